Source: an optimization exercise on an open RTL-to-GDS flow (aim: small area). Production flows keep margins and buffers that such runs may drop. Where RTL was checked, it was by simulation tests only, not by an equivalence proof against the original. Runs are listed by start time; runs that overlapped did not see each other's results, and the first one shown may already differ from the original design. The series may have gaps, and a smaller design here may also do less where the tests do not look. Function not checked in runs 2 and 4: the RTL went through the layout flow alone. The flow treats the clock pin as an ideal source, which a real chip does not have. Power and IR drop assume default switching activity.

[design/flow/design.v]
`timescale 1ns / 1ps
module uart_stopwatch(
    input clk, rst_n,
    input rx,
    output [7:0] seg_out,
    output [7:0] sel_out,
    output tx
);
    reg rd_uart;
    wire rx_empty;
    wire [7:0] rd_data;
    reg clr; 
    reg up_reg, up_nxt; 
    reg go_reg, go_nxt; 
    reg wr_uart;
    reg [7:0] displaytime[9:0]; 
    reg [7:0] wr_data, wr_data_nxt;
    wire [4:0] in0, in1, in2, in3, in4, in5, in6, in7; 
    reg [3:0] index, index_nxt; 
    reg lock, lock_nxt;
    enhanced_stopwatch m0(
        .clk(clk),
        .rst_n(rst_n),
        .up(up_reg),
        .go(go_reg),
        .clr(clr),
        .in0(in0), 
        .in1(in1), 
        .in2(in2), 
        .in3(in3),
        .in4(in4), 
        .in5(in5),  
        .in6(in6), 
        .in7(in7) 
    );
    LED_mux m1(
        .clk(clk),
        .rst(rst_n),
        .in0(in0),
        .in1(in1),
        .in2(in2),
        .in3(in3),
        .in4(in4),
        .in5(in5),
        .in6(in6),
        .in7(in7),
        .seg_out(seg_out),
        .sel_out(sel_out)
    );
    uart #(.DBIT(8), .SB_TICK(16), .DVSR(27), .DVSR_WIDTH(9), .FIFO_W(4)) m2(
        .clk(clk),
        .rst_n(rst_n),
        .rd_uart(rd_uart),
        .wr_uart(wr_uart),
        .wr_data(wr_data),
        .rx(rx),
        .tx(tx),
        .rd_data(rd_data),
        .rx_empty(rx_empty),
        .tx_full()
    );
    always @(posedge clk, negedge rst_n) 
        begin
            if (!rst_n) 
                begin
                    index <= 0;
                    up_reg <= 1;
                    go_reg <= 0;
                    lock <= 0;
                end
            else 
                begin
                    index <= index_nxt;
                    up_reg <= up_nxt;
                    go_reg <= go_nxt;
                    lock <= lock_nxt;
                end
        end
    always @* 
        begin
            up_nxt = up_reg;
            go_nxt = go_reg;
            lock_nxt = lock;
            index_nxt = index;
            wr_uart = 0;
            wr_data = 8'h00;
            rd_uart = 0;
            clr = 0;
            if (!rx_empty) 
                begin
                    if (rd_data == 8'h43 || rd_data == 8'h63) 
                        begin  
                            clr = 1;
                            up_nxt = 1;
                        end
                    else if (rd_data == 8'h47 || rd_data == 8'h67) 
                        begin  
                            go_nxt = 1;
                        end
                    else if (rd_data == 8'h50 || rd_data == 8'h70) 
                        begin  
                            go_nxt = 0;
                        end
                    else if (rd_data == 8'h55 || rd_data == 8'h75) 
                        begin  
                            up_nxt = !up_reg;
                        end
                    else if (rd_data == 8'h52 || rd_data == 8'h72) 
                        begin  
                            lock_nxt = 1;
                            index_nxt = 0;
                        end
                    rd_uart = 1;
                end
            if (lock) 
                begin
                    wr_data = displaytime[index];
                    wr_uart = 1;
                    if (index == 9) 
                        lock_nxt = 0;  
                    else 
                        index_nxt = index + 1;
                end    
        end
    always @* 
        begin
            displaytime[0] = {4'h3, in6[3:0]};  
            displaytime[1] = {4'h3, in5[3:0]};  
            displaytime[2] = 8'h3a;             
            displaytime[3] = {4'h3, in4[3:0]};  
            displaytime[4] = {4'h3, in3[3:0]};  
            displaytime[5] = 8'h3a;             
            displaytime[6] = {4'h3, in2[3:0]};  
            displaytime[7] = {4'h3, in1[3:0]};  
            displaytime[8] = 8'h2e;             
            displaytime[9] = {4'h3, in0[3:0]};  
        end
endmodule
`timescale 1ns / 1ps
module enhanced_stopwatch(   
    input clk, rst_n,
    input up, go, clr, 
    output [4:0] in0, in1, in2, in3, in4, in5, in6, in7
);
    reg [23:0] mod_10M;  
    reg [3:0] D0, S0, S1, M0, M1, H0, H1;
    reg [23:0] mod_10M_nxt;
    reg [3:0] D0_nxt, S0_nxt, S1_nxt, M0_nxt, M1_nxt, H0_nxt, H1_nxt;
    reg mod_10M_max, D0_max, S0_max, S1_max, M0_max, M1_max, H0_max, H1_max;
    always @(posedge clk, negedge rst_n) 
        begin
            if (!rst_n) 
                begin
                    mod_10M <= 0;
                    D0 <= 0;
                    S0 <= 0;
                    S1 <= 0;
                    M0 <= 0;
                    M1 <= 0;
                    H0 <= 0;
                    H1 <= 0;
                end
            else 
                begin
                    if (clr) 
                        begin
                            mod_10M <= 0;
                            D0 <= 0;
                            S0 <= 0;
                            S1 <= 0;
                            M0 <= 0;
                            M1 <= 0;
                            H0 <= 0;
                            H1 <= 0;    
                        end
                    else if (go) 
                        begin 
                            mod_10M <= mod_10M_nxt;
                            D0 <= D0_nxt;
                            S0 <= S0_nxt;
                            S1 <= S1_nxt;
                            M0 <= M0_nxt;
                            M1 <= M1_nxt;
                            H0 <= H0_nxt;
                            H1 <= H1_nxt;
                        end
                end
        end
    always @* 
        begin
            mod_10M_nxt = mod_10M;
            D0_nxt = D0;
            S0_nxt = S0;
            S1_nxt = S1;
            M0_nxt = M0;
            M1_nxt = M1;
            H0_nxt = H0;
            H1_nxt = H1;
            mod_10M_max = 0;
            D0_max = 0;
            S0_max = 0;
            S1_max = 0;
            M0_max = 0;
            M1_max = 0;
            H0_max = 0;
            H1_max = 0;
            mod_10M_nxt = up ? mod_10M + 1 : mod_10M - 1;  
            mod_10M_max = (mod_10M_nxt == 5 || mod_10M_nxt == {24{1'b1}}) ? 1 : 0; 
            mod_10M_nxt = (mod_10M_nxt == 5) ? 0 : mod_10M_nxt; 
            mod_10M_nxt = (mod_10M_nxt == {24{1'b1}}) ? 4 : mod_10M_nxt; 
            if (mod_10M_max) 
                begin  
                    D0_nxt = up ? D0 + 1 : D0 - 1;
                    D0_max = (D0_nxt == 10 || D0_nxt == 4'b1111) ? 1 : 0;
                    D0_nxt = (D0_nxt == 10) ? 0 : D0_nxt;
                    D0_nxt = (D0_nxt == 4'b1111) ? 9 : D0_nxt;
                end
            if (D0_max && mod_10M_max) 
                begin  
                    S0_nxt = up ? S0 + 1 : S0 - 1;
                    S0_max = (S0_nxt == 10 || S0_nxt == 4'b1111) ? 1 : 0;
                    S0_nxt = (S0_nxt == 10) ? 0 : S0_nxt;
                    S0_nxt = (S0_nxt == 4'b1111) ? 9 : S0_nxt;
                end
            if (S0_max && D0_max && mod_10M_max) 
                begin  
                    S1_nxt = up ? S1 + 1 : S1 - 1;
                    S1_max = (S1_nxt == 6 || S1_nxt == 4'b1111) ? 1 : 0;
                    S1_nxt = (S1_nxt == 6) ? 0 : S1_nxt;
                    S1_nxt = (S1_nxt == 4'b1111) ? 5 : S1_nxt;
                end
            if (S1_max && S0_max && D0_max && mod_10M_max) 
                begin  
                    M0_nxt = up ? M0 + 1 : M0 - 1;
                    M0_max = (M0_nxt == 10 || M0_nxt == 4'b1111) ? 1 : 0;
                    M0_nxt = (M0_nxt == 10) ? 0 : M0_nxt;
                    M0_nxt = (M0_nxt == 4'b1111) ? 9 : M0_nxt;
                end
            if (M0_max && S1_max && S0_max && D0_max && mod_10M_max) 
                begin  
                    M1_nxt = up ? M1 + 1 : M1 - 1;
                    M1_max = (M1_nxt == 6 || M1_nxt == 4'b1111) ? 1 : 0;
                    M1_nxt = (M1_nxt == 6) ? 0 : M1_nxt;
                    M1_nxt = (M1_nxt == 4'b1111) ? 5 : M1_nxt;
                end
            if (M1_max && M0_max && S1_max && S0_max && D0_max && mod_10M_max) 
                begin  
                    H0_nxt = up ? H0 + 1 : H0 - 1;
                    H0_max = (H0_nxt == 10 || H0_nxt == 4'b1111) ? 1 : 0;
                    H0_nxt = (H0_nxt == 10) ? 0 : H0_nxt;
                    H0_nxt = (H0_nxt == 4'b1111) ? 9 : H0_nxt;
                end
            if (H0_max && M1_max && M0_max && S1_max && S0_max && D0_max && mod_10M_max) 
                begin  
                    H1_nxt = up ? H1 + 1 : H1 - 1;
                    H1_max = (H1_nxt == 3 || H1_nxt == 4'b1111) ? 1 : 0;
                    H1_nxt = (H1_nxt == 3) ? 0 : H1_nxt;
                end        
            if (H1_max == 1) 
                begin 
                    mod_10M_nxt = mod_10M;
                    D0_nxt = D0;
                    S0_nxt = S0;
                    S1_nxt = S1;
                    M0_nxt = M0;
                    M1_nxt = M1;
                    H0_nxt = H0;
                    H1_nxt = H1;
                end
        end
    assign in0 = {1'b0, D0},
           in1 = {1'b1, S0},
           in2 = {2'b0, S1},
           in3 = {1'b1, M0},
           in4 = {2'b0, M1},
           in5 = {1'b1, H0},
           in6 = {1'b0, H1},
           in7 = 0;  
endmodule
`timescale 1ns / 1ps
module LED_mux #(parameter N=20)( 
    input clk, rst,
    input [4:0] in0, in1, in2, in3, in4, in5, in6, in7, 
    output reg [7:0] seg_out,
    output reg [7:0] sel_out
);
	reg [N-1:0] r_reg;
	reg [4:0] hex_out;
	wire [N-1:0] r_nxt;
	wire [2:0] out_counter;  
	always @(posedge clk or negedge rst)
	if (!rst) 
		r_reg <= 0;
	else 
		r_reg <= r_nxt;
	assign r_nxt = (r_reg == {3'd7, {(N-3){1'b1}}}) ? {N{1'b0}} : r_reg + 1'b1; 
	assign out_counter = r_reg[N-1:N-3];
	always @(out_counter) 
	   begin
	       sel_out = 8'b1111_1111; 
	       sel_out[out_counter] = 1'b0;
	   end
	always @* 
	   begin
	       hex_out = 0;
	       case(out_counter)
	           3'b000: hex_out = in0;
	           3'b001: hex_out = in1;
	           3'b010: hex_out = in2;
	           3'b011: hex_out = in3;
	           3'b100: hex_out = in4;
	           3'b101: hex_out = in5;
	           3'b110: hex_out = in6;
	           3'b111: hex_out = in7;
	       endcase
       end
	always @* 
	   begin
	       seg_out = 0;
	       case(hex_out[3:0])
	           4'h0: seg_out[6:0] = 7'b1000_000;
	           4'h1: seg_out[6:0] = 7'b1111_001;
	           4'h2: seg_out[6:0] = 7'b0100_100;
	           4'h3: seg_out[6:0] = 7'b0110_000;
	           4'h4: seg_out[6:0] = 7'b0011_001;
	           4'h5: seg_out[6:0] = 7'b0010_010;
	           4'h6: seg_out[6:0] = 7'b0000_010;
	           4'h7: seg_out[6:0] = 7'b1111_000;
	           4'h8: seg_out[6:0] = 7'b0000_000;
	           4'h9: seg_out[6:0] = 7'b0011_000;
	       endcase
	       seg_out[7] = !hex_out[4];
	   end
endmodule
`timescale 1ns / 1ps
module uart #(parameter DBIT = 8, SB_TICK = 16, DVSR = 326, DVSR_WIDTH = 9, FIFO_W = 2)(
    input clk, rst_n,
    input rd_uart, wr_uart,
    input[7:0] wr_data,
    input rx,
    output tx,
    output[7:0] rd_data,
    output rx_empty, tx_full
);
    wire s_tick, rx_done_tick, empty;
    wire[7:0] dout, rd_data_tx;
    baud_generator #(.N(DVSR), .N_width(DVSR_WIDTH)) m0(
        .clk(clk),
        .rst_n(rst_n),
        .s_tick(s_tick)
    );
    uart_rx #(.DBIT(DBIT), .SB_TICK(SB_TICK)) m1(
        .clk(clk),
        .rst_n(rst_n),
        .rx(rx),
        .s_tick(s_tick),
        .rx_done_tick(rx_done_tick),
        .dout(dout)
    );
    fifo #(.W(FIFO_W), .B(DBIT)) m2(
        .clk(clk),
        .rst_n(rst_n),
        .wr(rx_done_tick),
        .rd(rd_uart),
        .wr_data(dout),
        .rd_data(rd_data),
        .full(),
        .empty(rx_empty)
    );
    uart_tx #(.DBIT(DBIT), .SB_TICK(SB_TICK)) m3(
        .clk(clk),
        .rst_n(rst_n),
        .s_tick(s_tick),
        .tx_start(empty),
        .din(rd_data_tx),
        .tx_done_tick(tx_done_tick),
        .tx(tx)
    );
    fifo #(.W(FIFO_W), .B(DBIT)) m4(
        .clk(clk),
        .rst_n(rst_n),
        .wr(wr_uart),
        .rd(tx_done_tick),
        .wr_data(wr_data),
        .rd_data(rd_data_tx),
        .full(tx_full),
        .empty(empty)
    );
endmodule
`timescale 1ns / 1ps
module uart_rx #(parameter DBIT=8,SB_TICK=16)(  
    input clk, rst_n,
    input rx,
    input s_tick,
    output reg rx_done_tick,
    output[7:0] dout
);
    localparam[1:0] idle = 2'b00,
					start = 2'b01,
					data = 2'b10,
					stop = 2'b11;
	reg[1:0] state_reg, state_nxt;
	reg[3:0] s_reg, s_nxt; 
	reg[2:0] n_reg, n_nxt; 
	reg[7:0] b_reg, b_nxt; 
    always @(posedge clk, negedge rst_n) 
        begin
            if(!rst_n) 
                begin
                    state_reg <= idle;
                    s_reg <= 0;
                    n_reg <= 0;
                    b_reg <= 0;
                end
            else 
                begin
                    state_reg<=state_nxt;
                    s_reg<=s_nxt;
                    n_reg<=n_nxt;
                    b_reg<=b_nxt;		
	           	end
	    end
    always @* 
        begin
            state_nxt = state_reg;
            s_nxt = s_reg;
            n_nxt = n_reg;
            b_nxt = b_reg;
            rx_done_tick = 0;
            case(state_reg)
                idle: if(rx == 0) 
                    begin 
                        s_nxt = 0;
                        state_nxt = start;
                    end						
                start: if(s_tick == 1) 
                    begin 
                        if(s_reg == 7) 
                            begin
                                s_nxt = 0;
                                n_nxt = 0;
                                state_nxt = data;
                            end
                        else 
                            s_nxt = s_reg + 1;
                    end
                data: if(s_tick == 1) 
                    begin 
                        if(s_reg == 15) 
                            begin
                                b_nxt = {rx, b_reg[7:1]};
                                s_nxt = 0;
                                if(n_reg == DBIT-1) 
                                    state_nxt = stop;
                                else n_nxt = n_reg + 1;
                            end
                        else 
                            s_nxt = s_reg + 1;
                    end
                stop: if(s_tick == 1) 
                    begin  
                        if(s_reg == SB_TICK - 1) 
                            begin
                                rx_done_tick = 1;
                                state_nxt = idle;
                            end
                        else 
                            s_nxt = s_reg + 1;
                    end	
                default: state_nxt = idle;
            endcase
        end
    assign dout = b_reg;
endmodule
`timescale 1ns / 1ps
module uart_tx #(parameter DBIT=8, SB_TICK=16)(
    input clk, rst_n,
    input s_tick, tx_start,
    input[7:0] din,
    output reg tx_done_tick,
    output tx
);
    localparam[1:0] idle = 2'd0,
                    start = 2'd1,
                    data = 2'd2,
                    stop = 2'd3;
    reg[1:0] state_reg, state_nxt;
    reg[3:0] s_reg, s_nxt; 
    reg[2:0] n_reg, n_nxt; 
    reg[7:0] din_reg, din_nxt;
    reg tx_reg, tx_nxt;
    always @(posedge clk, negedge rst_n) 
        begin
            if(!rst_n) 
                begin
                    state_reg <= idle;
                    s_reg <= 0;
                    n_reg <= 0;
                    din_reg <= 0;
                    tx_reg <= 0;
                end
            else 
                begin
                    state_reg <= state_nxt;
                    s_reg <= s_nxt;
                    n_reg <= n_nxt;
                    din_reg <= din_nxt;
                    tx_reg <= tx_nxt;
                end
        end
    always @* 
        begin
            state_nxt = state_reg;
            s_nxt = s_reg;
            n_nxt = n_reg;
            din_nxt = din_reg;
            tx_nxt = tx_reg;
            tx_done_tick = 0;
            case(state_reg)
                idle: 
                    begin 
                        tx_nxt = 1;
                        if(tx_start == 0) 
                            begin 
                                din_nxt = din;
                                s_nxt = 0;
                                state_nxt = start;
                            end
                    end
                start: 
                    begin  
                        tx_nxt = 0;
                        if(s_tick == 1) 
                            begin
                                if(s_reg == 15) 
                                    begin
                                        s_nxt = 0;
                                        n_nxt = 0;
                                        state_nxt = data;
                                    end
                                else 
                                    s_nxt = s_reg + 1;
                            end
                    end
                data: 
                    begin 
                        tx_nxt = din_reg[0];
                        if(s_tick == 1) 
                            begin
                                if(s_reg == 15) 
                                    begin
                                        din_nxt = din_reg >> 1;
                                        s_nxt = 0;
                                        if(n_reg == DBIT - 1) 
                                            state_nxt = stop;
                                        else 
                                            n_nxt = n_reg + 1;
                                    end
                                else 
                                    s_nxt = s_reg + 1;
                            end
                    end
                stop: 
                    begin 
                        tx_nxt = 1;
                        if(s_tick == 1) 
                            begin
                                if(s_reg == SB_TICK - 1) 
                                    begin
                                        tx_done_tick = 1;
                                        state_nxt = idle;
                                    end
                                else 
                                    s_nxt = s_reg + 1;
                            end
                    end
                default: 
                    state_nxt = idle;
            endcase
        end
    assign tx = tx_reg;
endmodule
`timescale 1ns / 1ps
module baud_generator #(parameter N=163, N_width=8)(
    input clk, rst_n,
    output reg s_tick
);
    reg[N_width-1:0] counter;
    always @(posedge clk, negedge rst_n) 
        begin
            if(!rst_n) 
                begin
                    counter <= 0;
                    s_tick <= 0;
                end
            else 
                begin
                    s_tick <= (counter == N - 1);
                    if(counter == N - 1) 
                        counter <= 0;
                    else 
                        counter <= counter + 1;
                end
        end
endmodule
`timescale 1ns / 1ps
module fifo #(parameter W=4, B=8)(
    input clk, rst_n,
    input wr, rd,
    input[B-1:0] wr_data,
    output[B-1:0] rd_data,
    output reg full, empty
);
    reg[W-1:0] rd_ptr, wr_ptr;
    reg[B-1:0] array_reg[2**W-1:0];
    always @(posedge clk) 
        begin
            if(wr && !full && !(wr && rd && empty)) 
                array_reg[wr_ptr] <= wr_data;
        end
    assign rd_data = array_reg[rd_ptr];
    always @(posedge clk, negedge rst_n) 
        begin
            if(!rst_n) 
                begin
                    rd_ptr <= 0;
                    wr_ptr <= 0;
                    full <= 0;
                    empty <= 1;
                end
            else 
                begin
                    case({rd, wr})
                        2'b01: 
                            if(!full) 
                                begin
                                    wr_ptr <= wr_ptr + 1;
                                    empty <= 0;
                                    full <= ((wr_ptr + 1'b1) == rd_ptr);
                                end
                        2'b10: 
                            if(!empty) 
                                begin
                                    rd_ptr <= rd_ptr + 1;
                                    full <= 0;
                                    empty <= ((rd_ptr + 1'b1) == wr_ptr);
                                end
                        2'b11: 
                            if(!empty && !full) 
                                begin
                                    rd_ptr <= rd_ptr + 1;
                                    wr_ptr <= wr_ptr + 1;
                                end
                    endcase
                end
        end
endmodule
[design/flow/run.sh]
#!/bin/bash
# synth_recipe.tcl (not shown) runs the flow's synth.tcl, then flattens the netlist and writes it again
# the make line also repeats each setting of config.mk as NAME=value (left out here)
make -C /OpenROAD-flow-scripts/flow DESIGN_CONFIG=/design/flow/config.mk WORK_HOME=/design/flow/orfs CLKGATE_MAP_FILE= SYNTH_SCRIPT=/design/flow/synth_recipe.tcl finish
[design/flow/config.mk]
export PLATFORM = sky130hd
export DESIGN_NAME = uart_stopwatch
export DESIGN_NICKNAME = uart_stopwatch
export VERILOG_FILES = /design/flow/design.v
export SDC_FILE = /design/flow/constraint.sdc
export NUM_CORES = 4
export LEC_CHECK = 0
export CAP_MARGIN = 20
export CORE_MARGIN = 2
export CORE_UTILIZATION = 40
export PLACE_DENSITY = 0.6
export SLEW_MARGIN = 20
[design/flow/constraint.sdc]
create_clock -name core_clock -period 10.0 [get_ports {clk}]
set_input_delay 2.0000 -clock core_clock [delete_from_list [all_inputs] [get_ports {clk}]]
set_output_delay 2.0000 -clock core_clock [all_outputs]
set_load 0.01 [all_outputs]
==> flow_summary.ini, run 1 <==
[clock_network]
clk_pin_slew_worst_paths_ns = 0.06
cts_resized = 0
cts_sinks = 350
clock_latency_ns = 0.53
cts-buffers-inserted = 39
root_buffer = clkbuf_16
htreeDepth = 2
postCtsHoldBufs = 0
cts_tree = yes
clk_path_buf_depth = 3
post_cts_buffers = 0

[final_layout]
stdcell_area_mm2 = 0.0208
drive_gt1_frac = 0.100
fin_nets = 1696
area_delta_synth_final_pct = 11.3
n_fill_cell = 4161
largest_reg_flops = 112
antenna_cells = 0

[place]
dpl-instance-area_mm2 = 0.0195
port_buffers = 19
hpwlAfterDp_um = 29000
gp_congestion = 0.922

[timing]
final.period_utilization = 0.548
fin_skew_ns = 0.0195
timing.final.crit_period_ns = 5.48
drv_slew = 0
rsz0062_at_grt = no
clock.fmax_mhz = 182
slew_headroom = 0.291
whs_ns = 0.470
finalHoldViolations = 0
setup_viol = 0
fin_tns_setup_ns = 0
worstMarginPinSlew_ns = 1.05

[synthesis]
yosysMostFrequentCell = edfxtp_1
ys_warn_count = 9
synth_nets = 1690
synth_top_area_frac = 0.334
yosys.area.top_type = edfxtp_1
synth_edf_count = 208
netlist_instances = 1582
synth-seq-cells = 350
yosysUniqueCellTypes = 87
synth_common_cells = edfxtp_1 (208), dfrtp_1 (139), nand2_1 (123), nor2_1 (119), ha_1 (97)
synth_seq_area_share = 0.524
syn_area_mm2 = 0.0187
avgSynthCellArea_um2 = 11.8
synth_ff_type = edfxtp_1
synth-async-reset-ratio = 0.406
synth_area_leaders = edfxtp_1 (33%), dfrtp_1 (19%), ha_1 (6.5%)

[floorplanning]
die_y_um = 220
coreArea_mm2 = 0.0464
die_w_um = 220
die_area_mm2 = 0.0485
initial_core_util = 0.404
rows = 79
ios = 20

[detailed_routing]
wirelength_um = 41400
drtIter0Drc = 909
via_per_inst = 5.61
drcViolationCount = 0
vias = 12500
first_pass_iters = 5
ant_nets = 0
wl_per_cell_um = 18.6

[critical_path]
crit_type = flip-flop to primary output
cp_cell_sequence = inv_1 -> ha_1 -> nor2_1 -> a21oi_1 -> a21oi_1 -> o22ai_1 -> inv_1 -> ha_1 -> nor2_1 -> a211oi_1 -> a21oi_1 -> clkdlybuf4s50_1
cp-start-kind = flip-flop
cp_max_fo = 13
cp_slowest_cell = clkdlybuf4s50_1
worstReg2RegStart = up_reg$_DFFE_PN1P_
required_ns = 8.00
crit_top_cell = a21oi_1
critical_path.max_stage_delay_ns = 0.56
cp.arrival_ns = 3.48
endpoint_kind = primary output
rrSetupSlack_ns = 4.75
critical_path.startpoint = m1.r_reg[18]$_DFF_PN0_

[grt]
grtUsageTotal = 0.174
grtUsageMet3 = 0.0236
grt_overflow = 0
grt_pass1_wl_um = 67200
grt_use_met2 = 0.284
busiest_layer = met2
antenna_found_initial = 0
grt_max_degree = 74
gr-usage-met1 = 0.246
first_global_vias = 12300

[job]
maxCapViolCount = 0

[outcome]
status = timing/DRC/antenna clean

[worst_hold_path]
hold_class = flip-flop to flip-flop
hold_path_startpoint = m1.r_reg[16]$_DFF_PN0_
kinds of logic after synthesis:
family	Yosys count	share of synthesized area
mux	89	0.0826
compound gates	327	0.118
buf+inv	138	0.0299
fa+ha+maj	105	0.0734
simple gates	478	0.127
xor+xnor	95	0.0456
flops	350	0.524
stage by stage:
| stage | setup slack [ns] | instances | util |
|---|---|---|---|
| after detailed placement | 4.85 | 2154 | 0.420 |
| after floorplan | 4.99 | 1582 | - |
| after global placement | 4.89 | 2154 | 0.420 |
| final | 4.52 | 2225 | 0.449 |
| after CTS | 4.53 | 2225 | 0.449 |
| after global routing | 4.26 | 2225 | 0.449 |
area by class of cell:
class	instances	area, um2	share of cell area
repair buffers	34	304	0.0146
clock buffers	50	1070	0.0513
well taps	607	759	0.0365
flip-flops and latches	350	9800	0.471
multi-input cells	1094	8380	0.402
inverters	69	259	0.0124
clock inverters	21	259	0.0124
worst max-delay path: cells and delay by family (launching register included):
family / cells / cell delay [ns]
AND/OR/NAND/NOR: 2 / 0.25
buffers and inverters: 3 / 0.83
adder cells (fa/ha/maj): 2 / 0.66
AO/OA/AOI/OAI: 5 / 0.75
flip-flops: 1 / 0.46
path summary, 6_finish.rpt:
path,to,depth (start not counted)
worst max-delay path,seg_out[4],12
worst min-delay path,m1.r_reg[16]$_DFF_PN0_,1
worst max register to register,m0.H1[0]$_DFFE_PN0P_,14
worst min register to register,m1.r_reg[16]$_DFF_PN0_,1
max in group asynchronous,m0.H1[1]$_DFFE_PN0P_,2
min in group asynchronous,m2.m3.tx_reg$_DFF_PN0_,1
per-layer routing:
metal	vias to the layer above	routed length, um	part of all wire
li1	5941	-	-
met1	6234	19300	0.47
met2	242	19800	0.48
met3	65	1530	0.037
met4	0	741	0.018
met5	-	0	0
layout by cell type (no fill, tap or decap), types with 37 or more instances in the layout:
cell / instances
xor2_1: 37
a21oi_1: 89
o21ai_0: 64
dfrtp_1: 139
nand3_1: 66
ha_1: 97
inv_1: 69
edfxtp_1: 208
mux4_2: 51
xnor2_1: 56
nor2_1: 118
clkbuf_16: 41
nand2_1: 123
Power of run 1 is not shown: the default activity estimate is doubtful for this run.
==> inputs of run 2 (changes only) <==
==> design/flow/design.v (replaced) <==
`timescale 1ns / 1ps
module uart_stopwatch(
    input clk, rst_n,
    input rx,
    output [7:0] seg_out,
    output [7:0] sel_out,
    output tx
);
    reg [4:0] bcnt;
    wire s_tick = bcnt[4] & bcnt[3] & bcnt[1] & bcnt[0];    
    always @(posedge clk, negedge rst_n)
        if (!rst_n)
            bcnt <= 5'd0;
        else
            bcnt <= s_tick ? 5'd1 : bcnt + 5'd1;
    reg [7:0] rc;
    reg [2:0] rb;      
    reg       rok;     
    wire r_idle  = ~rc[7] & ~rc[6] & rc[4];
    wire r_data  = rc[7];
    wire r_sample = r_data & s_tick & (rc[3:0] == 4'hf);
    wire fire = r_idle & rok;    
    always @(posedge clk, negedge rst_n)
        if (!rst_n)
            rc <= 8'b0001_0000;
        else if (r_idle) begin
            if (!rx)
                rc <= 8'b0111_1000;
        end else if (s_tick)
            rc <= rc + 8'd1;
    always @(posedge clk)
        if (r_sample && !rc[6] && !(rc[5] & rc[4]))
            rb <= {rx, rb[2:1]};
    always @(posedge clk, negedge rst_n)
        if (!rst_n)
            rok <= 1'b0;
        else if (r_idle)
            rok <= 1'b0;
        else if (r_sample)
            case (rc[6:4])
                3'd0: rok <= 1'b1;
                3'd3: rok <= rok & ~rx;
                3'd4: rok <= rok & (rx ^ (rb[0] & rb[1]));
                3'd6: rok <= rok & rx;
                3'd7: rok <= rok & ~rx;
                default: ;
            endcase
    wire cmd_c = fire & ( rb[0] &  rb[1] & ~rb[2]);
    wire cmd_g = fire & ( rb[0] &  rb[1] &  rb[2]);
    wire cmd_p = fire & (~rb[0] & ~rb[1] & ~rb[2]);
    wire cmd_u = fire & ( rb[0] & ~rb[1] &  rb[2]);
    wire cmd_r = fire & (~rb[0] &  rb[1] & ~rb[2]);
    reg up, go;
    reg [3:0] idx;                           
    wire lock = ~(idx[3] & idx[1]);
    always @(posedge clk, negedge rst_n)
        if (!rst_n) begin
            up <= 1'b1;
            go <= 1'b0;
            idx <= 4'd10;
        end else begin
            if (cmd_c) up <= 1'b1;
            else if (cmd_u) up <= ~up;
            if (cmd_g) go <= 1'b1;
            else if (cmd_p) go <= 1'b0;
            if (cmd_r) idx <= 4'd0;
            else if (lock) idx <= idx + 4'd1;
        end
    reg [2:0] pm;
    reg [3:0] d0, s0, m0, h0;
    reg [2:0] s1, m1;
    reg [1:0] h1;
    wire t_pm = up ? (pm == 3'd4) : (pm == 3'd0);
    wire t_d0 = up ? (d0 == 4'd9) : (d0 == 4'd0);
    wire t_s0 = up ? (s0 == 4'd9) : (s0 == 4'd0);
    wire t_s1 = up ? (s1 == 3'd5) : (s1 == 3'd0);
    wire t_m0 = up ? (m0 == 4'd9) : (m0 == 4'd0);
    wire t_m1 = up ? (m1 == 3'd5) : (m1 == 3'd0);
    wire t_h0 = up ? (h0 == 4'd9) : (h0 == 4'd0);
    wire t_h1 = up ? (h1 == 2'd2) : (h1 == 2'd0);
    wire c1 = t_pm;
    wire c2 = c1 & t_d0;
    wire c3 = c2 & t_s0;
    wire c4 = c3 & t_s1;
    wire c5 = c4 & t_m0;
    wire c6 = c5 & t_m1;
    wire c7 = c6 & t_h0;
    wire adv = go & ~(c7 & t_h1);
    always @(posedge clk, negedge rst_n)
        if (!rst_n) begin
            pm <= 0; d0 <= 0; s0 <= 0; s1 <= 0; m0 <= 0; m1 <= 0; h0 <= 0; h1 <= 0;
        end else if (cmd_c) begin
            pm <= 0; d0 <= 0; s0 <= 0; s1 <= 0; m0 <= 0; m1 <= 0; h0 <= 0; h1 <= 0;
        end else if (adv) begin
            pm <= t_pm ? (up ? 3'd0 : 3'd4) : (up ? pm + 3'd1 : pm - 3'd1);
            if (c1) d0 <= t_d0 ? (up ? 4'd0 : 4'd9) : (up ? d0 + 4'd1 : d0 - 4'd1);
            if (c2) s0 <= t_s0 ? (up ? 4'd0 : 4'd9) : (up ? s0 + 4'd1 : s0 - 4'd1);
            if (c3) s1 <= t_s1 ? (up ? 3'd0 : 3'd5) : (up ? s1 + 3'd1 : s1 - 3'd1);
            if (c4) m0 <= t_m0 ? (up ? 4'd0 : 4'd9) : (up ? m0 + 4'd1 : m0 - 4'd1);
            if (c5) m1 <= t_m1 ? (up ? 3'd0 : 3'd5) : (up ? m1 + 3'd1 : m1 - 3'd1);
            if (c6) h0 <= t_h0 ? (up ? 4'd0 : 4'd9) : (up ? h0 + 4'd1 : h0 - 4'd1);
            if (c7) h1 <= up ? h1 + 2'd1 : h1 - 2'd1;
        end
    reg [3:0] code;
    always @*
        case (idx)
            4'd0: code = {2'b00, h1};
            4'd1: code = h0;
            4'd3: code = {1'b0, m1};
            4'd4: code = m0;
            4'd6: code = {1'b0, s1};
            4'd7: code = s0;
            4'd8: code = 4'he;
            4'd9: code = d0;
            default: code = 4'ha;
        endcase
    reg [3:0] q [0:15];    
    reg [4:0] qp;          
    wire q_empty = qp[4];
    wire q_full  = ~qp[4] & (qp[3:0] == 4'hf);
    wire tx_done;
    wire do_wr = lock & ~q_full & ~(tx_done & q_empty);
    wire do_rd = tx_done & ~q_empty & ~(lock & q_full);
    wire [3:0] head = q[qp[3:0]];
    integer i;
    always @(posedge clk)
        if (do_wr) begin
            q[0] <= code;
            for (i = 1; i < 16; i = i + 1)
                q[i] <= q[i-1];
        end
    always @(posedge clk, negedge rst_n)
        if (!rst_n)
            qp <= 5'h1f;
        else if (do_wr & ~do_rd)
            qp <= qp + 5'd1;
        else if (do_rd & ~do_wr)
            qp <= qp - 5'd1;
    reg [7:0] tc;
    reg tx_reg;
    wire t_idle = ~tc[7] & ~tc[6] & tc[4];
    wire t_start = ~tc[7] & tc[6];
    wire t_stop = ~tc[7] & ~tc[4];
    assign tx_done = t_stop & s_tick & (tc[3:0] == 4'hf);
    always @(posedge clk, negedge rst_n)
        if (!rst_n)
            tc <= 8'b0001_0000;
        else if (t_idle) begin
            if (!q_empty)
                tc <= 8'b0111_0000;
        end else if (s_tick)
            tc <= tc + 8'd1;
    reg tbit;
    always @*
        case (tc[6:4])
            3'd4: tbit = ~(head[3] & head[2]);
            3'd5: tbit = 1'b1;
            3'd6, 3'd7: tbit = 1'b0;
            default: tbit = head[tc[5:4]];
        endcase
    always @(posedge clk, negedge rst_n)
        if (!rst_n)
            tx_reg <= 1'b0;
        else
            tx_reg <= tc[7] ? tbit : ~t_start;
    assign tx = tx_reg;
    reg [19:0] dcnt;
    always @(posedge clk, negedge rst_n)
        if (!rst_n)
            dcnt <= 20'd0;
        else
            dcnt <= dcnt + 20'd1;
    wire [2:0] pos = dcnt[19:17];
    assign sel_out = ~(8'b1 << pos);
    reg [3:0] hx;
    always @*
        case (pos)
            3'd0: hx = d0;
            3'd1: hx = s0;
            3'd2: hx = {1'b0, s1};
            3'd3: hx = m0;
            3'd4: hx = {1'b0, m1};
            3'd5: hx = h0;
            3'd6: hx = {2'b00, h1};
            default: hx = 4'd0;
        endcase
    wire A = hx[3], B = hx[2], C = hx[1], D = hx[0];
    wire sa = A | C | (B & D) | (~B & ~D);
    wire sb = ~B | (~C & ~D) | (C & D);
    wire sc = B | ~C | D;
    wire sd = (~B & ~D) | (~B & C) | (C & ~D) | (B & ~C & D);
    wire se = (~B & ~D) | (C & ~D);
    wire sf = A | (~C & ~D) | (B & ~C) | (B & ~D);
    wire sg = A | (~B & C) | (B & ~C) | (C & ~D);
    assign seg_out[6:0] = ~{sg, sf, se, sd, sc, sb, sa};
    assign seg_out[7] = ~(pos[0] & ~(pos[1] & pos[2]));
endmodule
==> run 2 against run 1 <==
Die area is 56% lower. Synthesized cell count fell by 51%. Still clean. Largest cell class unchanged. Via count fell by 52%.
==> flow_summary.ini, run 2 <==
[synthesis]
synth_ff_type = dfrtp_1
synth-async-reset-ratio = 0.547
syn_area_mm2 = 0.00805
synth_top_area_frac = 0.250
yosysMostFrequentCell = dfrtp_1
synth_area_leaders = edfxtp_1 (25%), dfrtp_1 (22%), xnor2_1 (3.6%)
avgSynthCellArea_um2 = 10.4
synth_edf_count = 67
netlist_instances = 771
synth_seq_area_share = 0.503
synth_nets = 802
synth_common_cells = dfrtp_1 (71), edfxtp_1 (67), nor2_1 (67), nand2_1 (55), o21ai_0 (41)
yosys.area.top_type = edfxtp_1
ys_warn_count = 2
synth-seq-cells = 148
yosysUniqueCellTypes = 73

[timing]
worstMarginPinSlew_ns = 0.862
timing.final.crit_period_ns = 5.10
final.period_utilization = 0.510
slew_headroom = 0.425
finalHoldViolations = 0
clock.fmax_mhz = 196
fin_tns_setup_ns = 0
fin_skew_ns = 0.00604
setup_viol = 0
rsz0062_at_grt = no
drv_slew = 0

[critical_path]
crit_buf_inv = 1
required_ns = 8.00
cp_max_fo = 18
cp-start-kind = flip-flop
cp_cell_sequence = mux4_2 -> mux2i_1 -> xor2_1 -> o21ai_0 -> clkdlybuf4s50_1
path_delay_family = multiplexers
cp.arrival_ns = 3.10
crit_type = flip-flop to primary output
endpoint_kind = primary output
critical_path.max_stage_delay_ns = 0.69
cp_slowest_cell = dfrtp_1

[final_layout]
final_cell_mix = dfrtp_1 (71), nor2_1 (67), edfxtp_1 (67), nand2_1 (55), o21ai_0 (41)
area_delta_synth_final_pct = 12.0
mostFrequentLayoutCell = dfrtp_1
largest_reg_flops = 64
drive_gt1_frac = 0.0902
fin_nets = 805
antenna_cells = 0

[grt]
antenna_found_initial = 0
grtUsageTotal = 0.174
grt_pass1_wl_um = 30400
grt_overflow = 0
first_global_vias = 6028
grt_max_degree = 82

[outcome]
status = timing/DRC/antenna clean

[clock_network]
htreeDepth = 4
cts_tree = yes
clock_latency_ns = 0.42
cts_resized = 0
cts_sinks = 148
root_buffer = clkbuf_16
clk_pin_slew_worst_paths_ns = 0.06
cts-buffers-inserted = 17
clk_path_buf_depth = 2
postCtsHoldBufs = 0
post_cts_buffers = 0

[floorplanning]
rows = 51
die_area_mm2 = 0.0213
initial_core_util = 0.411
die_y_um = 146
ios = 20
die_w_um = 146
coreArea_mm2 = 0.0196

[worst_hold_path]
hold_class = flip-flop to flip-flop

[detailed_routing]
drtIter0Drc = 429
via_per_inst = 5.67
wl_per_cell_um = 16.9
wirelength_um = 17800
drcViolationCount = 0
first_pass_iters = 5
ant_nets = 0
vias = 5962

[place]
hpwlAfterDp_um = 12000
gp_congestion = 0.839
port_buffers = 19

[job]
maxCapViolCount = 0
## run 2: final timing paths
check / start / to / slack, ns / cells after the start
hold / removal: q[4][0]$_DFFE_PP_ / q[5][0]$_DFFE_PP_ / 0.44 / 0
setup reg to reg: qp[3]$_DFFE_PN1P_ / qp[4]$_DFFE_PN1P_ / 6.38 / 12
setup / recovery: dcnt[17]$_DFF_PN0_ / seg_out[3] / 4.90 / 5
max in group asynchronous: rst_n / rc[0]$_DFFE_PN0P_ / 7.83 / 1
min in group asynchronous: rst_n / h0[0]$_DFFE_PN0P_ / 1.61 / 1
hold reg to reg: q[4][0]$_DFFE_PP_ / q[5][0]$_DFFE_PP_ / 0.44 / 0
## run 2: per-layer routing
layer | wire [um] | GRT usage | vias up
met2 | 8540 | 0.282 | 141
met3 | 790 | 0.0348 | 35
met5 | 0 | 0 | -
li1 | - | - | 2833
met1 | 8050 | 0.231 | 2953
met4 | 432 | 0.0691 | 0
## run 2: layout make-up
cell class,count,area [um2]
Tap cell,265,332
Fill cell,1846,10600
Inverter,28,105
Sequential cell,148,4050
Clock inverter,12,131
Multi-Input combinational cell,558,3760
Timing Repair Buffer,21,206
Clock buffer,20,437
## run 2: logic make-up (layout without fill, tap and decap cells)
group,Yosys count,count (layout),synth area share
AND/OR/NAND/NOR,279,279,0.177
buffers and inverters,65,81,0.0326
XOR/XNOR,53,53,0.0576
flip-flops,148,148,0.503
AO/OA/AOI/OAI,172,172,0.144
multiplexers,26,26,0.0350
adder cells (fa/ha/maj),28,28,0.0510
## run 2: metrics by stage
step | utilization | hold slack (ns) | cell area [um2] | setup slack, ns | instances
after floorplan | - | 0.417 | 8050 | 2.04 | 771
after global placement | 0.431 | 0.425 | 8450 | 5.46 | 1020
after detailed placement | 0.431 | 0.429 | 8450 | 5.35 | 1020
after CTS | 0.460 | 0.443 | 9020 | 4.87 | 1052
after global routing | 0.460 | 0.458 | 9020 | 4.63 | 1052
final | 0.460 | 0.445 | 9020 | 4.90 | 1052
Power of run 2 is not shown: the default activity estimate is doubtful for this run.
==> inputs of run 3 (changes only) <==
--- a/design/flow/design.v
+++ b/design/flow/design.v
@@ -8,4 +8,26 @@
 );
+    wire s_tick, fire, lock, q_empty, q_full, tx_done;
+    wire [2:0] rb;
+    wire [3:0] code, head;
+    wire [3:0] d0, s0, m0, h0;
+    wire [2:0] s1, m1;
+    wire [1:0] h1;
+    wire cmd_c;
+    wire up, go;
+    sw_baud u_baud(.clk(clk), .rst_n(rst_n), .s_tick(s_tick));
+    sw_rx u_rx(.clk(clk), .rst_n(rst_n), .rx(rx), .s_tick(s_tick), .fire(fire), .rb(rb));
+    sw_ctrl u_ctrl(.clk(clk), .rst_n(rst_n), .fire(fire), .rb(rb), .cmd_c(cmd_c), .up(up), .go(go),
+                   .lock(lock), .d0(d0), .s0(s0), .s1(s1), .m0(m0), .m1(m1), .h0(h0), .h1(h1), .code(code));
+    sw_time u_time(.clk(clk), .rst_n(rst_n), .clr(cmd_c), .up(up), .go(go),
+                   .d0(d0), .s0(s0), .s1(s1), .m0(m0), .m1(m1), .h0(h0), .h1(h1));
+    sw_txq u_txq(.clk(clk), .rst_n(rst_n), .wr(lock), .code(code), .rd(tx_done),
+                 .head(head), .empty(q_empty), .full(q_full));
+    sw_tx u_tx(.clk(clk), .rst_n(rst_n), .s_tick(s_tick), .head(head), .empty(q_empty),
+               .tx_done(tx_done), .tx(tx));
+    sw_led u_led(.clk(clk), .rst_n(rst_n), .d0(d0), .s0(s0), .s1(s1), .m0(m0), .m1(m1), .h0(h0), .h1(h1),
+                 .seg_out(seg_out), .sel_out(sel_out));
+endmodule
+module sw_baud(input clk, rst_n, output s_tick);
     reg [4:0] bcnt;
-    wire s_tick = bcnt[4] & bcnt[3] & bcnt[1] & bcnt[0];    
+    assign s_tick = bcnt[4] & bcnt[3] & bcnt[1] & bcnt[0];    
     always @(posedge clk, negedge rst_n)
@@ -15,9 +37,9 @@
             bcnt <= s_tick ? 5'd1 : bcnt + 5'd1;
+endmodule
+module sw_rx(input clk, rst_n, rx, s_tick, output fire, output reg [2:0] rb);
     reg [7:0] rc;
-    reg [2:0] rb;      
     reg       rok;     
     wire r_idle  = ~rc[7] & ~rc[6] & rc[4];
-    wire r_data  = rc[7];
-    wire r_sample = r_data & s_tick & (rc[3:0] == 4'hf);
-    wire fire = r_idle & rok;    
+    wire r_sample = rc[7] & s_tick & (rc[3:0] == 4'hf);
+    assign fire = r_idle & rok;    
     always @(posedge clk, negedge rst_n)
@@ -47,3 +69,8 @@
             endcase
-    wire cmd_c = fire & ( rb[0] &  rb[1] & ~rb[2]);
+endmodule
+module sw_ctrl(input clk, rst_n, fire, input [2:0] rb,
+               output cmd_c, output reg up, go, output lock,
+               input [3:0] d0, s0, m0, h0, input [2:0] s1, m1, input [1:0] h1,
+               output reg [3:0] code);
+    assign cmd_c = fire & ( rb[0] &  rb[1] & ~rb[2]);
     wire cmd_g = fire & ( rb[0] &  rb[1] &  rb[2]);
@@ -52,5 +79,4 @@
     wire cmd_r = fire & (~rb[0] &  rb[1] & ~rb[2]);
-    reg up, go;
     reg [3:0] idx;                           
-    wire lock = ~(idx[3] & idx[1]);
+    assign lock = ~(idx[3] & idx[1]);
     always @(posedge clk, negedge rst_n)
@@ -68,6 +94,18 @@
         end
+    always @*
+        case (idx)
+            4'd0: code = {2'b00, h1};
+            4'd1: code = h0;
+            4'd3: code = {1'b0, m1};
+            4'd4: code = m0;
+            4'd6: code = {1'b0, s1};
+            4'd7: code = s0;
+            4'd8: code = 4'he;
+            4'd9: code = d0;
+            default: code = 4'ha;
+        endcase
+endmodule
+module sw_time(input clk, rst_n, clr, up, go,
+               output reg [3:0] d0, s0, m0, h0, output reg [2:0] s1, m1, output reg [1:0] h1);
     reg [2:0] pm;
-    reg [3:0] d0, s0, m0, h0;
-    reg [2:0] s1, m1;
-    reg [1:0] h1;
     wire t_pm = up ? (pm == 3'd4) : (pm == 3'd0);
@@ -91,3 +129,3 @@
             pm <= 0; d0 <= 0; s0 <= 0; s1 <= 0; m0 <= 0; m1 <= 0; h0 <= 0; h1 <= 0;
-        end else if (cmd_c) begin
+        end else if (clr) begin
             pm <= 0; d0 <= 0; s0 <= 0; s1 <= 0; m0 <= 0; m1 <= 0; h0 <= 0; h1 <= 0;
@@ -103,23 +141,11 @@
         end
-    reg [3:0] code;
-    always @*
-        case (idx)
-            4'd0: code = {2'b00, h1};
-            4'd1: code = h0;
-            4'd3: code = {1'b0, m1};
-            4'd4: code = m0;
-            4'd6: code = {1'b0, s1};
-            4'd7: code = s0;
-            4'd8: code = 4'he;
-            4'd9: code = d0;
-            default: code = 4'ha;
-        endcase
-    reg [3:0] q [0:15];    
+endmodule
+module sw_txq(input clk, rst_n, wr, rd, input [3:0] code,
+              output [3:0] head, output empty, full);
+    reg [3:0] q [0:15];
     reg [4:0] qp;          
-    wire q_empty = qp[4];
-    wire q_full  = ~qp[4] & (qp[3:0] == 4'hf);
-    wire tx_done;
-    wire do_wr = lock & ~q_full & ~(tx_done & q_empty);
-    wire do_rd = tx_done & ~q_empty & ~(lock & q_full);
-    wire [3:0] head = q[qp[3:0]];
+    assign empty = qp[4];
+    assign full  = ~qp[4] & (qp[3:0] == 4'hf);
+    wire do_wr = wr & ~full;
+    assign head = q[qp[3:0]];
     integer i;
@@ -134,8 +160,9 @@
             qp <= 5'h1f;
-        else if (do_wr & ~do_rd)
+        else if (do_wr)
             qp <= qp + 5'd1;
-        else if (do_rd & ~do_wr)
+        else if (rd)
             qp <= qp - 5'd1;
+endmodule
+module sw_tx(input clk, rst_n, s_tick, empty, input [3:0] head, output tx_done, output reg tx);
     reg [7:0] tc;
-    reg tx_reg;
     wire t_idle = ~tc[7] & ~tc[6] & tc[4];
@@ -148,3 +175,3 @@
         else if (t_idle) begin
-            if (!q_empty)
+            if (!empty)
                 tc <= 8'b0111_0000;
@@ -162,6 +189,8 @@
         if (!rst_n)
-            tx_reg <= 1'b0;
+            tx <= 1'b0;
         else
-            tx_reg <= tc[7] ? tbit : ~t_start;
-    assign tx = tx_reg;
+            tx <= tc[7] ? tbit : ~t_start;
+endmodule
+module sw_led(input clk, rst_n, input [3:0] d0, s0, m0, h0, input [2:0] s1, m1, input [1:0] h1,
+              output [7:0] seg_out, sel_out);
     reg [19:0] dcnt;
==> run 3 against run 2 <==
Non-clock buffer count stayed put. Fmax shrank 2.5%. Clock skew barely moved. Global-route usage decreased by 0.82 points. Core utilization decreased by 0.24 points. Sequential share of layout area up 0.38 points. Area after synthesis shrank 0.73%. Critical path type unchanged. Critical endpoint unchanged. Highest routed layer unchanged.
==> flow_summary.ini, run 3 <==
[outcome]
status = timing/DRC/antenna clean

[clock_network]
postCtsHoldBufs = 0
clock_latency_ns = 0.42
htreeDepth = 4
cts-buffers-inserted = 17
clk_path_buf_depth = 2
cts_tree = yes
post_cts_buffers = 0
root_buffer = clkbuf_16
cts_sinks = 148
cts_resized = 0
clk_pin_slew_worst_paths_ns = 0.06

[final_layout]
drive_gt1_frac = 0.0915
mostFrequentLayoutCell = dfrtp_1
multiInputGateArea_mm2 = 0.00367
n_fill_cell = 1807
fin_nets = 782
final_core_util = 0.458
largest_reg_flops = 64
antenna_cells = 0
final_cell_mix = dfrtp_1 (71), edfxtp_1 (67), nand2_1 (57), nor2_1 (52), nand3_1 (45)
regArea_mm2 = 0.00405
area_delta_synth_final_pct = 11.9

[worst_hold_path]
hold_class = flip-flop to flip-flop
hold_path_startpoint = u_txq.q[2][3]$_DFFE_PP_
hold_end = u_txq.q[3][3]$_DFFE_PP_
hold_depth = 0

[place]
hpwlAfterDp_um = 11200
gp_congestion = 0.838
port_buffers = 19

[grt]
grtUsageTotal = 0.166
grt_pass1_wl_um = 28700
antenna_found_initial = 0
first_global_vias = 5736
grt_max_degree = 82
grt_overflow = 0

[timing]
worstMarginPinSlew_ns = 0.993
rsz0062_at_grt = no
timing.final.crit_period_ns = 5.23
drv_slew = 0
clock.fmax_mhz = 191
finalHoldViolations = 0
slew_headroom = 0.338
setup_viol = 0
fin_tns_setup_ns = 0
final.period_utilization = 0.523
fin_skew_ns = 0.00613

[synthesis]
yosysUniqueCellTypes = 74
syn_area_mm2 = 0.00800
synth_common_cells = dfrtp_1 (71), edfxtp_1 (67), nand2_1 (57), nor2_1 (52), nand3_1 (45)
netlist_instances = 753
yosys.area.top_type = edfxtp_1
avgSynthCellArea_um2 = 10.6
synth_area_leaders = edfxtp_1 (25%), dfrtp_1 (22%), xnor2_1 (4.3%)
synth_edf_count = 67
synth_top_area_frac = 0.252
ys_warn_count = 8
synth_seq_area_share = 0.507
synth_nets = 783
synth_ff_type = dfrtp_1
synth-seq-cells = 148
yosysMostFrequentCell = dfrtp_1
synth-async-reset-ratio = 0.547

[floorplanning]
die_w_um = 145
die_area_mm2 = 0.0211
die_y_um = 145
rows = 51
coreArea_mm2 = 0.0195
ios = 20
initial_core_util = 0.409

[critical_path]
critical_path.startpoint = u_led.dcnt[17]$_DFF_PN0_
cp-start-kind = flip-flop
cp.arrival_ns = 3.23
required_ns = 8.00
crit_type = flip-flop to primary output
r2r-end = u_time.h1[1]$_DFFE_PN0P_
endpoint_kind = primary output
critical_path.max_stage_delay_ns = 0.74
r2r_cells = 6
cp_slowest_cell = dfrtp_1
rrSetupSlack_ns = 6.60
cp_cell_sequence = mux4_2 -> a21oi_1 -> xnor2_1 -> o21ai_0 -> clkdlybuf4s50_1
cp_max_fo = 19
worstReg2RegStart = u_ctrl.up$_DFFE_PN1P_

[detailed_routing]
via_per_inst = 5.56
wl_per_cell_um = 16.4
ant_nets = 0
drcViolationCount = 0
first_pass_iters = 5
drtIter0Drc = 352
wirelength_um = 16900
vias = 5731

[job]
maxCapViolCount = 0
run 3: cell types whose count changed in the layout (fill, tap and decap cells not counted), sizes merged, moves of 6 or more:
cell / before / now
nor3: 21 / 9
a31oi: 18 / 7
nor2: 67 / 52
xnor2: 33 / 39
a21oi: 31 / 42
nand3: 40 / 46
nand2b: 8 / 14
run 3: worst max-delay path by stage:
| stage | endpoint | cells past startpoint |
|---|---|---|
| final | seg_out[3] | 5 |
| after global routing | seg_out[6] | 7 |
| after CTS | seg_out[3] | 5 |
| after detailed placement | seg_out[3] | 5 |
| after global placement | seg_out[3] | 5 |
| after floorplan | seg_out[3] | 5 |
run 3: layer usage:
layer	track usage	routed length (um)	vias up
met1	0.213	7610	2882
met5	0	0	-
met4	0.0627	229	0
met2	0.280	8550	82
met3	0.0323	540	19
li1	-	-	2748
run 3: final cells by class:
class                      count  area share
clock buffer                  17      0.0476
clock inverter                15      0.0173
tap                          265      0.0371
timing repair buffer          21      0.0231
inverter                      28      0.0118
sequential                   148       0.453
multi-input combinational    536       0.410
run 3: cells by family after synthesis:
logic type | share of synthesized area
buffers and inverters | 0.0344
adder cells (fa/ha/maj) | 0.0498
flip-flops | 0.507
multiplexers | 0.0413
AO/OA/AOI/OAI | 0.139
AND/OR/NAND/NOR | 0.167
XOR/XNOR | 0.0624
run 3: critical path, delay by kind of cell (launching register included):
kind                   cells  cell delay, ns
AO/OA/AOI/OAI              2            0.72
XOR/XNOR                   1            0.16
multiplexers               1            0.60
flip-flops                 1            0.74
buffers and inverters      1            0.59
run 3: through the flow:
step | instance area [um2] | setup slack [ns] | hold WS (ns) | std cells
2_1_floorplan | 8000 | 6.01 | 0.417 | 753
3_3_place_gp | 8360 | 5.41 | 0.425 | 998
3_5_place_dp | 8360 | 5.30 | 0.424 | 998
4_1_cts | 8940 | 4.82 | 0.439 | 1030
5_1_grt | 8940 | 4.65 | 0.453 | 1030
6_report | 8940 | 4.77 | 0.444 | 1030
Power of run 3 is not shown: the default activity estimate is doubtful for this run.
==> inputs of run 4 (changes only) <==
--- a/design/flow/design.v
+++ b/design/flow/design.v
@@ -110,10 +110,27 @@
     reg [2:0] pm;
-    wire t_pm = up ? (pm == 3'd4) : (pm == 3'd0);
-    wire t_d0 = up ? (d0 == 4'd9) : (d0 == 4'd0);
-    wire t_s0 = up ? (s0 == 4'd9) : (s0 == 4'd0);
-    wire t_s1 = up ? (s1 == 3'd5) : (s1 == 3'd0);
-    wire t_m0 = up ? (m0 == 4'd9) : (m0 == 4'd0);
-    wire t_m1 = up ? (m1 == 3'd5) : (m1 == 3'd0);
-    wire t_h0 = up ? (h0 == 4'd9) : (h0 == 4'd0);
-    wire t_h1 = up ? (h1 == 2'd2) : (h1 == 2'd0);
+    wire [2:0] tg_pm = up ? {pm[2] | (pm[1] & pm[0]), pm[0], ~pm[2]}
+                          : {~pm[1] & ~pm[0], ~pm[0] & (pm[1] | pm[2]), pm[2] | pm[1] | pm[0]};
+    wire t_pm = up ? pm[2] : ~(pm[2] | pm[1] | pm[0]);
+    function [3:0] tg10(input u, input [3:0] b);
+        tg10 = u ? {(b[2] & b[1] & b[0]) | (b[3] & b[0]), b[1] & b[0], b[0] & ~b[3], 1'b1}
+                 : {(b[3] & ~b[0]) | ~(b[3] | b[2] | b[1] | b[0]), ~b[1] & ~b[0] & (b[2] | b[3]),
+                    ~b[0] & (b[1] | b[2] | b[3]), 1'b1};
+    endfunction
+    function tm10(input u, input [3:0] b);
+        tm10 = u ? (b[3] & b[0]) : ~(b[3] | b[2] | b[1] | b[0]);
+    endfunction
+    function [2:0] tg6(input u, input [2:0] b);
+        tg6 = u ? {b[0] & (b[1] | b[2]), b[0] & ~b[2], 1'b1}
+                : {~b[1] & ~b[0], ~b[0] & (b[1] | b[2]), 1'b1};
+    endfunction
+    function tm6(input u, input [2:0] b);
+        tm6 = u ? (b[2] & b[0]) : ~(b[2] | b[1] | b[0]);
+    endfunction
+    wire t_d0 = tm10(up, d0);
+    wire t_s0 = tm10(up, s0);
+    wire t_s1 = tm6(up, s1);
+    wire t_m0 = tm10(up, m0);
+    wire t_m1 = tm6(up, m1);
+    wire t_h0 = tm10(up, h0);
+    wire t_h1 = up ? h1[1] : ~(h1[1] | h1[0]);
     wire c1 = t_pm;
@@ -129,13 +146,11 @@
             pm <= 0; d0 <= 0; s0 <= 0; s1 <= 0; m0 <= 0; m1 <= 0; h0 <= 0; h1 <= 0;
-        end else if (clr) begin
-            pm <= 0; d0 <= 0; s0 <= 0; s1 <= 0; m0 <= 0; m1 <= 0; h0 <= 0; h1 <= 0;
-        end else if (adv) begin
-            pm <= t_pm ? (up ? 3'd0 : 3'd4) : (up ? pm + 3'd1 : pm - 3'd1);
-            if (c1) d0 <= t_d0 ? (up ? 4'd0 : 4'd9) : (up ? d0 + 4'd1 : d0 - 4'd1);
-            if (c2) s0 <= t_s0 ? (up ? 4'd0 : 4'd9) : (up ? s0 + 4'd1 : s0 - 4'd1);
-            if (c3) s1 <= t_s1 ? (up ? 3'd0 : 3'd5) : (up ? s1 + 3'd1 : s1 - 3'd1);
-            if (c4) m0 <= t_m0 ? (up ? 4'd0 : 4'd9) : (up ? m0 + 4'd1 : m0 - 4'd1);
-            if (c5) m1 <= t_m1 ? (up ? 3'd0 : 3'd5) : (up ? m1 + 3'd1 : m1 - 3'd1);
-            if (c6) h0 <= t_h0 ? (up ? 4'd0 : 4'd9) : (up ? h0 + 4'd1 : h0 - 4'd1);
-            if (c7) h1 <= up ? h1 + 2'd1 : h1 - 2'd1;
+        end else begin
+            pm <= {3{~clr}} & (pm ^ ({3{adv}} & tg_pm));
+            d0 <= {4{~clr}} & (d0 ^ ({4{adv & c1}} & tg10(up, d0)));
+            s0 <= {4{~clr}} & (s0 ^ ({4{adv & c2}} & tg10(up, s0)));
+            s1 <= {3{~clr}} & (s1 ^ ({3{adv & c3}} & tg6(up, s1)));
+            m0 <= {4{~clr}} & (m0 ^ ({4{adv & c4}} & tg10(up, m0)));
+            m1 <= {3{~clr}} & (m1 ^ ({3{adv & c5}} & tg6(up, m1)));
+            h0 <= {4{~clr}} & (h0 ^ ({4{adv & c6}} & tg10(up, h0)));
+            h1 <= {2{~clr}} & (h1 ^ ({2{adv & c7}} & {~(up ^ h1[0]), 1'b1}));
         end
--- a/design/flow/config.mk
+++ b/design/flow/config.mk
@@ -10,2 +10,5 @@
 export CORE_UTILIZATION = 40
+export CTS_BUF_LIST = sky130_fd_sc_hd__clkbuf_8
+export CTS_CLUSTER_DIAMETER = 100
+export CTS_CLUSTER_SIZE = 30
 export PLACE_DENSITY = 0.6
==> run 4 against run 3 <==
Critical endpoint is now seg_out[0]. Critical path type unchanged. Clock skew is 0.015 ns higher. Sequential share of layout area is 1.9 points higher. Still clean on timing, DRC and antenna. Core utilization is 1.4 points lower. Via count is 0.19% higher.
==> flow_summary.ini, run 4 <==
[final_layout]
drive_gt1_frac = 0.101
largest_reg_flops = 64
antenna_cells = 0
final_cell_mix = dfrtp_1 (71), edfxtp_1 (67), nor2_1 (65), nand2_1 (64), nand3_1 (37)
fin_nets = 755
mostFrequentLayoutCell = dfrtp_1
area_delta_synth_final_pct = 9.45
stdcell_area_mm2 = 0.00858

[outcome]
status = timing/DRC/antenna clean

[critical_path]
crit_type = flip-flop to primary output
critical_path.max_stage_delay_ns = 0.72
cp_slowest_cell = dfrtp_1
required_ns = 8.00
endpoint_kind = primary output
cp_cell_sequence = mux2i_1 -> a2bb2oi_1 -> nor2_1 -> a211oi_1 -> xnor2_1 -> and3_1 -> clkdlybuf4s50_1
cp.arrival_ns = 3.21
rrSetupSlack_ns = 6.58
cp-start-kind = flip-flop
path_delay_family = compound AO/OA/AOI/OAI gates
worstReg2RegStart = u_txq.qp[1]$_DFFE_PN1P_
critical_path.startpoint = u_led.dcnt[19]$_DFF_PN0_
cp_max_fo = 17
crit_buf_inv = 1

[synthesis]
synth_nets = 767
yosysMostFrequentCell = dfrtp_1
synth_top_area_frac = 0.257
yosysUniqueCellTypes = 80
synth_seq_area_share = 0.517
synth_edf_count = 67
netlist_instances = 752
synth_ff_type = dfrtp_1
synth-seq-cells = 148
synth_area_leaders = edfxtp_1 (26%), dfrtp_1 (23%), xnor2_1 (3.7%)
avgSynthCellArea_um2 = 10.4
yosys.area.top_type = edfxtp_1
synth_common_cells = dfrtp_1 (71), edfxtp_1 (67), nor2_1 (65), nand2_1 (64), clkbuf_1 (40)
synth-async-reset-ratio = 0.547
ys_warn_count = 8
syn_area_mm2 = 0.00784

[grt]
grt_overflow = 0
grt_max_degree = 82
grt_pass1_wl_um = 27900
first_global_vias = 5471
antenna_found_initial = 0
grtUsageTotal = 0.171

[floorplanning]
rows = 51
initial_core_util = 0.405
die_w_um = 144
ios = 20
die_area_mm2 = 0.0207
die_y_um = 144
coreArea_mm2 = 0.0193

[place]
dpl-instance-area_mm2 = 0.00816
gp_congestion = 0.898
hpwlAfterDp_um = 11300
port_buffers = 19

[timing]
slew_headroom = 0.325
final.period_utilization = 0.521
rsz0062_at_grt = no
timing.final.crit_period_ns = 5.21
fin_skew_ns = 0.0208
setup_viol = 0
worstMarginPinSlew_ns = 1.01
drv_slew = 0
finalHoldViolations = 0
fin_tns_setup_ns = 0
clock.fmax_mhz = 192

[clock_network]
cts_resized = 0
clk_path_buf_depth = 2
cts_sinks = 148
clock_latency_ns = 0.45
root_buffer = clkbuf_8
post_cts_buffers = 0
postCtsHoldBufs = 0
cts_tree = yes
clk_pin_slew_worst_paths_ns = 0.08
cts-buffers-inserted = 17
htreeDepth = 4

[detailed_routing]
drtIter0Drc = 527
wl_per_cell_um = 16.7
vias = 5742
drcViolationCount = 0
first_pass_iters = 9
ant_nets = 0
wirelength_um = 17000
via_per_inst = 5.64

[worst_hold_path]
hold_class = flip-flop to flip-flop
hold_path_startpoint = u_txq.q[2][2]$_DFFE_PP_

[job]
maxCapViolCount = 0
==> run 4: cell count changes after synthesis, moves of 7 or more <==
cell / previous run / this run
a21oi_1: 42 / 35
fa_1: 8 / 1
ha_1: 19 / 11
inv_1: 28 / 21
nand2_1: 57 / 64
nand2b_1: 14 / 6
nand3_1: 45 / 37
nor2_1: 52 / 65
o211ai_1: 10 / 3
==> run 4: final cells by class <==
class                           instances  area [um2]
Tap cell                              265         332
Clock buffer                           18         248
Timing Repair Buffer                   20         199
Sequential cell                       148        4050
Clock inverter                         14         171
Fill cell                            1828       10800
Inverter                               21        78.8
Multi-Input combinational cell        532        3500
==> run 4: kinds of logic (layout without fill, tap and decap cells) <==
| group | after synthesis | after routing | synth area share |
|---|---|---|---|
| buffers and inverters | 72 | 73 | 0.0367 |
| adders and majority gates | 12 | 12 | 0.0201 |
| muxes | 22 | 22 | 0.0315 |
| AOI/OAI and AO/OA | 171 | 171 | 0.154 |
| DFF | 148 | 148 | 0.517 |
| and+or+nand+nor | 274 | 274 | 0.182 |
| xor gates and xnor gates | 53 | 53 | 0.0592 |
==> run 4: layer usage <==
metal / track usage / vias to the layer above / part of all wire / wire length [um]
li1: - / 2739 / - / -
met1: 0.231 / 2827 / 0.45 / 7730
met2: 0.272 / 159 / 0.49 / 8340
met3: 0.0348 / 17 / 0.042 / 721
met4: 0.0671 / 0 / 0.013 / 228
met5: 0 / - / 0 / 0
==> run 4: final timing paths <==
| check | to | depth (start not counted) |
|---|---|---|
| worst min register to register | u_txq.q[3][2]$_DFFE_PP_ | 0 |
| min in group asynchronous | u_time.m0[1]$_DFF_PN0_ | 1 |
| worst min-delay path | u_txq.q[3][2]$_DFFE_PP_ | 0 |
| worst max register to register | u_txq.qp[4]$_DFFE_PN1P_ | 9 |
| worst max-delay path | seg_out[0] | 7 |
| max in group asynchronous | u_ctrl.idx[2]$_DFFE_PN0P_ | 1 |
==> run 4: metrics by stage <==
stage / setup WS [ns] / hold slack, ns / util / instances
2_1_floorplan: 5.83 / 0.417 / - / 752
3_3_place_gp: 5.35 / 0.421 / 0.422 / 986
3_5_place_dp: 5.28 / 0.432 / 0.422 / 986
4_1_cts: 4.76 / 0.452 / 0.443 / 1018
5_1_grt: 4.54 / 0.466 / 0.444 / 1018
6_report: 4.79 / 0.443 / 0.444 / 1018
Power of run 4 is not shown: the default activity estimate is doubtful for this run.
==> inputs of run 5 (changes only) <==
--- a/design/flow/design.v
+++ b/design/flow/design.v
@@ -16,5 +16,6 @@
     wire up, go;
-    sw_baud u_baud(.clk(clk), .rst_n(rst_n), .s_tick(s_tick));
+    wire [4:0] bcnt;
+    sw_baud u_baud(.clk(clk), .rst_n(rst_n), .s_tick(s_tick), .bcnt(bcnt));
     sw_rx u_rx(.clk(clk), .rst_n(rst_n), .rx(rx), .s_tick(s_tick), .fire(fire), .rb(rb));
-    sw_ctrl u_ctrl(.clk(clk), .rst_n(rst_n), .fire(fire), .rb(rb), .cmd_c(cmd_c), .up(up), .go(go),
+    sw_ctrl u_ctrl(.clk(clk), .rst_n(rst_n), .fire(fire), .rb(rb), .bcnt(bcnt), .cmd_c(cmd_c), .up(up), .go(go),
                    .lock(lock), .d0(d0), .s0(s0), .s1(s1), .m0(m0), .m1(m1), .h0(h0), .h1(h1), .code(code));
@@ -29,4 +30,3 @@
 endmodule
-module sw_baud(input clk, rst_n, output s_tick);
-    reg [4:0] bcnt;
+module sw_baud(input clk, rst_n, output s_tick, output reg [4:0] bcnt);
     assign s_tick = bcnt[4] & bcnt[3] & bcnt[1] & bcnt[0];    
@@ -70,4 +70,4 @@
 endmodule
-module sw_ctrl(input clk, rst_n, fire, input [2:0] rb,
-               output cmd_c, output reg up, go, output lock,
+module sw_ctrl(input clk, rst_n, fire, input [2:0] rb, input [4:0] bcnt,
+               output cmd_c, output reg up, go, lock,
                input [3:0] d0, s0, m0, h0, input [2:0] s1, m1, input [1:0] h1,
@@ -79,4 +79,2 @@
     wire cmd_r = fire & (~rb[0] &  rb[1] & ~rb[2]);
-    reg [3:0] idx;                           
-    assign lock = ~(idx[3] & idx[1]);
     always @(posedge clk, negedge rst_n)
@@ -85,3 +83,3 @@
             go <= 1'b0;
-            idx <= 4'd10;
+            lock <= 1'b0;
         end else begin
@@ -91,15 +89,15 @@
             else if (cmd_p) go <= 1'b0;
-            if (cmd_r) idx <= 4'd0;
-            else if (lock) idx <= idx + 4'd1;
+            if (cmd_r) lock <= 1'b1;
+            else if (bcnt[3] & bcnt[1] & bcnt[0]) lock <= 1'b0;    
         end
     always @*
-        case (idx)
-            4'd0: code = {2'b00, h1};
-            4'd1: code = h0;
-            4'd3: code = {1'b0, m1};
-            4'd4: code = m0;
-            4'd6: code = {1'b0, s1};
-            4'd7: code = s0;
-            4'd8: code = 4'he;
-            4'd9: code = d0;
+        case (bcnt[3:0])
+            4'd2: code = {2'b00, h1};
+            4'd3: code = h0;
+            4'd5: code = {1'b0, m1};
+            4'd6: code = m0;
+            4'd8: code = {1'b0, s1};
+            4'd9: code = s0;
+            4'd10: code = 4'he;
+            4'd11: code = d0;
             default: code = 4'ha;
@@ -210,9 +208,14 @@
               output [7:0] seg_out, sel_out);
-    reg [19:0] dcnt;
-    always @(posedge clk, negedge rst_n)
-        if (!rst_n)
-            dcnt <= 20'd0;
-        else
-            dcnt <= dcnt + 20'd1;
-    wire [2:0] pos = dcnt[19:17];
+    reg [16:0] lf;
+    reg [2:0] pos;
+    wire lz = ~|lf[15:0];
+    always @(posedge clk, negedge rst_n)
+        if (!rst_n) begin
+            lf <= 17'd1;
+            pos <= 3'd0;
+        end else begin
+            lf <= {lf[15:0], lf[16] ^ lf[13] ^ lz};
+            if (lz & ~lf[16])
+                pos <= pos + 3'd1;
+        end
     assign sel_out = ~(8'b1 << pos);
==> design/flow/flow/run.sh (new file) <==
#!/bin/bash
# Own layout flow: the standard ORFS flow (standard.sh) with
#  * an area-oriented ABC script (flow/area.abc) for the combinational logic;
#    registers are mapped by the standard synthesis script, unchanged;
#  * a clock tree of clkbuf_8 without dummy loads;
#  * clkbuf-free minimum-size port buffers (buf_1) on every input and output.
# Each tool's output goes to a log file in this folder (ORFS also keeps its
# per-step logs under orfs/logs/).
set -euo pipefail
work=$(pwd)

# Synthesis script: synth_recipe.tcl with Yosys's abc call given our script.
{
  head -n 1 synth_recipe.tcl
  cat <<EOT
proc abc {args} {
  set i [lsearch \$args -script]
  lset args [expr {\$i + 1}] $work/flow/area.abc
  yosys abc {*}\$args
}
EOT
  tail -n +2 synth_recipe.tcl
} > own_synth.tcl
sed "s#$work/synth_recipe.tcl#$work/own_synth.tcl#" standard.sh > own_standard.sh
grep -q own_synth.tcl own_standard.sh

bash own_standard.sh \
  "CTS_ARGS=-sink_clustering_enable -repair_clock_nets -dont_use_dummy_load -sink_clustering_size 30 -sink_clustering_max_diameter 100 -buf_list sky130_fd_sc_hd__clkbuf_8" \
  "BUFFER_PORTS_ARGS=-buffer_cell sky130_fd_sc_hd__buf_1" \
  finish > flow_make.log 2>&1
test -s out/final.def
==> design/flow/flow/area.abc (new file) <==
&get -n
&st
&dc2
&dch
&nf -R 1000
&put
==> design/flow/standard.sh (new file) <==
#!/bin/bash
# synth_recipe.tcl (not shown) runs the flow's synth.tcl, then flattens the netlist and writes it again
# the make line also repeats each setting of config.mk as NAME=value (left out here)
make -C /OpenROAD-flow-scripts/flow DESIGN_CONFIG=/design/flow/config.mk WORK_HOME=/design/flow/orfs CLKGATE_MAP_FILE= SYNTH_SCRIPT=/design/flow/synth_recipe.tcl "${@:-finish}"
--- a/design/flow/config.mk
+++ b/design/flow/config.mk
@@ -10,5 +10,2 @@
 export CORE_UTILIZATION = 40
-export CTS_BUF_LIST = sky130_fd_sc_hd__clkbuf_8
-export CTS_CLUSTER_DIAMETER = 100
-export CTS_CLUSTER_SIZE = 30
 export PLACE_DENSITY = 0.6
removed: design/flow/run.sh
==> run 5 against run 4 <==
Register-to-register slack got worse by 1.3 ns. Area after synthesis fell by 14%. Worst setup slack improved by 0.39 ns. Largest cell class unchanged. Still clean on timing, DRC and antenna.
==> flow_summary.ini, run 5 <==
[outcome]
status = timing/DRC/antenna clean

[final_layout]
mostFrequentLayoutCell = dfrtp_1
drive_gt1_frac = 0.0459
antenna_cells = 0
regArea_mm2 = 0.00398
fin_nets = 674
n_fill_cell = 1570
stdcell_area_mm2 = 0.00730
area_delta_synth_final_pct = 8.90
largest_reg_flops = 64
final_cell_mix = dfrtp_1 (69), edfxtp_1 (67), a21oi_1 (57), nand2_1 (51), nor2_1 (47)
multiInputGateArea_mm2 = 0.00263

[synthesis]
syn_area_mm2 = 0.00670
netlist_instances = 616
yosys.area.top_type = edfxtp_1
synth_common_cells = dfrtp_1 (69), edfxtp_1 (67), a21oi_1 (57), nand2_1 (51), nor2_1 (47)
avgSynthCellArea_um2 = 10.9
ys_warn_count = 8
synth_seq_area_share = 0.593
synth_top_area_frac = 0.300
yosysUniqueCellTypes = 47
synth_ff_type = dfrtp_1
synth_nets = 635
synth_edf_count = 67
synth-async-reset-ratio = 0.538
synth_area_leaders = edfxtp_1 (30%), dfrtp_1 (26%), a21oi_1 (4.3%)
synth-seq-cells = 145
yosysMostFrequentCell = dfrtp_1

[place]
gp_congestion = 0.865
dpl-instance-area_mm2 = 0.00707
port_buffers = 19
hpwlAfterDp_um = 10200

[worst_hold_path]
hold_class = flip-flop to flip-flop
hold_depth = 0

[timing]
final.period_utilization = 0.482
setup_viol = 0
fin_skew_ns = 0.0215
worstMarginPinSlew_ns = 0.991
finalHoldViolations = 0
timing.final.crit_period_ns = 4.82
rsz0062_at_grt = no
drv_slew = 0
fin_tns_setup_ns = 0
slew_headroom = 0.334
clock.fmax_mhz = 207

[clock_network]
postCtsHoldBufs = 0
cts_tree = yes
htreeDepth = 4
clk_pin_slew_worst_paths_ns = 0.08
cts_sinks = 145
cts_resized = 0
clock_latency_ns = 0.45
cts-buffers-inserted = 17
clk_path_buf_depth = 2
root_buffer = clkbuf_8
post_cts_buffers = 0

[critical_path]
cp_max_fo = 6
crit_type = flip-flop to primary output
cp.arrival_ns = 2.82
cp_cell_sequence = clkinv_1 -> ha_1 -> nor2b_1 -> clkinv_1 -> o22ai_1 -> a221oi_1 -> nand3_1 -> clkinv_1 -> o21ai_0 -> nand2_1 -> nor2_1 -> buf_1
cp-start-kind = flip-flop
r2r_cells = 14
endpoint_kind = primary output
critical_path.max_stage_delay_ns = 0.40
crit_top_cell = clkinv_1
cp_slowest_cell = dfrtp_1
required_ns = 8.00

[detailed_routing]
drtIter0Drc = 616
ant_nets = 0
drcViolationCount = 0
vias = 5085
wirelength_um = 15100
first_pass_iters = 8
wl_per_cell_um = 17.4
via_per_inst = 5.82

[floorplanning]
die_area_mm2 = 0.0178
coreArea_mm2 = 0.0165
rows = 47
die_w_um = 133
initial_core_util = 0.407
die_y_um = 133
ios = 20

[grt]
first_global_vias = 4944
grt_overflow = 0
grt_max_degree = 79
grt_pass1_wl_um = 24700
antenna_found_initial = 0
grtUsageTotal = 0.177

[job]
maxCapViolCount = 0
-- run 5: cell types whose count changed after synthesis, sizes merged, moves of 13 or more --
cell / change
mux2i: -13
clkinv: +28
xnor2: -27
nor2: -18
inv: -21
a21oi: +20
xor2: -13
nand2: -13
nor3: +18
clkbuf: -41
a22oi: +16
-- run 5: worst paths after layout --
check / to / slack (ns) / start
min: u_led.lf[2]$_DFF_PN0_ / 0.37 / u_led.lf[1]$_DFF_PN0_
max reg2reg: u_time.s1[1]$_DFF_PN0_ / 5.30 / u_ctrl.up$_DFFE_PN1P_
min reg2reg: u_led.lf[2]$_DFF_PN0_ / 0.37 / u_led.lf[1]$_DFF_PN0_
min in group asynchronous: u_time.m0[1]$_DFF_PN0_ / 1.69 / rst_n
max: seg_out[6] / 5.18 / u_led.pos[1]$_DFFE_PN0P_
max in group asynchronous: u_tx.tc[6]$_DFFE_PN0P_ / 7.65 / rst_n
-- run 5: layout make-up --
type                       count  share of cell area
multi-input combinational    443               0.360
tap                          220              0.0377
clock buffer                  17              0.0321
inverter                      28              0.0144
sequential                   145               0.545
timing repair buffer          20              0.0113
-- run 5: cells by family after synthesis --
| family | share of synthesized area |
|---|---|
| AND/OR/NAND/NOR | 0.169 |
| multiplexers | 0.00336 |
| XOR/XNOR | 0.0170 |
| adder cells (fa/ha/maj) | 0.0310 |
| AO/OA/AOI/OAI | 0.171 |
| flip-flops | 0.593 |
| buffers and inverters | 0.0157 |
-- run 5: through the flow --
stage                util  setup slack, ns  std cells  hold slack, ns
floorplan               -             5.96        616           0.354
global placement    0.429             5.54        856           0.361
detailed placement  0.429             5.35        856           0.366
CTS                 0.443             5.23        873           0.379
global route        0.443             4.93        873           0.389
finish              0.443             5.18        873           0.372
-- run 5: critical path: cells and delay by family, from the launching register on --
family / cells / cell delay (ns)
AO/OA/AOI/OAI: 3 / 0.48
adder cells (fa/ha/maj): 1 / 0.24
buffers and inverters: 4 / 0.52
AND/OR/NAND/NOR: 4 / 0.74
flip-flops: 1 / 0.40
-- run 5: layer usage --
layer | vias to the layer above | track usage | routed length, um
met3 | 34 | 0.0438 | 742
met1 | 2488 | 0.230 | 6710
met2 | 148 | 0.278 | 7230
li1 | 2415 | - | -
met5 | - | 0 | 0
met4 | 0 | 0.0845 | 471
Power of run 5 is not shown: the default activity estimate is doubtful for this run.
==> inputs of run 6 (changes only) <==
--- a/design/flow/design.v
+++ b/design/flow/design.v
@@ -46,8 +46,10 @@
         if (!rst_n)
-            rc <= 8'b0001_0000;
+            rc[7:4] <= 4'b0001;
         else if (r_idle) begin
             if (!rx)
-                rc <= 8'b0111_1000;
+                rc[7:4] <= 4'b0111;
         end else if (s_tick)
-            rc <= rc + 8'd1;
+            rc[7:4] <= rc[7:4] + {3'd0, rc[3:0] == 4'hf};
+    always @(posedge clk)
+        rc[3:0] <= r_idle ? 4'b1000 : rc[3:0] + {3'd0, s_tick};
     always @(posedge clk)
@@ -186,8 +188,10 @@
         if (!rst_n)
-            tc <= 8'b0001_0000;
+            tc[7:4] <= 4'b0001;
         else if (t_idle) begin
             if (!empty)
-                tc <= 8'b0111_0000;
+                tc[7:4] <= 4'b0111;
         end else if (s_tick)
-            tc <= tc + 8'd1;
+            tc[7:4] <= tc[7:4] + {3'd0, tc[3:0] == 4'hf};
+    always @(posedge clk)
+        tc[3:0] <= t_idle ? 4'b0000 : tc[3:0] + {3'd0, s_tick};
     reg tbit;
--- a/design/flow/flow/run.sh
+++ b/design/flow/flow/run.sh
@@ -5,3 +5,3 @@
 #  * a clock tree of clkbuf_8 without dummy loads;
-#  * clkbuf-free minimum-size port buffers (buf_1) on every input and output.
+#  * minimum-size port buffers (buf_1) on every input and output.
 # Each tool's output goes to a log file in this folder (ORFS also keeps its
==> run 6 against run 5 <==
Critical endpoint unchanged. Global-route usage up 0.065 points. Cell count fell by 1.8%. Cell area fell by 0.51%. Worst hold slack got worse by 0.0012 ns.
==> flow_summary.ini, run 6 <==
[clock_network]
postCtsHoldBufs = 0
cts_tree = yes
clock_latency_ns = 0.45
htreeDepth = 4
cts_sinks = 145
post_cts_buffers = 0
root_buffer = clkbuf_8
clk_path_buf_depth = 2
cts-buffers-inserted = 17
clk_pin_slew_worst_paths_ns = 0.07
cts_resized = 0

[grt]
antenna_found_initial = 0
grt_pass1_wl_um = 24700
grt_max_degree = 71
first_global_vias = 4901
grt_overflow = 0
grtUsageTotal = 0.177

[final_layout]
final_cell_mix = edfxtp_1 (67), dfrtp_1 (61), a21oi_1 (49), nor2_1 (48), nand2_1 (42)
fin_nets = 664
mostFrequentLayoutCell = edfxtp_1
drive_gt1_frac = 0.0487
antenna_cells = 0
stdcell_area_mm2 = 0.00726
largest_reg_flops = 64
area_delta_synth_final_pct = 9.04
n_fill_cell = 1489

[critical_path]
critical_path.max_stage_delay_ns = 0.41
crit_top_cell = nand2_1
cp_max_fo = 6
worstReg2RegStart = u_ctrl.up$_DFFE_PN1P_
crit_type = flip-flop to primary output
critical_path.startpoint = u_led.pos[0]$_DFFE_PN0P_
r2r_cells = 14
r2r-end = u_time.s1[1]$_DFF_PN0_
required_ns = 8.00
rrSetupSlack_ns = 5.31
crit_buf_inv = 3
cp-start-kind = flip-flop
endpoint_kind = primary output
cp_slowest_cell = dfrtp_1
path_delay_family = simple AND/OR/NAND/NOR gates
cp_cell_sequence = clkinv_1 -> ha_1 -> nor2b_1 -> clkinv_1 -> o22ai_1 -> a221oi_1 -> o211ai_1 -> nand2_1 -> nand2_1 -> nand2_1 -> nor2_1 -> buf_1
cp.arrival_ns = 2.73

[floorplanning]
initial_core_util = 0.406
ios = 20
die_w_um = 133
coreArea_mm2 = 0.0164
die_area_mm2 = 0.0177
rows = 47
die_y_um = 133

[synthesis]
yosysUniqueCellTypes = 49
ys_warn_count = 8
yosys.area.top_type = edfxtp_1
synth_common_cells = edfxtp_1 (67), dfrtp_1 (61), a21oi_1 (49), nor2_1 (48), nand2_1 (42)
synth_edf_count = 67
synth_seq_area_share = 0.591
yosysMostFrequentCell = edfxtp_1
avgSynthCellArea_um2 = 11.1
synth_nets = 624
synth_area_leaders = edfxtp_1 (30%), dfrtp_1 (23%), ha_1 (3.9%)
synth_top_area_frac = 0.302
syn_area_mm2 = 0.00666
netlist_instances = 599
synth-async-reset-ratio = 0.483
synth-seq-cells = 145
synth_ff_type = edfxtp_1

[timing]
clock.fmax_mhz = 211
final.period_utilization = 0.473
fin_skew_ns = 0.0206
drv_slew = 0
slew_headroom = 0.300
timing.final.ws_setup_ns = 5.27
finalHoldViolations = 0
fin_tns_setup_ns = 0
rsz0062_at_grt = no
timing.final.crit_period_ns = 4.73
worstMarginPinSlew_ns = 1.04
whs_ns = 0.371
setup_viol = 0

[outcome]
status = timing/DRC/antenna clean

[detailed_routing]
vias = 4987
wirelength_um = 14800
via_per_inst = 5.82
ant_nets = 0
first_pass_iters = 6
wl_per_cell_um = 17.3
drtIter0Drc = 646
drcViolationCount = 0

[place]
gp_congestion = 0.893
dpl-instance-area_mm2 = 0.00703
hpwlAfterDp_um = 10100
place_ws_ns = 5.41
port_buffers = 19

[job]
maxCapViolCount = 0

[worst_hold_path]
hold_end = u_led.lf[8]$_DFF_PN0_
hold_class = flip-flop to flip-flop
hold_depth = 0
hold_path_startpoint = u_led.lf[7]$_DFF_PN0_
-- run 6: how the worst max path moves through the flow --
stage | endpoint | slack, ns | cells after the start
floorplan | u_time.s0[3]$_DFF_PN0_ | 6.07 | 14
global placement | u_time.s0[3]$_DFF_PN0_ | 5.54 | 14
detailed placement | u_time.s0[3]$_DFF_PN0_ | 5.41 | 14
CTS | seg_out[6] | 5.26 | 12
global route | u_time.s0[1]$_DFF_PN0_ | 4.79 | 13
finish | seg_out[6] | 5.27 | 12
-- run 6: through the flow --
step	std cells	util
after floorplan	599	-
after CTS	857	0.443
after global routing	857	0.443
after detailed placement	840	0.428
after global placement	840	0.428
final	857	0.443
-- run 6: cell type report --
class	instances	area [um2]	area share
clock buffers	17	234	0.0322
inverters	28	105	0.0145
multi-input cells	426	2630	0.361
flip-flops and latches	145	3940	0.542
well taps	220	275	0.0379
repair buffers	21	87.6	0.0121
-- run 6: cells by family (layout without fill, tap and decap cells) --
logic type      Yosys count  after routing  synth area share
simple gates            212            212             0.157
flops                   145            145             0.591
buf+inv                  28             66            0.0158
compound gates          174            174             0.170
fa+ha+maj                22             22            0.0425
xor+xnor                 16             16            0.0210
mux                       2              2           0.00319
-- run 6: routing by layer --
metal,vias to the layer above,global-route usage,routed length [um]
li1,2362,-,-
met1,2420,0.225,6470
met2,179,0.292,7180
met3,26,0.0471,878
met4,0,0.0651,269
met5,-,0,0
Power of run 6 is not shown: the default activity estimate is doubtful for this run.
==> inputs of run 7 (changes only) <==
--- a/design/flow/flow/run.sh
+++ b/design/flow/flow/run.sh
@@ -4,3 +4,4 @@
 #    registers are mapped by the standard synthesis script, unchanged;
-#  * a clock tree of clkbuf_8 without dummy loads;
+#  * a clock tree of clkbuf_4 without dummy loads, where a buffer whose
+#    loads see too slow a clock edge becomes clkbuf_8 (flow/cts_fix.tcl);
 #  * minimum-size port buffers (buf_1) on every input and output.
@@ -27,3 +28,4 @@
 bash own_standard.sh \
-  "CTS_ARGS=-sink_clustering_enable -repair_clock_nets -dont_use_dummy_load -sink_clustering_size 30 -sink_clustering_max_diameter 100 -buf_list sky130_fd_sc_hd__clkbuf_8" \
+  "CTS_ARGS=-sink_clustering_enable -repair_clock_nets -dont_use_dummy_load -sink_clustering_size 30 -sink_clustering_max_diameter 100 -buf_list sky130_fd_sc_hd__clkbuf_4" \
+  "POST_CTS_TCL=$work/flow/cts_fix.tcl" \
   "BUFFER_PORTS_ARGS=-buffer_cell sky130_fd_sc_hd__buf_1" \
==> design/flow/flow/cts_fix.tcl (new file) <==
# POST_CTS hook: the clock tree is built from clkbuf_4; a clock buffer whose
# loads see a slew above 110 ps is swapped to clkbuf_8, then the placement is
# legalized again.
proc clk_fix {target bigmaster} {
  set block [ord::get_db_block]
  set big [[ord::get_db] findMaster $bigmaster]
  for {set iter 0} {$iter < 5} {incr iter} {
    set changed 0
    estimate_parasitics -placement
    foreach inst [$block getInsts] {
      set m [[$inst getMaster] getName]
      if {![string match "sky130_fd_sc_hd__clkbuf_*" $m] || $m eq $bigmaster} continue
      set onet [[$inst findITerm X] getNet]
      if {$onet eq "NULL" || [$onet getSigType] ne "CLOCK"} continue
      set worst 0
      foreach it [$onet getITerms] {
        if {[$it isOutputSignal]} continue
        set pin [get_pins -quiet [$it getName /]]
        if {$pin eq ""} continue
        foreach x {slew_max_rise slew_max_fall} {
          set s [get_property $pin $x]
          if {$s > $worst} { set worst $s }
        }
      }
      if {$worst > $target} {
        puts "clk_fix: [$inst getName] $m -> $bigmaster (slew [format %.3f $worst])"
        $inst swapMaster $big
        set changed 1
      }
    }
    if {!$changed} break
  }
}
clk_fix 0.110 sky130_fd_sc_hd__clkbuf_8
detailed_placement
check_placement -verbose
estimate_parasitics -placement
==> run 7 against run 6 <==
Fmax increased by 0.40%. Cell count unchanged. Core utilization decreased by 0.46 points. Synthesized cell count unchanged. Via count decreased by 0.44%. Critical endpoint unchanged. Worst setup slack improved by 0.019 ns. Count of clock-buffer cells in the layout unchanged. Non-clock buffer count unchanged. Routed wire length increased by 0.26%. Flip-flop and latch count unchanged. Die area unchanged. Global-route usage about the same.
==> flow_summary.ini, run 7 <==
[timing]
setup_viol = 0
clock.fmax_mhz = 212
fin_skew_ns = 0.0270
rsz0062_at_grt = no
worstMarginPinSlew_ns = 1.04
slew_headroom = 0.301
timing.final.crit_period_ns = 4.71
final.period_utilization = 0.471
finalHoldViolations = 0
drv_slew = 0
fin_tns_setup_ns = 0

[detailed_routing]
wl_per_cell_um = 17.3
via_per_inst = 5.79
ant_nets = 0
vias = 4965
drcViolationCount = 0
wirelength_um = 14800
first_pass_iters = 7
drtIter0Drc = 603

[clock_network]
clock_latency_ns = 0.43
clk_pin_slew_worst_paths_ns = 0.09
cts_tree = yes
cts_sinks = 145

[final_layout]
n_fill_cell = 1488
largest_reg_flops = 64
antenna_cells = 0
final_cell_mix = edfxtp_1 (67), dfrtp_1 (61), a21oi_1 (49), nor2_1 (48), nand2_1 (42)
drive_gt1_frac = 0.0487
mostFrequentLayoutCell = edfxtp_1
area_delta_synth_final_pct = 7.91
fin_nets = 664

[grt]
grt_pass1_wl_um = 24800
grtUsageTotal = 0.177
antenna_found_initial = 0
first_global_vias = 4891
grt_overflow = 0
grt_max_degree = 71

[outcome]
status = timing/DRC/antenna clean

[critical_path]
critical_path.max_stage_delay_ns = 0.42
required_ns = 8.00
cp_max_fo = 6
cp_cell_sequence = clkinv_1 -> ha_1 -> nor2b_1 -> clkinv_1 -> o22ai_1 -> a221oi_1 -> o211ai_1 -> nand2_1 -> nand2_1 -> nand2_1 -> nor2_1 -> buf_1
crit_top_cell = nand2_1
cp.arrival_ns = 2.71
crit_type = flip-flop to primary output
crit_buf_inv = 3
path_delay_family = simple AND/OR/NAND/NOR gates
endpoint_kind = primary output
critical_path.startpoint = u_led.pos[0]$_DFFE_PN0P_
worstReg2RegStart = u_ctrl.up$_DFFE_PN1P_
cp-start-kind = flip-flop
cp_slowest_cell = dfrtp_1

[floorplanning]
die_y_um = 133
initial_core_util = 0.406
rows = 47
die_w_um = 133
coreArea_mm2 = 0.0164
die_area_mm2 = 0.0177
ios = 20

[synthesis]
synth_area_leaders = edfxtp_1 (30%), dfrtp_1 (23%), ha_1 (3.9%)
synth_common_cells = edfxtp_1 (67), dfrtp_1 (61), a21oi_1 (49), nor2_1 (48), nand2_1 (42)
synth_seq_area_share = 0.591
yosys.area.top_type = edfxtp_1
synth-async-reset-ratio = 0.483
yosysMostFrequentCell = edfxtp_1
avgSynthCellArea_um2 = 11.1
ys_warn_count = 8
synth_top_area_frac = 0.302
synth_ff_type = edfxtp_1
yosysUniqueCellTypes = 49
syn_area_mm2 = 0.00666
synth-seq-cells = 145
synth_edf_count = 67
synth_nets = 624
netlist_instances = 599

[job]
maxCapViolCount = 0

[place]
port_buffers = 19
gp_congestion = 0.893
hpwlAfterDp_um = 10100

[worst_hold_path]
hold_path_startpoint = u_led.lf[8]$_DFF_PN0_
hold_class = flip-flop to flip-flop
[run 7: cell counts after synthesis]
Identical to the previous run, type by type.
[run 7: worst register-to-register path: stages, from the launching register on]
cell and delay, ns:
dfstp_2 0.94, nand2_1 0.18, and2_0 0.20, or3_1 0.39, nor3_1 0.22, clkinv_1 0.12
a211oi_1 0.25, nor3b_1 0.31, o211ai_1 0.16, or3_1 0.45, o21ai_0 0.69, nor2_1 0.22
and3_1 0.22, o21ai_0 0.14, a21oi_1 0.05
[run 7: layer usage]
metal / global-route usage / vias up / routed length (um)
met5: 0 / - / 0
met4: 0.0585 / 0 / 242
met3: 0.0460 / 19 / 953
met2: 0.293 / 197 / 7170
met1: 0.227 / 2383 / 6480
li1: - / 2366 / -
[run 7: cell families after synthesis]
group,count (synthesis),share of synthesized area
adder cells (fa/ha/maj),22,0.0425
multiplexers,2,0.00319
flip-flops,145,0.591
buffers and inverters,28,0.0158
XOR/XNOR,16,0.0210
AO/OA/AOI/OAI,174,0.170
AND/OR/NAND/NOR,212,0.157
[run 7: cell type report]
cell class                      instances  area, um2  share of cell area
Multi-Input combinational cell        426       2630               0.365
Timing Repair Buffer                   21       87.6              0.0122
Sequential cell                       145       3940               0.548
Inverter                               28        105              0.0146
Tap cell                              220        275              0.0383
Clock buffer                           17        159              0.0221
[run 7: path summary, 6_finish.rpt]
| path | endpoint | slack (ns) | depth (start not counted) |
|---|---|---|---|
| hold / removal | u_led.lf[9]$_DFF_PN0_ | 0.36 | 0 |
| hold reg to reg | u_led.lf[9]$_DFF_PN0_ | 0.36 | 0 |
| setup / recovery | seg_out[6] | 5.29 | 12 |
| min in group asynchronous | u_time.d0[0]$_DFF_PN0_ | 1.77 | 2 |
| setup reg to reg | u_time.s0[3]$_DFF_PN0_ | 5.32 | 14 |
| max in group asynchronous | u_led.lf[6]$_DFF_PN0_ | 7.61 | 2 |
[run 7: per-stage QoR]
step	instance area (um2)	hold WS, ns	util	setup WS [ns]	std cells
after floorplan	6660	0.354	-	6.07	599
after global placement	7020	0.360	0.428	5.54	840
after detailed placement	7030	0.363	0.428	5.41	840
after global routing	7190	0.381	0.438	4.80	857
final	7190	0.365	0.438	5.29	857
Power of run 7 is not shown: the default activity estimate is doubtful for this run.
==> inputs of run 8 (changes only) <==
--- a/design/flow/design.v
+++ b/design/flow/design.v
@@ -39,3 +39,5 @@
 module sw_rx(input clk, rst_n, rx, s_tick, output fire, output reg [2:0] rb);
-    reg [7:0] rc;
+    reg [3:0] rs;              
+    reg [3:0] rc_lo;
+    wire [7:0] rc = {rs ^ 4'b0001, rc_lo};
     reg       rok;     
@@ -46,10 +48,10 @@
         if (!rst_n)
-            rc[7:4] <= 4'b0001;
+            rs <= 4'b0000;
         else if (r_idle) begin
             if (!rx)
-                rc[7:4] <= 4'b0111;
+                rs <= 4'b0110;
         end else if (s_tick)
-            rc[7:4] <= rc[7:4] + {3'd0, rc[3:0] == 4'hf};
-    always @(posedge clk)
-        rc[3:0] <= r_idle ? 4'b1000 : rc[3:0] + {3'd0, s_tick};
+            rs <= (rc[7:4] + {3'd0, rc[3:0] == 4'hf}) ^ 4'b0001;
+    always @(posedge clk)
+        rc_lo <= r_idle ? 4'b1000 : rc_lo + {3'd0, s_tick};
     always @(posedge clk)
@@ -73,3 +75,3 @@
 module sw_ctrl(input clk, rst_n, fire, input [2:0] rb, input [4:0] bcnt,
-               output cmd_c, output reg up, go, lock,
+               output cmd_c, output up, output reg go, lock,
                input [3:0] d0, s0, m0, h0, input [2:0] s1, m1, input [1:0] h1,
@@ -81,5 +83,7 @@
     wire cmd_r = fire & (~rb[0] &  rb[1] & ~rb[2]);
+    reg dn;                                  
+    assign up = ~dn;
     always @(posedge clk, negedge rst_n)
         if (!rst_n) begin
-            up <= 1'b1;
+            dn <= 1'b0;
             go <= 1'b0;
@@ -87,4 +91,4 @@
         end else begin
-            if (cmd_c) up <= 1'b1;
-            else if (cmd_u) up <= ~up;
+            if (cmd_c) dn <= 1'b0;
+            else if (cmd_u) dn <= ~dn;
             if (cmd_g) go <= 1'b1;
@@ -160,3 +164,4 @@
     reg [3:0] q [0:15];
-    reg [4:0] qp;          
+    reg [4:0] qn;          
+    wire [4:0] qp = ~qn;
     assign empty = qp[4];
@@ -174,10 +179,12 @@
         if (!rst_n)
-            qp <= 5'h1f;
+            qn <= 5'h00;
         else if (do_wr)
-            qp <= qp + 5'd1;
+            qn <= qn - 5'd1;
         else if (rd)
-            qp <= qp - 5'd1;
+            qn <= qn + 5'd1;
 endmodule
 module sw_tx(input clk, rst_n, s_tick, empty, input [3:0] head, output tx_done, output reg tx);
-    reg [7:0] tc;
+    reg [3:0] ts;              
+    reg [3:0] tc_lo;
+    wire [7:0] tc = {ts ^ 4'b0001, tc_lo};
     wire t_idle = ~tc[7] & ~tc[6] & tc[4];
@@ -188,10 +195,10 @@
         if (!rst_n)
-            tc[7:4] <= 4'b0001;
+            ts <= 4'b0000;
         else if (t_idle) begin
             if (!empty)
-                tc[7:4] <= 4'b0111;
+                ts <= 4'b0110;
         end else if (s_tick)
-            tc[7:4] <= tc[7:4] + {3'd0, tc[3:0] == 4'hf};
-    always @(posedge clk)
-        tc[3:0] <= t_idle ? 4'b0000 : tc[3:0] + {3'd0, s_tick};
+            ts <= (tc[7:4] + {3'd0, tc[3:0] == 4'hf}) ^ 4'b0001;
+    always @(posedge clk)
+        tc_lo <= t_idle ? 4'b0000 : tc_lo + {3'd0, s_tick};
     reg tbit;
--- a/design/flow/flow/run.sh
+++ b/design/flow/flow/run.sh
@@ -3,3 +3,4 @@
 #  * an area-oriented ABC script (flow/area.abc) for the combinational logic;
-#    registers are mapped by the standard synthesis script, unchanged;
+#    registers are mapped by the standard synthesis script, unchanged; adders
+#    are left to ABC too (no ADDER_MAP_FILE);
 #  * a clock tree of clkbuf_4 without dummy loads, where a buffer whose
@@ -31,2 +32,3 @@
   "BUFFER_PORTS_ARGS=-buffer_cell sky130_fd_sc_hd__buf_1" \
+  "ADDER_MAP_FILE=" \
   finish > flow_make.log 2>&1
==> design/flow/flow/area.abc (replaced) <==
strash
ifraig
scorr
dc2
strash
&get -n
&dch
&nf -R 1000
&put
==> run 8 against run 7 <==
Count of clock-buffer cells in the layout unchanged. Global-route usage increased by 0.37 points. First-iteration DRC count shrank 2.7%. Worst hold slack worse by 0.0029 ns. Worst setup slack better by 0.016 ns. Highest routed layer unchanged. Register-to-register slack improved by 0.90 ns. Flip-flop and latch count unchanged. Fmax is 0.35% higher. Largest cell class unchanged. Cell count down 0.12%.
==> flow_summary.ini, run 8 <==
[timing]
final.period_utilization = 0.469
whs_ns = 0.362
rsz0062_at_grt = no
finalHoldViolations = 0
setup_viol = 0
fin_skew_ns = 0.0313
clock.fmax_mhz = 213
worstMarginPinSlew_ns = 0.909
timing.final.crit_period_ns = 4.69
fin_tns_setup_ns = 0
drv_slew = 0
slew_headroom = 0.394

[final_layout]
antenna_cells = 0
n_fill_cell = 1449
final_cell_mix = dfrtp_1 (69), edfxtp_1 (67), nor2_1 (61), nand2_1 (57), o21ai_0 (57)
largest_reg_flops = 64
regArea_mm2 = 0.00393
area_delta_synth_final_pct = 8.36
fin_nets = 645
drive_gt1_frac = 0.0375
multiInputGateArea_mm2 = 0.00244
mostFrequentLayoutCell = dfrtp_1

[synthesis]
synth_seq_area_share = 0.610
yosysMostFrequentCell = dfrtp_1
synth_top_area_frac = 0.313
synth_common_cells = dfrtp_1 (69), edfxtp_1 (67), nor2_1 (61), nand2_1 (57), o21ai_0 (57)
syn_area_mm2 = 0.00644
avgSynthCellArea_um2 = 10.7
ys_warn_count = 8
synth_nets = 603
synth_edf_count = 67
synth-seq-cells = 145
netlist_instances = 600
synth_ff_type = dfrtp_1
synth-async-reset-ratio = 0.483
yosys.area.top_type = edfxtp_1
synth_area_leaders = edfxtp_1 (31%), dfrtp_1 (27%), o21ai_0 (4.4%)
yosysUniqueCellTypes = 45

[power_and_ir_drop]
p_sw_frac = 0.207
pwr-share-seq = 0.680
leakage_nw = 2.65
combPwrFrac = 0.012
power_density_mw_per_mm2 = 131
intPower_mw = 0.727
ir_worst_vdd_v = 0.0000743
p_switching_mw = 0.189
p_clk_frac = 0.308

[floorplanning]
die_w_um = 131
initial_core_util = 0.407
rows = 46
die_y_um = 131
coreArea_mm2 = 0.0158
ios = 20
die_area_mm2 = 0.0171

[grt]
grtUsageTotal = 0.181
antenna_found_initial = 0
first_global_vias = 4725
grt_overflow = 0
grt_max_degree = 71
grt_pass1_wl_um = 23700

[place]
port_buffers = 19
gp_congestion = 0.875
hpwlAfterDp_um = 9710

[detailed_routing]
vias = 4929
drcViolationCount = 0
first_pass_iters = 7
drtIter0Drc = 587
wirelength_um = 14400
wl_per_cell_um = 16.9
ant_nets = 0
via_per_inst = 5.76

[critical_path]
cp.arrival_ns = 2.69
required_ns = 8.00
cp_max_fo = 10
cp-start-kind = flip-flop
endpoint_kind = primary output
crit_type = flip-flop to primary output

[job]
maxCapViolCount = 0

[clock_network]
clock_latency_ns = 0.43
cts_sinks = 145
cts_tree = yes
clk_pin_slew_worst_paths_ns = 0.09

[outcome]
status = timing/DRC/antenna clean

[worst_hold_path]
hold_class = flip-flop to flip-flop
run 8: changes by cell type after synthesis, moves of 4 or more:
| cell | change |
|---|---|
| dfstp_2 | -8 |
| a222oi_1 | -5 |
| nand2_1 | +15 |
| nand3_1 | -11 |
| xor2_1 | +4 |
| ha_1 | -21 |
| o21ai_0 | +18 |
| nor2_1 | +13 |
| a221oi_1 | +4 |
| o31ai_1 | -4 |
| a22oi_1 | +7 |
| clkinv_1 | -9 |
| a22o_1 | +4 |
| dfrtp_1 | +8 |
run 8: kinds of logic (layout without fill, tap and decap cells):
| logic type | Yosys count | count (layout) | share of synthesized area |
|---|---|---|---|
| compound gates | 189 | 189 | 0.186 |
| fa+ha+maj | 1 | 1 | 0.00155 |
| buf+inv | 19 | 59 | 0.0111 |
| flops | 145 | 145 | 0.610 |
| xor+xnor | 18 | 18 | 0.0245 |
| simple gates | 228 | 228 | 0.167 |
run 8: path summary, 6_finish.rpt:
path,start,end,slack [ns],depth (start not counted)
setup reg to reg,u_ctrl.dn$_DFFE_PN0P_,u_time.h0[1]$_DFF_PN0_,6.22,13
min in group asynchronous,rst_n,u_rx.rs[2]$_DFFE_PN0P_,1.77,2
setup / recovery,u_led.pos[0]$_DFFE_PN0P_,seg_out[5],5.31,8
hold reg to reg,u_led.lf[10]$_DFF_PN0_,u_led.lf[11]$_DFF_PN0_,0.36,0
max in group asynchronous,rst_n,u_led.lf[10]$_DFF_PN0_,7.61,2
hold / removal,u_led.lf[10]$_DFF_PN0_,u_led.lf[11]$_DFF_PN0_,0.36,0
run 8: per-stage QoR:
step	area (um2)	util	instances	worst slack [ns]	power, mW
finish	6980	0.441	856	5.31	0.916
global route	6980	0.441	856	5.05	0.955
detailed placement	6810	0.430	839	5.77	0.647
global placement	6810	0.430	839	5.85	0.647
floorplan	6440	-	600	6.01	0.639
run 8: layer usage:
| metal | track usage | vias to the layer above | part of all wire |
|---|---|---|---|
| met5 | 0 | - | 0 |
| met4 | 0.0882 | 0 | 0.024 |
| met3 | 0.0423 | 34 | 0.041 |
| met2 | 0.279 | 132 | 0.47 |
| met1 | 0.241 | 2401 | 0.46 |
| li1 | - | 2362 | - |
run 8: worst max-delay path, cell delays in order (launching register included):
cell      delay (ns)
dfrtp_1         0.48
nor2b_1         0.20
and2_0          0.24
a222oi_1        0.35
and3_1          0.28
nor2_1          0.10
or3_1           0.37
nor2_1          0.10
buf_1           0.17
run 8: power groups by stage:
stage / Combinational, mW / Clock, mW / Sequential, mW
2_1_floorplan: 0.00420 / 0 / 0.635
6_report: 0.0114 / 0.282 / 0.623
5_1_grt: 0.0137 / 0.319 / 0.623
3_3_place_gp: 0.0116 / 0 / 0.635
3_5_place_dp: 0.0120 / 0 / 0.635
run 8: area by class of cell:
type                    count  area share
multi-input cells         436       0.350
well taps                 216      0.0387
clock buffers              17      0.0237
repair buffers             23      0.0147
flip-flops and latches    145       0.563
inverters                  19      0.0102
==> inputs of run 9 (changes only) <==
--- a/design/flow/design.v
+++ b/design/flow/design.v
@@ -38,3 +38,3 @@
 endmodule
-module sw_rx(input clk, rst_n, rx, s_tick, output fire, output reg [2:0] rb);
+module sw_rx(input clk, rst_n, rx, s_tick, output fire, output [2:0] rb);
     reg [3:0] rs;              
@@ -42,6 +42,7 @@
     wire [7:0] rc = {rs ^ 4'b0001, rc_lo};
-    reg       rok;     
+    reg [2:0] rbs;             
+    assign rb = rbs ^ 3'b110;
     wire r_idle  = ~rc[7] & ~rc[6] & rc[4];
     wire r_sample = rc[7] & s_tick & (rc[3:0] == 4'hf);
-    assign fire = r_idle & rok;    
+    assign fire = r_idle;
     always @(posedge clk, negedge rst_n)
@@ -56,19 +57,18 @@
         rc_lo <= r_idle ? 4'b1000 : rc_lo + {3'd0, s_tick};
-    always @(posedge clk)
-        if (r_sample && !rc[6] && !(rc[5] & rc[4]))
-            rb <= {rx, rb[2:1]};
-    always @(posedge clk, negedge rst_n)
-        if (!rst_n)
-            rok <= 1'b0;
-        else if (r_idle)
-            rok <= 1'b0;
-        else if (r_sample)
-            case (rc[6:4])
-                3'd0: rok <= 1'b1;
-                3'd3: rok <= rok & ~rx;
-                3'd4: rok <= rok & (rx ^ (rb[0] & rb[1]));
-                3'd6: rok <= rok & rx;
-                3'd7: rok <= rok & ~rx;
-                default: ;
-            endcase
+    reg kill;
+    always @*
+        case (rc[6:4])
+            3'd3: kill = rx;
+            3'd4: kill = ~(rx ^ (rb[0] & rb[1]));
+            3'd6: kill = ~rx;
+            3'd7: kill = rx;
+            default: kill = 1'b0;
+        endcase
+    always @(posedge clk, negedge rst_n)
+        if (!rst_n)
+            rbs <= 3'b000;
+        else if (r_idle || (r_sample && kill))
+            rbs <= 3'b000;
+        else if (r_sample && !rc[6] && !(rc[5] & rc[4]))
+            rbs <= {rx, rb[2:1]} ^ 3'b110;
 endmodule
--- a/design/flow/config.mk
+++ b/design/flow/config.mk
@@ -9,4 +9,4 @@
 export CORE_MARGIN = 2
-export CORE_UTILIZATION = 40
-export PLACE_DENSITY = 0.6
+export CORE_UTILIZATION = 65
+export PLACE_DENSITY = 0.8
 export SLEW_MARGIN = 20
==> run 9 against run 8 <==
Power decreased by 1.9%. Critical path type unchanged. Worst hold slack got worse by 0.011 ns. Flip-flop and latch count decreased by 1. Combinational power increased by 17%. Highest routed layer unchanged. Clock skew increased by 0.0038 ns. Critical path depth decreased by 1.
==> flow_summary.ini, run 9 <==
[outcome]
status = timing/DRC/antenna clean

[final_layout]
largest_reg_flops = 64
stdcell_area_mm2 = 0.00679
n_fill_cell = 736
regArea_mm2 = 0.00388
mostFrequentLayoutCell = dfrtp_1
fin_nets = 633
area_delta_synth_final_pct = 6.68
antenna_cells = 0
drive_gt1_frac = 0.0366
final_cell_mix = dfrtp_1 (71), edfxtp_1 (64), nor2_1 (54), a21oi_1 (53), o21ai_0 (52)
fin_cells = 761
multiInputGateArea_mm2 = 0.00244

[grt]
first_global_vias = 4660
grt_max_degree = 73
busiest_layer = met2
gr-usage-met1 = 0.400
grt_pass1_wl_um = 23000
grtUsageMet3 = 0.0698
grt_overflow = 0
grt_use_met2 = 0.439
antenna_found_initial = 0
grtUsageTotal = 0.285

[critical_path]
endpoint_kind = primary output
cp.arrival_ns = 2.77
critical_path.max_stage_delay_ns = 0.64
crit_buf_inv = 1
cp_max_fo = 10
cp_cell_sequence = nor3_1 -> a22o_1 -> a21oi_1 -> nand3_1 -> xor2_1 -> a2111oi_0 -> buf_1
worstReg2RegStart = u_ctrl.dn$_DFFE_PN0P_
crit_type = flip-flop to primary output
cp-start-kind = flip-flop
critical_path.startpoint = u_led.pos[0]$_DFFE_PN0P_
path_delay_family = simple AND/OR/NAND/NOR gates
cp_slowest_cell = nor3_1
required_ns = 8.00

[synthesis]
synthAdderAreaFrac = 0
synth_mux_area_frac = 0.00157
synth_edf_count = 64
netlist_instances = 589
yosys.area_share.simple = 0.168
synth_compound_area_frac = 0.186
ys_warn_count = 8
synth_top_area_frac = 0.302
synth_seq_area_share = 0.610
yosysUniqueCellTypes = 39
syn_area_mm2 = 0.00637
synth_top_family_by_area = compound AO/OA/AOI/OAI gates
synth_area_leaders = edfxtp_1 (30%), dfrtp_1 (28%), a21oi_1 (4.2%)
synth-async-reset-ratio = 0.500
synth_nets = 592
synth-seq-cells = 144
synth_ff_type = dfrtp_1
yosys.area.top_type = edfxtp_1
yosysMostFrequentCell = dfrtp_1
yosys.area_share.xor_xnor = 0.0261
avgSynthCellArea_um2 = 10.8
synth_common_cells = dfrtp_1 (71), edfxtp_1 (64), a21oi_1 (54), nor2_1 (54), o21ai_0 (52)

[floorplanning]
rows = 36
die_area_mm2 = 0.0106
coreArea_mm2 = 0.00964
ios = 20
die_y_um = 103
initial_core_util = 0.661
die_w_um = 103

[place]
hpwlAfterDp_um = 9480
gp_congestion = 0.931
port_buffers = 19
dp_cells = 744
dpl-instance-area_mm2 = 0.00664

[timing]
final.period_utilization = 0.477
fin_skew_ns = 0.0351
setup_viol = 0
slew_headroom = 0.325
clock.fmax_mhz = 210
timing.final.crit_period_ns = 4.77
whs_ns = 0.351
worstMarginPinSlew_ns = 1.01
finalHoldViolations = 0
fin_tns_setup_ns = 0
rsz0062_at_grt = no
drv_slew = 0

[job]
maxCapViolCount = 0

[detailed_routing]
wirelength_um = 14100
drtIter0Drc = 591
drcViolationCount = 0
vias = 5045
via_per_inst = 6.63
ant_nets = 0
wl_per_cell_um = 18.5
first_pass_iters = 8

[power_and_ir_drop]
power_density_mw_per_mm2 = 132
p_total_mw = 0.899
ir_worst_vdd_v = 0.000138
leakage_nw = 2.58

[worst_hold_path]
hold_class = flip-flop to flip-flop
hold_path_startpoint = u_led.lf[11]$_DFF_PN0_

[clock_network]
cts_sinks = 144
cts_tree = yes
clk_pin_slew_worst_paths_ns = 0.11
clock_latency_ns = 0.43
==> run 9: changes by cell type after synthesis, sizes merged, moves of 4 or more <==
cell / before / now
a211oi: 3 / 8
a221oi: 14 / 5
a22oi: 24 / 29
clkinv: 19 / 15
nand2: 57 / 48
nor2: 61 / 54
nor2b: 4 / 8
o21ai: 57 / 52
==> run 9: cell families after synthesis <==
| family | after synthesis |
|---|---|
| multiplexers | 1 |
| flip-flops | 144 |
| buffers and inverters | 15 |
| XOR/XNOR | 19 |
| AO/OA/AOI/OAI | 189 |
| AND/OR/NAND/NOR | 221 |
==> run 9: metal layers <==
| layer | wire length, um | vias up |
|---|---|---|
| met2 | 6770 | 237 |
| met1 | 5930 | 2462 |
| met3 | 1070 | 29 |
| met5 | 0 | - |
| met4 | 305 | 0 |
| li1 | - | 2317 |
==> run 9: worst reg2reg max path, delay by kind of cell (launching register included) <==
| kind | cells | cell delay, ns |
|---|---|---|
| AND/OR/NAND/NOR | 6 | 1.68 |
| flip-flops | 1 | 1.00 |
| AO/OA/AOI/OAI | 4 | 0.73 |
| buffers and inverters | 1 | 0.50 |
==> run 9: final timing paths <==
kind / slack [ns] / endpoint / cells after the start
max: 5.23 / seg_out[0] / 7
min: 0.35 / u_led.lf[12]$_DFF_PN0_ / 0
max reg2reg: 5.98 / u_time.h0[2]$_DFF_PN0_ / 11
min reg2reg: 0.35 / u_led.lf[12]$_DFF_PN0_ / 0
max in group asynchronous: 7.57 / u_rx.rs[3]$_DFFE_PN0P_ / 2
min in group asynchronous: 1.76 / u_led.lf[1]$_DFF_PN0_ / 2
==> run 9: where the power goes <==
| group | internal, mW | switching (mW) | total (mW) | leakage (nW) |
|---|---|---|---|---|
| clock | 0.0960 | 0.172 | 0.268 | 0.0886 |
| combinational | 0.00305 | 0.0102 | 0.0133 | 0.846 |
| sequential | 0.615 | 0.00243 | 0.617 | 1.64 |
==> run 9: cell type report <==
class	instances	area share
clock buffer	17	0.0225
tap	133	0.0245
timing repair buffer	22	0.0140
multi-input combinational	430	0.359
inverter	15	0.00829
sequential	144	0.572
==> run 9: metrics by stage <==
step,utilization,setup WS [ns]
after floorplan,-,4.92
final,0.705,5.23
after global routing,0.705,5.09
after global placement,0.689,5.95
after detailed placement,0.689,5.83
==> inputs of run 10 (changes only) <==
--- a/design/flow/design.v
+++ b/design/flow/design.v
@@ -108,3 +108,4 @@
             4'd11: code = d0;
-            default: code = 4'ha;
+            4'd4, 4'd7: code = 4'ha;
+            default: code = 4'h0;
         endcase
==> design/flow/flow/area.abc (replaced) <==
strash
ifraig
scorr
dc2
strash
&get -n
&dch
&nf -R 1000 -C 32
&put
==> run 10 against run 9 <==
Still clean. Synthesized cell count is 3.6% lower. Worst hold slack better by 0.029 ns. Sequential share of layout area is 0.75 points higher. Area after synthesis is 1.0% lower. Global-route usage is 0.80 points lower.
==> flow_summary.ini, run 10 <==
[final_layout]
area_delta_synth_final_pct = 6.37
mostFrequentLayoutCell = dfrtp_1
drive_gt1_frac = 0.0363
antenna_cells = 0
final_cell_mix = dfrtp_1 (71), edfxtp_1 (64), nand2_1 (54), nor2_1 (54), a21oi_1 (45)
final_core_util = 0.719
fin_nets = 611
largest_reg_flops = 64

[synthesis]
yosys.area_share.xor_xnor = 0.0306
yosys.area.top_type = edfxtp_1
synth_edf_count = 64
synthAdderAreaFrac = 0
yosysMostFrequentCell = dfrtp_1
yosys.area_share.simple = 0.170
ys_warn_count = 8
synth-seq-cells = 144
yosysUniqueCellTypes = 43
syn_area_mm2 = 0.00630
synth_ff_type = dfrtp_1
synth_common_cells = dfrtp_1 (71), edfxtp_1 (64), nand2_1 (54), nor2_1 (54), a21oi_1 (45)
synth-async-reset-ratio = 0.500
synth_nets = 571
synth_compound_area_frac = 0.173
synth_seq_area_share = 0.616
synth_area_leaders = edfxtp_1 (30%), dfrtp_1 (28%), a222oi_1 (3.8%)
netlist_instances = 568
synth_mux_area_frac = 0.00159
synth_top_area_frac = 0.305
synth_top_family_by_area = compound AO/OA/AOI/OAI gates
avgSynthCellArea_um2 = 11.1

[critical_path]
crit_buf_inv = 1
required_ns = 8.00
cp-start-kind = flip-flop
crit_type = flip-flop to primary output
critical_path.max_stage_delay_ns = 0.48
cp_max_fo = 10
cp_slowest_cell = dfrtp_1
cp_cell_sequence = nor2b_1 -> and2_0 -> a222oi_1 -> and3_1 -> xor2_1 -> nor3b_1 -> buf_1
cp.arrival_ns = 2.58
rrSetupSlack_ns = 6.10
endpoint_kind = primary output
path_delay_family = simple AND/OR/NAND/NOR gates

[floorplanning]
initial_core_util = 0.676
ios = 20
die_y_um = 102
die_area_mm2 = 0.0105
rows = 35
coreArea_mm2 = 0.00933
die_w_um = 102

[power_and_ir_drop]
pwr-share-seq = 0.692
leakage_nw = 2.60
p_switching_mw = 0.178
power_density_mw_per_mm2 = 133
combPwrFrac = 0.015
ir_worst_vdd_v = 0.0000983
p_sw_frac = 0.199
p_clk_frac = 0.294
intPower_mw = 0.714

[detailed_routing]
ant_nets = 0
first_pass_iters = 6
drcViolationCount = 0
vias = 4795
via_per_inst = 6.52
wirelength_um = 13500
wl_per_cell_um = 18.3
drtIter0Drc = 453

[job]
maxCapViolCount = 0

[timing]
drv_slew = 0
fin_skew_ns = 0.0278
clock.fmax_mhz = 218
fin_tns_setup_ns = 0
finalHoldViolations = 0
worstMarginPinSlew_ns = 0.929
setup_viol = 0
rsz0062_at_grt = no
final.period_utilization = 0.458
timing.final.crit_period_ns = 4.58
slew_headroom = 0.381

[place]
hpwlAfterDp_um = 9260
gp_congestion = 0.953
port_buffers = 19

[grt]
grt_max_degree = 73
grtUsageTotal = 0.277
grt_pass1_wl_um = 22200
antenna_found_initial = 0
grt_overflow = 0
first_global_vias = 4470

[clock_network]
clock_latency_ns = 0.41
cts_tree = yes
clk_pin_slew_worst_paths_ns = 0.08
cts_sinks = 144

[outcome]
status = timing/DRC/antenna clean

[worst_hold_path]
hold_class = flip-flop to flip-flop
## run 10: cell types whose count changed after synthesis, moves of 4 or more
cell / change
a222oi_1: +20
a22oi_1: -14
o21ai_0: -10
a21oi_1: -9
a22o_1: -6
nand2_1: +6
nand3_1: -5
xnor2_1: +5
and3_1: +4
## run 10: path summary, 6_finish.rpt
kind                                           from                      to  cells after the start
max                        u_led.pos[0]$_DFFE_PN0P_              seg_out[0]                      7
min                           u_led.lf[6]$_DFF_PN0_   u_led.lf[7]$_DFF_PN0_                      0
max reg2reg                   u_ctrl.dn$_DFFE_PN0P_  u_time.h0[2]$_DFF_PN0_                     12
min reg2reg                   u_led.lf[6]$_DFF_PN0_   u_led.lf[7]$_DFF_PN0_                      0
max in group asynchronous                     rst_n   u_led.lf[2]$_DFF_PN0_                      2
min in group asynchronous                     rst_n       u_tx.tx$_DFF_PN0_                      2
## run 10: layout make-up
cell class / instances / area [um2]
Clock buffer: 17 / 153
Fill cell: 647 / 2620
Inverter: 14 / 52.6
Multi-Input combinational cell: 410 / 2370
Sequential cell: 144 / 3880
Tap cell: 129 / 161
Timing Repair Buffer: 21 / 87.6
## run 10: kinds of logic (layout without fill, tap and decap cells)
group,count (synthesis),count (layout)
AOI/OAI and AO/OA,165,165
xor gates and xnor gates,22,22
buffers and inverters,14,52
DFF,144,144
muxes,1,1
and+or+nand+nor,222,222
## run 10: power groups by stage
stage               Sequential, mW  Combinational [mW]  Clock (mW)
floorplan                    0.629             0.00535           0
global placement             0.629              0.0131           0
detailed placement           0.629              0.0135           0
global route                 0.617              0.0153       0.293
finish                       0.617              0.0130       0.262
## run 10: stage by stage
step	area, um2	total power [mW]	worst slack (ns)	std cells	hold WS [ns]
floorplan	6300	0.634	6.13	568	0.354
finish	6710	0.892	5.42	735	0.381
global route	6710	0.926	5.26	735	0.392
detailed placement	6550	0.643	5.89	718	0.363
global placement	6550	0.643	6.04	718	0.360
## run 10: metal layers
metal / vias to the layer above / routed length (um) / track usage / share of wire
li1: 2258 / - / - / -
met1: 2288 / 5880 / 0.379 / 0.44
met2: 207 / 6250 / 0.432 / 0.46
met3: 42 / 902 / 0.0725 / 0.067
met4: 0 / 439 / 0.101 / 0.033
met5: - / 0 / 0 / 0

re-timing with driven ports:
The results above use ideal ports. As a check the final layouts listed here were re-extracted and re-timed, cells and wires unchanged. Step 1: set_driving_cell puts a clkbuf_16 on clk and a buf_2 on each other input, an assumption about the parent block. Step 2 also shifts input and output timing later by t, the mid clock arrival at the registers, as if the neighbouring blocks saw the same clock. Three values: ideal ports, drivers, drivers and shift; two values: the first two.
run	shift t [ns]	setup slack, ns	worst hold slack (ns)	worst setup path at the end
run 1	0.575	4.520 / 4.470 / 4.746	0.470 / 0.470 / 0.470	register to register
run 2	0.458	4.898 / 4.857 / 5.315	0.445 / 0.445 / 0.445	register to output
run 3	0.468	4.766 / 4.719 / 5.187	0.444 / 0.444 / 0.444	register to output
run 4	0.475	4.788 / 4.748 / 5.223	0.443 / 0.443 / 0.443	register to output
run 5	0.482	5.177 / 5.139 / 5.297	0.372 / 0.372 / 0.372	register to register
run 6	0.479	5.271 / 5.231 / 5.311	0.371 / 0.371 / 0.371	register to register
run 7	0.449	5.290 / 5.252 / 5.323	0.365 / 0.365 / 0.365	register to register
run 8	0.452	5.306 / 5.271 / 5.722	0.362 / 0.362 / 0.362	register to output
run 9	0.443	5.232 / 5.199 / 5.642	0.351 / 0.351 / 0.351	register to output
run 10	0.426	5.419 / 5.385 / 5.811	0.381 / 0.381 / 0.381	register to output
After both steps setup and hold are still met in every run listed.
